What follows belongs to an exercise in optimizing a design on an open flow for small area; a production flow would make more cautious choices. Only simulation tests tie the RTL to the original design; equivalence was not proved. The runs stand in the order in which they began. Some may have run side by side, so a run need not build on the results above it, and the first need not be the original design. Some runs may be left out. An edit can pass the tests and still lose a function that they never use.

`flow/config.mk`:
```
export PLATFORM = sky130hd
export DESIGN_NAME = DDRControlModule
export DESIGN_NICKNAME = DDRControlModule
export VERILOG_FILES = /design/flow/design.v
export SDC_FILE = /design/flow/constraint.sdc
export NUM_CORES = 4
export LEC_CHECK = 0
export CAP_MARGIN = 20
export CORE_AREA = 5 5 315 315
export DIE_AREA = 0 0 320 320
export SLEW_MARGIN = 20
```
`flow/constraint.sdc`:
```
create_clock -name core_clock -period 7.0 [get_ports {clk}]
set_input_delay 1.4000 -clock core_clock [delete_from_list [all_inputs] [get_ports {clk}]]
set_output_delay 1.4000 -clock core_clock [all_outputs]
set_load 0.01 [all_outputs]
```
`flow/design.v`:
```
module DDRControlModule(input clk, input reset,
    input  io_init_calib_complete,
    input  io_mig_data_valid,
    input  io_mig_rdy,
    input  io_mig_wdf_rdy,
    input [127:0] io_data_from_mig,
    input  io_ram_en,
    input  io_ram_write,
    input [29:0] io_ram_addr,
    input [255:0] io_data_to_ram,
    output[2:0] io_cmd_to_mig,
    output io_app_en,
    output io_ram_rdy,
    output io_app_wdf_wren,
    output io_app_wdf_end,
    output[26:0] io_addr_to_mig,
    output[127:0] io_data_to_mig,
    output[255:0] io_data_to_cpu,
    output[4:0] io_state_to_cpu
);
  reg [4:0] state;
  wire[4:0] T283;
  wire[4:0] T0;
  wire[4:0] T1;
  wire[4:0] T2;
  wire[4:0] T3;
  wire[4:0] T4;
  wire[4:0] T5;
  wire[4:0] T6;
  wire[4:0] T7;
  wire[4:0] T8;
  wire[4:0] T9;
  wire[4:0] T10;
  wire[4:0] T11;
  wire[4:0] T12;
  wire[4:0] T13;
  wire[4:0] T14;
  wire[4:0] T15;
  wire[4:0] T16;
  wire[4:0] T17;
  wire[4:0] T18;
  wire[4:0] T19;
  wire[4:0] T20;
  wire[4:0] T21;
  wire[4:0] T22;
  wire[4:0] T23;
  wire[4:0] T24;
  wire[4:0] T25;
  wire[4:0] T26;
  wire[4:0] T27;
  wire[4:0] T28;
  wire T29;
  wire T30;
  wire T31;
  wire T32;
  wire T33;
  wire not_move;
  wire T34;
  wire T35;
  reg  ram_write_old;
  wire T284;
  wire T36;
  wire T37;
  wire T38;
  wire[22:0] T39;
  wire[22:0] T285;
  reg [21:0] ram_addr_old;
  wire[21:0] T286;
  wire[22:0] T287;
  wire[22:0] T40;
  wire[22:0] T288;
  wire[22:0] T41;
  wire T42;
  wire T43;
  wire T44;
  wire T45;
  wire T46;
  wire T47;
  wire T48;
  wire T49;
  wire T50;
  wire T51;
  wire T52;
  wire T53;
  wire T54;
  wire T55;
  wire T56;
  reg [5:0] counter;
  wire[5:0] T289;
  wire[5:0] T57;
  wire[5:0] T58;
  wire[5:0] T59;
  wire[5:0] T60;
  wire[5:0] T61;
  wire[5:0] T62;
  wire[5:0] T63;
  wire[5:0] T64;
  wire[5:0] T65;
  wire[5:0] T66;
  wire[5:0] T67;
  wire[5:0] T68;
  wire[5:0] T69;
  wire[5:0] T70;
  wire[5:0] T71;
  wire[5:0] T72;
  wire[5:0] T73;
  wire[5:0] T74;
  wire[5:0] T75;
  wire[5:0] T76;
  wire[5:0] T77;
  wire[5:0] T78;
  wire[5:0] T79;
  wire[5:0] T80;
  wire[5:0] T81;
  wire[5:0] T82;
  wire[5:0] T83;
  wire[5:0] T84;
  wire[5:0] T85;
  wire[5:0] T86;
  wire[5:0] T87;
  wire[5:0] T88;
  wire[5:0] T89;
  wire[5:0] T90;
  wire[5:0] T91;
  wire[5:0] T92;
  wire[5:0] T93;
  wire[5:0] T94;
  wire T95;
  wire T96;
  wire[5:0] T97;
  wire T98;
  wire T99;
  wire[5:0] T100;
  wire T101;
  wire T102;
  wire[5:0] T103;
  wire T104;
  wire T105;
  wire[5:0] T106;
  wire T107;
  wire T108;
  wire[5:0] T109;
  wire T110;
  wire T111;
  wire[5:0] T112;
  wire T113;
  wire T114;
  wire[5:0] T115;
  wire T116;
  wire T117;
  wire[5:0] T118;
  wire T119;
  wire T120;
  wire[5:0] T121;
  wire T122;
  wire T123;
  wire[5:0] T124;
  wire T125;
  wire T126;
  wire T127;
  wire T128;
  wire T129;
  wire T130;
  wire T131;
  wire T132;
  wire T133;
  wire T134;
  wire T135;
  wire T136;
  wire T137;
  wire T138;
  wire[127:0] T139;
  wire T140;
  wire T141;
  wire T142;
  wire T143;
  wire T144;
  wire T145;
  wire T146;
  wire T147;
  wire T148;
  wire T149;
  wire T150;
  wire T151;
  wire T152;
  wire T153;
  wire T154;
  wire T155;
  wire T156;
  wire T157;
  wire T158;
  wire T159;
  wire T160;
  wire[127:0] T161;
  wire T162;
  wire T163;
  wire T164;
  wire T165;
  wire T166;
  wire T167;
  wire T168;
  wire T169;
  wire T170;
  wire T171;
  wire T172;
  wire T173;
  wire T174;
  wire T175;
  wire T176;
  wire T177;
  wire T178;
  wire T179;
  wire T180;
  wire T181;
  wire T182;
  wire T183;
  wire[127:0] T184;
  reg [127:0] buffer_old;
  wire[127:0] T290;
  wire[128:0] T291;
  wire[128:0] T185;
  wire[128:0] T186;
  wire[128:0] T292;
  wire[128:0] T187;
  wire[128:0] T293;
  wire[127:0] T188;
  wire[127:0] T189;
  wire[128:0] T190;
  wire[128:0] T191;
  wire[128:0] T192;
  wire[128:0] T294;
  wire[128:0] T193;
  wire[128:0] T295;
  wire[127:0] T194;
  wire[127:0] T195;
  wire[128:0] T196;
  wire[128:0] T197;
  wire[128:0] T198;
  wire T199;
  wire T200;
  wire T201;
  wire T202;
  wire T203;
  wire T204;
  wire T205;
  wire T206;
  wire T207;
  wire T208;
  wire T209;
  wire T210;
  wire T211;
  wire T212;
  wire T213;
  wire T214;
  wire T215;
  wire T216;
  wire T217;
  wire T218;
  wire T219;
  wire T220;
  wire[127:0] T221;
  wire T222;
  wire T223;
  wire T224;
  wire T225;
  wire T226;
  wire T227;
  reg [255:0] buffer;
  wire[255:0] T296;
  wire[256:0] T297;
  wire[256:0] T228;
  wire[256:0] T298;
  wire[255:0] T229;
  wire[255:0] T230;
  wire[255:0] T299;
  wire[127:0] T231;
  wire[127:0] T232;
  wire[255:0] T233;
  wire[255:0] T300;
  wire[128:0] T234;
  wire[128:0] T235;
  wire[126:0] T301;
  wire T302;
  wire[256:0] T236;
  wire[256:0] T303;
  wire[255:0] T237;
  wire[127:0] T238;
  wire[256:0] T239;
  wire[256:0] T240;
  wire[256:0] T241;
  wire[256:0] T304;
  wire[127:0] T242;
  wire[127:0] T243;
  wire[127:0] T244;
  wire[127:0] T245;
  wire[26:0] T305;
  wire[27:0] T246;
  wire[27:0] T247;
  wire[27:0] T248;
  wire[27:0] T249;
  wire[27:0] T250;
  wire[27:0] T251;
  wire[27:0] T252;
  wire[27:0] T253;
  wire[27:0] T254;
  wire[22:0] T255;
  wire[27:0] T256;
  wire[22:0] T257;
  wire[27:0] T258;
  wire[22:0] T259;
  wire[27:0] T260;
  wire[22:0] T261;
  wire[27:0] T262;
  wire[22:0] T263;
  wire[27:0] T264;
  wire[22:0] T265;
  wire[27:0] T266;
  wire[22:0] T267;
  wire[27:0] T268;
  wire[22:0] T269;
  wire T270;
  wire T271;
  wire T272;
  wire T273;
  wire T274;
  wire T275;
  wire T276;
  wire T277;
  wire T278;
  wire T279;
  wire T280;
  wire[2:0] T306;
  wire T281;
  wire T282;
  assign io_state_to_cpu = state;
  assign T283 = reset ? 5'h0 : T0;
  assign T0 = T226 ? 5'h0 : T1;
  assign T1 = T222 ? 5'hf : T2;
  assign T2 = T219 ? 5'hd : T3;
  assign T3 = T216 ? 5'h11 : T4;
  assign T4 = T213 ? 5'h10 : T5;
  assign T5 = T209 ? 5'hd : T6;
  assign T6 = T206 ? 5'hf : T7;
  assign T7 = T203 ? 5'he : T8;
  assign T8 = T199 ? 5'hb : T9;
  assign T9 = T182 ? 5'h9 : T10;
  assign T10 = T179 ? 5'hd : T11;
  assign T11 = T176 ? 5'hc : T12;
  assign T12 = T172 ? 5'h9 : T13;
  assign T13 = T169 ? 5'hb : T14;
  assign T14 = T166 ? 5'ha : T15;
  assign T15 = T162 ? 5'h7 : T16;
  assign T16 = T159 ? 5'h3 : T17;
  assign T17 = T154 ? 5'h11 : T18;
  assign T18 = T151 ? 5'h8 : T19;
  assign T19 = T148 ? 5'h7 : T20;
  assign T20 = T144 ? 5'h4 : T21;
  assign T21 = T140 ? 5'h5 : T22;
  assign T22 = T137 ? 5'h1 : T23;
  assign T23 = T132 ? 5'h3 : T24;
  assign T24 = T129 ? 5'h6 : T25;
  assign T25 = T54 ? 5'h5 : T26;
  assign T26 = T50 ? 5'h2 : T27;
  assign T27 = T48 ? 5'h1 : T28;
  assign T28 = T29 ? 5'h9 : state;
  assign T29 = T32 & T30;
  assign T30 = io_ram_en & T31;
  assign T31 = ~ io_ram_write;
  assign T32 = T46 & T33;
  assign T33 = ~ not_move;
  assign not_move = T43 | T34;
  assign T34 = T37 & T35;
  assign T35 = ram_write_old == io_ram_write;
  assign T284 = reset ? 1'h0 : T36;
  assign T36 = T226 ? io_ram_write : ram_write_old;
  assign T37 = T42 & T38;
  assign T38 = T285 == T39;
  assign T39 = io_ram_addr[25:3];
  assign T285 = {1'h0, ram_addr_old};
  assign T286 = T287[21:0];
  assign T287 = reset ? 23'h0 : T40;
  assign T40 = T226 ? T41 : T288;
  assign T288 = {1'h0, ram_addr_old};
  assign T41 = io_ram_addr[25:3];
  assign T42 = state == 5'h0;
  assign T43 = T45 & T44;
  assign T44 = io_ram_en == 1'h0;
  assign T45 = state == 5'h0;
  assign T46 = io_init_calib_complete & T47;
  assign T47 = state == 5'h0;
  assign T48 = T32 & T49;
  assign T49 = io_ram_en & io_ram_write;
  assign T50 = T52 & T51;
  assign T51 = io_mig_rdy & io_mig_wdf_rdy;
  assign T52 = io_init_calib_complete & T53;
  assign T53 = state == 5'h1;
  assign T54 = T127 & T55;
  assign T55 = io_mig_rdy & T56;
  assign T56 = 6'h3 <= counter;
  assign T289 = reset ? 6'h0 : T57;
  assign T57 = T222 ? 6'h0 : T58;
  assign T58 = T125 ? T124 : T59;
  assign T59 = T213 ? 6'h0 : T60;
  assign T60 = T122 ? T121 : T61;
  assign T61 = T209 ? 6'h0 : T62;
  assign T62 = T206 ? 6'h0 : T63;
  assign T63 = T119 ? T118 : T64;
  assign T64 = T203 ? 6'h0 : T65;
  assign T65 = T116 ? T115 : T66;
  assign T66 = T199 ? 6'h0 : T67;
  assign T67 = T179 ? 6'h0 : T68;
  assign T68 = T113 ? T112 : T69;
  assign T69 = T176 ? 6'h0 : T70;
  assign T70 = T110 ? T109 : T71;
  assign T71 = T172 ? 6'h0 : T72;
  assign T72 = T169 ? 6'h0 : T73;
  assign T73 = T107 ? T106 : T74;
  assign T74 = T166 ? 6'h0 : T75;
  assign T75 = T104 ? T103 : T76;
  assign T76 = T162 ? 6'h0 : T77;
  assign T77 = T154 ? 6'h0 : T78;
  assign T78 = T151 ? 6'h0 : T79;
  assign T79 = T101 ? T100 : T80;
  assign T80 = T148 ? 6'h0 : T81;
  assign T81 = T98 ? T97 : T82;
  assign T82 = T144 ? 6'h0 : T83;
  assign T83 = T140 ? 6'h0 : T84;
  assign T84 = T132 ? 6'h0 : T85;
  assign T85 = T129 ? 6'h0 : T86;
  assign T86 = T95 ? T94 : T87;
  assign T87 = T54 ? 6'h0 : T88;
  assign T88 = T127 ? T93 : T89;
  assign T89 = T50 ? 6'h0 : T90;
  assign T90 = T32 ? 6'h0 : T91;
  assign T91 = io_init_calib_complete ? T92 : counter;
  assign T92 = counter + 6'h1;
  assign T93 = counter + 6'h1;
  assign T94 = counter + 6'h1;
  assign T95 = io_init_calib_complete & T96;
  assign T96 = state == 5'h5;
  assign T97 = counter + 6'h1;
  assign T98 = io_init_calib_complete & T99;
  assign T99 = state == 5'h4;
  assign T100 = counter + 6'h1;
  assign T101 = io_init_calib_complete & T102;
  assign T102 = state == 5'h7;
  assign T103 = counter + 6'h1;
  assign T104 = io_init_calib_complete & T105;
  assign T105 = state == 5'h9;
  assign T106 = counter + 6'h1;
  assign T107 = io_init_calib_complete & T108;
  assign T108 = state == 5'ha;
  assign T109 = counter + 6'h1;
  assign T110 = io_init_calib_complete & T111;
  assign T111 = state == 5'hb;
  assign T112 = counter + 6'h1;
  assign T113 = io_init_calib_complete & T114;
  assign T114 = state == 5'hc;
  assign T115 = counter + 6'h1;
  assign T116 = io_init_calib_complete & T117;
  assign T117 = state == 5'hd;
  assign T118 = counter + 6'h1;
  assign T119 = io_init_calib_complete & T120;
  assign T120 = state == 5'he;
  assign T121 = counter + 6'h1;
  assign T122 = io_init_calib_complete & T123;
  assign T123 = state == 5'hf;
  assign T124 = counter + 6'h1;
  assign T125 = io_init_calib_complete & T126;
  assign T126 = state == 5'h10;
  assign T127 = io_init_calib_complete & T128;
  assign T128 = state == 5'h2;
  assign T129 = T95 & T130;
  assign T130 = io_mig_rdy & T131;
  assign T131 = 6'h1 <= counter;
  assign T132 = T135 & T133;
  assign T133 = io_mig_data_valid & T134;
  assign T134 = 6'h4 <= counter;
  assign T135 = io_init_calib_complete & T136;
  assign T136 = state == 5'h6;
  assign T137 = T132 & T138;
  assign T138 = io_data_from_mig != T139;
  assign T139 = io_data_to_ram[127:0];
  assign T140 = T135 & T141;
  assign T141 = T143 & T142;
  assign T142 = 6'h3c <= counter;
  assign T143 = ~ io_mig_data_valid;
  assign T144 = T146 & T145;
  assign T145 = io_mig_rdy & io_mig_wdf_rdy;
  assign T146 = io_init_calib_complete & T147;
  assign T147 = state == 5'h3;
  assign T148 = T98 & T149;
  assign T149 = io_mig_rdy & T150;
  assign T150 = 6'h3 <= counter;
  assign T151 = T101 & T152;
  assign T152 = io_mig_rdy & T153;
  assign T153 = 6'h1 <= counter;
  assign T154 = T157 & T155;
  assign T155 = io_mig_data_valid & T156;
  assign T156 = 6'h4 <= counter;
  assign T157 = io_init_calib_complete & T158;
  assign T158 = state == 5'h8;
  assign T159 = T154 & T160;
  assign T160 = io_data_from_mig != T161;
  assign T161 = io_data_to_ram[255:128];
  assign T162 = T157 & T163;
  assign T163 = T165 & T164;
  assign T164 = 6'h3c <= counter;
  assign T165 = ~ io_mig_data_valid;
  assign T166 = T104 & T167;
  assign T167 = io_mig_rdy & T168;
  assign T168 = 6'h1 <= counter;
  assign T169 = T107 & T170;
  assign T170 = io_mig_data_valid & T171;
  assign T171 = 6'h4 <= counter;
  assign T172 = T107 & T173;
  assign T173 = T175 & T174;
  assign T174 = 6'h3c <= counter;
  assign T175 = ~ io_mig_data_valid;
  assign T176 = T110 & T177;
  assign T177 = io_mig_rdy & T178;
  assign T178 = 6'h1 <= counter;
  assign T179 = T113 & T180;
  assign T180 = io_mig_data_valid & T181;
  assign T181 = 6'h4 <= counter;
  assign T182 = T179 & T183;
  assign T183 = io_data_from_mig != T184;
  assign T184 = buffer_old;
  assign T290 = T291[127:0];
  assign T291 = reset ? 129'h0 : T185;
  assign T185 = T206 ? T193 : T186;
  assign T186 = T169 ? T187 : T292;
  assign T292 = {1'h0, buffer_old};
  assign T187 = T190 | T293;
  assign T293 = {1'h0, T188};
  assign T188 = T189 << 1'h0;
  assign T189 = io_data_from_mig & 128'hffffffffffffffffffffffffffffffff;
  assign T190 = T294 & T191;
  assign T191 = ~ T192;
  assign T192 = 129'hffffffffffffffffffffffffffffffff;
  assign T294 = {1'h0, buffer_old};
  assign T193 = T196 | T295;
  assign T295 = {1'h0, T194};
  assign T194 = T195 << 1'h0;
  assign T195 = io_data_from_mig & 128'hffffffffffffffffffffffffffffffff;
  assign T196 = T186 & T197;
  assign T197 = ~ T198;
  assign T198 = 129'hffffffffffffffffffffffffffffffff;
  assign T199 = T113 & T200;
  assign T200 = T202 & T201;
  assign T201 = 6'h3c <= counter;
  assign T202 = ~ io_mig_data_valid;
  assign T203 = T116 & T204;
  assign T204 = io_mig_rdy & T205;
  assign T205 = 6'h1 <= counter;
  assign T206 = T119 & T207;
  assign T207 = io_mig_data_valid & T208;
  assign T208 = 6'h4 <= counter;
  assign T209 = T119 & T210;
  assign T210 = T212 & T211;
  assign T211 = 6'h3c <= counter;
  assign T212 = ~ io_mig_data_valid;
  assign T213 = T122 & T214;
  assign T214 = io_mig_rdy & T215;
  assign T215 = 6'h1 <= counter;
  assign T216 = T125 & T217;
  assign T217 = io_mig_data_valid & T218;
  assign T218 = 6'h4 <= counter;
  assign T219 = T216 & T220;
  assign T220 = io_data_from_mig != T221;
  assign T221 = buffer_old;
  assign T222 = T125 & T223;
  assign T223 = T225 & T224;
  assign T224 = 6'h3c <= counter;
  assign T225 = ~ io_mig_data_valid;
  assign T226 = io_init_calib_complete & T227;
  assign T227 = state == 5'h11;
  assign io_data_to_cpu = buffer;
  assign T296 = T297[255:0];
  assign T297 = reset ? 257'h0 : T228;
  assign T228 = T216 ? T236 : T298;
  assign T298 = {1'h0, T229};
  assign T229 = T179 ? T230 : buffer;
  assign T230 = T233 | T299;
  assign T299 = {128'h0, T231};
  assign T231 = T232 << 1'h0;
  assign T232 = io_data_from_mig & 128'hffffffffffffffffffffffffffffffff;
  assign T233 = buffer & T300;
  assign T300 = {T301, T234};
  assign T234 = ~ T235;
  assign T235 = 129'hffffffffffffffffffffffffffffffff;
  assign T301 = T302 ? 127'h7fffffffffffffffffffffffffffffff : 127'h0;
  assign T302 = T234[128];
  assign T236 = T239 | T303;
  assign T303 = {1'h0, T237};
  assign T237 = T238 << 8'h80;
  assign T238 = io_data_from_mig & 128'hffffffffffffffffffffffffffffffff;
  assign T239 = T304 & T240;
  assign T240 = ~ T241;
  assign T241 = 257'hffffffffffffffffffffffffffffffff00000000000000000000000000000000;
  assign T304 = {1'h0, T229};
  assign io_data_to_mig = T242;
  assign T242 = T146 ? T245 : T243;
  assign T243 = T52 ? T244 : 128'h0;
  assign T244 = io_data_to_ram[127:0];
  assign T245 = io_data_to_ram[255:128];
  assign io_addr_to_mig = T305;
  assign T305 = T246[26:0];
  assign T246 = T122 ? T268 : T247;
  assign T247 = T116 ? T266 : T248;
  assign T248 = T110 ? T264 : T249;
  assign T249 = T104 ? T262 : T250;
  assign T250 = T101 ? T260 : T251;
  assign T251 = T146 ? T258 : T252;
  assign T252 = T95 ? T256 : T253;
  assign T253 = T52 ? T254 : 28'h0;
  assign T254 = {T255, 5'h0};
  assign T255 = io_ram_addr[25:3];
  assign T256 = {T257, 5'h0};
  assign T257 = io_ram_addr[25:3];
  assign T258 = {T259, 5'h10};
  assign T259 = io_ram_addr[25:3];
  assign T260 = {T261, 5'h10};
  assign T261 = io_ram_addr[25:3];
  assign T262 = {T263, 5'h0};
  assign T263 = io_ram_addr[25:3];
  assign T264 = {T265, 5'h0};
  assign T265 = io_ram_addr[25:3];
  assign T266 = {T267, 5'h10};
  assign T267 = io_ram_addr[25:3];
  assign T268 = {T269, 5'h10};
  assign T269 = io_ram_addr[25:3];
  assign io_app_wdf_end = T270;
  assign T270 = T146 ? 1'h1 : T52;
  assign io_app_wdf_wren = T271;
  assign T271 = T146 ? 1'h1 : T52;
  assign io_ram_rdy = T272;
  assign T272 = not_move | T273;
  assign T273 = state == 5'h11;
  assign io_app_en = T274;
  assign T274 = T122 ? 1'h1 : T275;
  assign T275 = T116 ? 1'h1 : T276;
  assign T276 = T110 ? 1'h1 : T277;
  assign T277 = T104 ? 1'h1 : T278;
  assign T278 = T101 ? 1'h1 : T279;
  assign T279 = T146 ? 1'h1 : T280;
  assign T280 = T95 ? 1'h1 : T52;
  assign io_cmd_to_mig = T306;
  assign T306 = {2'h0, T281};
  assign T281 = T146 ? 1'h0 : T282;
  assign T282 = T52 == 1'h0;
  always @(posedge clk) begin
    if(reset) begin
      state <= 5'h0;
    end else if(T226) begin
      state <= 5'h0;
    end else if(T222) begin
      state <= 5'hf;
    end else if(T219) begin
      state <= 5'hd;
    end else if(T216) begin
      state <= 5'h11;
    end else if(T213) begin
      state <= 5'h10;
    end else if(T209) begin
      state <= 5'hd;
    end else if(T206) begin
      state <= 5'hf;
    end else if(T203) begin
      state <= 5'he;
    end else if(T199) begin
      state <= 5'hb;
    end else if(T182) begin
      state <= 5'h9;
    end else if(T179) begin
      state <= 5'hd;
    end else if(T176) begin
      state <= 5'hc;
    end else if(T172) begin
      state <= 5'h9;
    end else if(T169) begin
      state <= 5'hb;
    end else if(T166) begin
      state <= 5'ha;
    end else if(T162) begin
      state <= 5'h7;
    end else if(T159) begin
      state <= 5'h3;
    end else if(T154) begin
      state <= 5'h11;
    end else if(T151) begin
      state <= 5'h8;
    end else if(T148) begin
      state <= 5'h7;
    end else if(T144) begin
      state <= 5'h4;
    end else if(T140) begin
      state <= 5'h5;
    end else if(T137) begin
      state <= 5'h1;
    end else if(T132) begin
      state <= 5'h3;
    end else if(T129) begin
      state <= 5'h6;
    end else if(T54) begin
      state <= 5'h5;
    end else if(T50) begin
      state <= 5'h2;
    end else if(T48) begin
      state <= 5'h1;
    end else if(T29) begin
      state <= 5'h9;
    end
    if(reset) begin
      ram_write_old <= 1'h0;
    end else if(T226) begin
      ram_write_old <= io_ram_write;
    end
    ram_addr_old <= T286;
    if(reset) begin
      counter <= 6'h0;
    end else if(T222) begin
      counter <= 6'h0;
    end else if(T125) begin
      counter <= T124;
    end else if(T213) begin
      counter <= 6'h0;
    end else if(T122) begin
      counter <= T121;
    end else if(T209) begin
      counter <= 6'h0;
    end else if(T206) begin
      counter <= 6'h0;
    end else if(T119) begin
      counter <= T118;
    end else if(T203) begin
      counter <= 6'h0;
    end else if(T116) begin
      counter <= T115;
    end else if(T199) begin
      counter <= 6'h0;
    end else if(T179) begin
      counter <= 6'h0;
    end else if(T113) begin
      counter <= T112;
    end else if(T176) begin
      counter <= 6'h0;
    end else if(T110) begin
      counter <= T109;
    end else if(T172) begin
      counter <= 6'h0;
    end else if(T169) begin
      counter <= 6'h0;
    end else if(T107) begin
      counter <= T106;
    end else if(T166) begin
      counter <= 6'h0;
    end else if(T104) begin
      counter <= T103;
    end else if(T162) begin
      counter <= 6'h0;
    end else if(T154) begin
      counter <= 6'h0;
    end else if(T151) begin
      counter <= 6'h0;
    end else if(T101) begin
      counter <= T100;
    end else if(T148) begin
      counter <= 6'h0;
    end else if(T98) begin
      counter <= T97;
    end else if(T144) begin
      counter <= 6'h0;
    end else if(T140) begin
      counter <= 6'h0;
    end else if(T132) begin
      counter <= 6'h0;
    end else if(T129) begin
      counter <= 6'h0;
    end else if(T95) begin
      counter <= T94;
    end else if(T54) begin
      counter <= 6'h0;
    end else if(T127) begin
      counter <= T93;
    end else if(T50) begin
      counter <= 6'h0;
    end else if(T32) begin
      counter <= 6'h0;
    end else if(io_init_calib_complete) begin
      counter <= T92;
    end
    buffer_old <= T290;
    buffer <= T296;
  end
endmodule
```
`flow/run.sh`:
```
#!/bin/bash
# synth_recipe.tcl (not shown) runs the flow's synth.tcl, then flattens the netlist and writes it again
# the make line also repeats each setting of config.mk as NAME=value (left out here)
make -C /OpenROAD-flow-scripts/flow DESIGN_CONFIG=/design/flow/config.mk WORK_HOME=/design/flow/orfs CLKGATE_MAP_FILE= SYNTH_SCRIPT=/design/flow/synth_recipe.tcl finish
```
==> results of run 1 <==
==> kinds of logic (layout without fill, tap and decap cells) <==
logic type / after synthesis / after routing / synth area share
simple gates: 1073 / 1073 / 0.215
compound gates: 593 / 593 / 0.168
flops: 418 / 418 / 0.390
xor+xnor: 407 / 407 / 0.166
other cells: 1 / 18 / 0.000175
mux: 2 / 2 / 0.000932
buf+inv: 322 / 1011 / 0.0590
fa+ha+maj: 2 / 2 / 0.00117
==> worst reg2reg max path, cell delays in order, from the launching register on <==
cell      delay (ps)
dfxtp_1          430
o41ai_4          640
nor2b_1          280
nand2b_4         860
buf_4            670
nand2_1          100
a21oi_1          170
==> cell usage in the layout (no fill, tap or decap), types with 5 or more instances in the layout <==
| cell type | instances |
|---|---|
| dfxtp_1 | 418 |
| bufinv_16 | 8 |
| inv_1 | 10 |
| nor4_1 | 69 |
| o21ai_0 | 6 |
| conb_1 | 6 |
| nand3_1 | 9 |
| nand2_1 | 832 |
| clkinv_2 | 5 |
| xnor2_1 | 176 |
| and2_1 | 27 |
| clkbuf_16 | 53 |
| nand4_1 | 63 |
| nor3_1 | 7 |
| clkbuf_1 | 8 |
| xor2_1 | 231 |
| diode_2 | 12 |
| clkdlybuf4s50_1 | 830 |
| buf_12 | 7 |
| clkbuf_8 | 13 |
| a21oi_1 | 420 |
| nor2_1 | 27 |
| buf_4 | 62 |
| a22o_1 | 129 |
==> worst max-delay path by stage <==
stage / cells after the start / start / endpoint
6_report: 7 / io_init_calib_complete / io_data_to_mig[103]
5_1_grt: 7 / io_init_calib_complete / io_data_to_mig[103]
4_1_cts: 6 / io_init_calib_complete / io_data_to_mig[71]
3_5_place_dp: 6 / io_init_calib_complete / io_data_to_mig[71]
3_3_place_gp: 6 / io_init_calib_complete / io_data_to_mig[71]
2_1_floorplan: 5 / io_init_calib_complete / io_data_to_mig[108]
==> routing by layer <==
metal  global-route usage  share of wire
met1                0.365           0.44
met2                0.426           0.45
met3               0.0541          0.076
met4               0.0905          0.036
met5                    0       0.000089
==> final cells by class <==
cell class                 instances  area, µm²
fill                            9930      62300
multi-input combinational       2083      11900
timing repair buffer             901       8930
sequential                       418       8370
tap                             1265       1580
clock buffer                      74       1540
clock inverter                    26        440
inverter                          10       37.5
antenna                           12       30.0
==> registers in the layout, summed over array words and instances (netlist names) <==
register       cells
buffer           256
buffer_old       128
ram_addr_old      22
counter            6
state              5
ram_write_old      1
==> stage by stage <==
stage	std cells	utilization	worst slack (ps)	cell area (µm²)
after floorplan	2823	-	2700	21500
after global placement	4676	0.324	1250	30900
after detailed placement	4677	0.324	1190	30900
after CTS	4777	0.345	1160	32800
after global routing	4785	0.345	986	32900
final	4789	0.345	1160	32900
==> summary.md, run 1 <==
| Metric | Value |
|---|---|
| Run status | finished clean |
| Top cells by area, synth | dfxtp_1, nand2_1, a21oi_1 |
| FF-to-FF setup slack | 3750 ps |
| Hold Crit Class | flip-flop to flip-flop |
| Largest net degree at the start of global routing | 169 |
| Port buffer count | between 800 and 900 |
| Setup TNS | 0 ps |
| WL/cell | 30.5 µm |
| Clock Skew | roughly 35 ps |
| HPWL Detailed | 116000 µm |
| Final hold slack | 453 ps |
| Setup CP Type | input pin to output pin |
| Total Wirelength | ~150000 µm |
| Initial antenna violation count | 23 |
| Slowest stage cell on the critical path | and2_4 |
| Actual slew at the worst max-slew pin | 1160 ps |
| Cells after synthesis | 2818 |
| Number of buffers created by CTS | 53 |
| Crit path capture type | output pin |
| Slew headroom | 0.220 |
| FF-to-FF Start | counter[2] |
| Ports | 845 |
| RSZ-0062 raised after global routing | false |
| Initial drt markers | around 2300 |
| Critical Path AT | 4440 ps |
| Clock latency on the worst-skew pair | about 660 ps |
| Reg clk slew, reported paths | ~60 ps |
| Hold path endpoint | buffer[6] |
| CP max FO | 39 |
| Clk root buf | clkbuf_16 |
| Fin crit share | 0.834 |
| Area leader, netlist | dfxtp_1 |
| Worst path bufs/invs | 4 |
| Delay-heaviest family, CP | buffers and inverters |
| Gp weighted congestion | just over 0.9 |
| Yosys cell types | 63 |
| CTS tree | yes |
| Min-delay src | buffer[6] |
| Cell with the most instances after synthesis | nand2_1 |
| Min Tclk post-route | 5840 ps |
| Final antenna-violating net count | 0 |
| Top post-synthesis cells by count | nand2_1, a21oi_1, dfxtp_1, clkbuf_1, xor2_1 |
| Worst Hold Depth | 2 |
| Top cell type's share of synthesized area | 0.390 |
| Initial Utilization | 0.226 |
| Ys async rst share | 0 |
| FF-to-FF End | buffer_old[7] |
| Post-synth EDFFs | 0 |
| Clock buffer depth | 3 |
| Main synth FF type | dfxtp_1 |
| Max capacitance violation total | 0 |
| Vias in the first global route | between 20000 and 25000 |
| Gr usage total | 0.268 |
| P&R area growth vs syn | 53.0% |
| Slew Viols, Final | 0 |
| Ys Warns | 1 |
| Share of cells above drive strength 1 | 0.0544 |
| Area of the die | between 100000 and 150000 µm² |
| Syn_area_per_cell | 7.62 µm² |
| DIE HEIGHT | 320 µm |
| Hold Vio Cnt, Final | 0 |
| Die X | 320 µm |
| H-tree depth | 2 |
| Sequential element share of the synthesized area | 0.390 |
| Postcts setup bufs | 0 |
| Mapped cell area | 21500 µm² |
| Detailed Routing Iterations Pass 1 | 5 |
| Row count | 113 |
| CP Cell Sequence | clkdlybuf4s50_1 -> buf_4 -> nor4b_1 -> and2_4 -> buf_4 -> a22o_1 -> clkdlybuf4s50_1 |
| FMAX | 171 MHz |
| Nets | 3891 |
| # DRC | 0 |
| Critical Path Source Type | input pin |
| CTS Hold Bufs | 0 |
| Yosys reg bits | 418 |
| Worst EP required | 5600 ps |
| DR vias/cell | 4.85 |
| R2r worst-path depth | 6 |
| Total number of vias | 23200 |
| Crit-path max cell delay | 790 ps |
| Grt ovf | 0 |
| Cts repair resizes | 0 |
| Core Area | ~95000 µm² |
| # clock sinks | roughly 420 |
| First-pass GRT wire length | 191000 µm |
| Final setup fails | 0 |
Power of run 1 is not shown: the default activity estimate is doubtful for this run.
==> run 2, diff against run 1 <==
==> flow/design.v (replaced) <==
module DDRControlModule(input clk, input reset,
    input  io_init_calib_complete,
    input  io_mig_data_valid,
    input  io_mig_rdy,
    input  io_mig_wdf_rdy,
    input [127:0] io_data_from_mig,
    input  io_ram_en,
    input  io_ram_write,
    input [29:0] io_ram_addr,
    input [255:0] io_data_to_ram,
    output[2:0] io_cmd_to_mig,
    output io_app_en,
    output io_ram_rdy,
    output io_app_wdf_wren,
    output io_app_wdf_end,
    output[26:0] io_addr_to_mig,
    output[127:0] io_data_to_mig,
    output[255:0] io_data_to_cpu,
    output[4:0] io_state_to_cpu
);
  reg  [4:0]   state;
  reg  [5:0]   counter;
  reg          ram_write_old;
  reg  [21:0]  ram_addr_old;
  reg  [127:0] lo;
  reg  [127:0] hi;
  wire c = io_init_calib_complete;
  wire v = io_mig_data_valid;
  wire s0  = state == 5'd0;
  wire s16 = state[4] & ~state[0];
  wire s17 = state[4] & state[0];
  wire lowst = ~state[4];
  wire [3:0] sl = state[3:0];
  wire ge1  = counter != 6'd0;
  wire ge3  = counter >= 6'd3;
  wire ge4  = counter >= 6'd4;
  wire ge60 = counter >= 6'd60;
  wire hit  = ~io_ram_addr[25] & (ram_addr_old == io_ram_addr[24:3]) &
              (ram_write_old == io_ram_write);
  wire move = io_ram_en & ~hit;
  wire rsel = state[4] | (state[3] & state[2]);
  wire hsel = state[3] | (state[1] & ~state[2]);
  wire [127:0] op = rsel ? hi : (hsel ? io_data_to_ram[255:128] : io_data_to_ram[127:0]);
  wire mismatch = io_data_from_mig != op;
  wire rb_done = v & ge4;
  wire rb_to   = ~v & ge60;
  reg [4:0] nstate;
  reg       clr;
  always @(*) begin
    nstate = state;
    clr = 1'b0;
    if (s17) begin
      nstate = 5'd0;
    end else if (s16) begin
      if (rb_done) nstate = mismatch ? 5'd13 : 5'd17;
      else if (rb_to) begin nstate = 5'd15; clr = 1'b1; end
    end else begin
      case (sl)
        4'd0:  if (move) begin nstate = io_ram_write ? 5'd1 : 5'd9; clr = 1'b1; end
        4'd1:  if (io_mig_rdy & io_mig_wdf_rdy) begin nstate = 5'd2; clr = 1'b1; end
        4'd2:  if (io_mig_rdy & ge3) begin nstate = 5'd5; clr = 1'b1; end
        4'd3:  if (io_mig_rdy & io_mig_wdf_rdy) begin nstate = 5'd4; clr = 1'b1; end
        4'd4:  if (io_mig_rdy & ge3) begin nstate = 5'd7; clr = 1'b1; end
        4'd5:  if (io_mig_rdy & ge1) begin nstate = 5'd6; clr = 1'b1; end
        4'd6:  if (rb_done) begin nstate = mismatch ? 5'd1 : 5'd3; clr = 1'b1; end
               else if (rb_to) begin nstate = 5'd5; clr = 1'b1; end
        4'd7:  if (io_mig_rdy & ge1) begin nstate = 5'd8; clr = 1'b1; end
        4'd8:  if (rb_done) begin nstate = mismatch ? 5'd3 : 5'd17; clr = 1'b1; end
               else if (rb_to) begin nstate = 5'd7; clr = 1'b1; end
        4'd9:  if (io_mig_rdy & ge1) begin nstate = 5'd10; clr = 1'b1; end
        4'd10: if (rb_done) begin nstate = 5'd11; clr = 1'b1; end
               else if (rb_to) begin nstate = 5'd9; clr = 1'b1; end
        4'd11: if (io_mig_rdy & ge1) begin nstate = 5'd12; clr = 1'b1; end
        4'd12: if (rb_done) begin nstate = mismatch ? 5'd9 : 5'd13; clr = 1'b1; end
               else if (rb_to) begin nstate = 5'd11; clr = 1'b1; end
        4'd13: if (io_mig_rdy & ge1) begin nstate = 5'd14; clr = 1'b1; end
        4'd14: if (rb_done) begin nstate = 5'd15; clr = 1'b1; end
               else if (rb_to) begin nstate = 5'd13; clr = 1'b1; end
        default: if (io_mig_rdy & ge1) begin nstate = 5'd16; clr = 1'b1; end
      endcase
    end
  end
  wire hi_we = c & lowst & ((sl == 4'd10) | (sl == 4'd14)) & rb_done;
  wire lo_we = c & lowst & (sl == 4'd12) & rb_done;
  wire done_we = c & s17;
  always @(posedge clk) begin
    if (reset) state <= 5'd0;
    else if (c) state <= nstate;
    if (c) counter <= clr ? 6'd0 : counter + 6'd1;
    if (reset) begin
      ram_write_old <= 1'b0;
      ram_addr_old <= 22'd0;
    end else if (done_we) begin
      ram_write_old <= io_ram_write;
      ram_addr_old <= io_ram_addr[24:3];
    end
    if (reset) hi <= 128'd0;
    else if (hi_we) hi <= io_data_from_mig;
    if (reset) lo <= 128'd0;
    else if (lo_we) lo <= hi;
  end
  wire iss = c & state[0] & lowst;
  wire wr  = iss & ~state[3] & ~state[2];
  assign io_state_to_cpu = state;
  assign io_ram_rdy      = (s0 & (~io_ram_en | hit)) | s17;
  assign io_app_en       = iss;
  assign io_app_wdf_wren = wr;
  assign io_app_wdf_end  = wr;
  assign io_cmd_to_mig   = {2'b00, state[3] | state[2]};
  assign io_addr_to_mig  = {io_ram_addr[24:3], state[3] ? state[2] : state[1], 4'h0};
  assign io_data_to_mig  = op;
  assign io_data_to_cpu  = {hi, lo};
endmodule
==> summary.md, run 2 <==
| Metric | Value |
|---|---|
| Vias in the first global route | 22600 (was 21800) |
| Gr usage total | 0.316 (was 0.268) |
| Top cells by area, synth | dfxtp_1, nand2_1, a21oi_1 (unchanged) |
| Crit path capture type | output pin (unchanged) |
| H-tree depth | 2 (unchanged) |
| Sequential element share of the synthesized area | 0.334 (was 0.390) |
| Min Tclk post-route | 5750 ps (was 5840 ps) |
| Post-synth EDFFs | 6 (was 0) |
| Largest net degree at the start of global routing | 168 (was 169) |
| Row count | 113 (unchanged) |
| Total number of vias | 24300 (was 23200) |
| Gp weighted congestion | 0.998 (was 0.906) |
| Setup CP Type | flip-flop to output pin (was input pin to output pin) |
| Clock buffer depth | 3 (unchanged) |
| Grt ovf | 0 (unchanged) |
| Run status | finished clean (unchanged) |
| Clk root buf | clkbuf_16 (unchanged) |
| Number of buffers created by CTS | 44 (was 53) |
| Initial antenna violation count | 120 (was 23) |
| Hold Crit Class | flip-flop to flip-flop (unchanged) |
| Hold Vio Cnt, Final | 0 (unchanged) |
| CTS Hold Bufs | 0 (unchanged) |
| Worst Slack Setup Final | 1250 ps (was 1160 ps) |
| XOR/XNOR share of the synthesized area | 0.0145 (was 0.166) |
| Area of the die | 102000 µm² (unchanged) |
| Share of cells above drive strength 1 | 0.0545 (was 0.0544) |
| Setup TNS | 0 ps (unchanged) |
| Port buffer count | 831 (unchanged) |
| FMAX | 174 MHz (was 171 MHz) |
| Ys Warns | 1 (unchanged) |
| Yosys cell types | 89 (was 63) |
| Reg clk slew, reported paths | 60 ps (about the same) |
| P&R area growth vs syn | 62.7% (was 53.0%) |
| Ports | 845 (unchanged) |
| CP endpoint | io_data_to_mig[86] (was io_data_to_mig[103]) |
| Placed Area | 26900 µm² (was 30900 µm²) |
| Yosys reg bits | 290 (was 418) |
| R2r worst-path depth | 10 (was 6) |
| Initial drt markers | 3065 (was 2299) |
| CTS tree | yes (unchanged) |
| # clock sinks | 290 (was 418) |
| Final setup fails | 0 (unchanged) |
| Cts repair resizes | 0 (unchanged) |
| Largest regs | hi (128), lo (128), ram_addr_old (22) (was buffer (256), buffer_old (128), ram_addr_old (22)) |
| Fin crit share | 0.822 (was 0.834) |
| FF-to-FF End | state[2] (was buffer_old[7]) |
| Final Instance Area | 28500 µm² (was 32900 µm²) |
| Critical Path Source Type | flip-flop (was input pin) |
| Cells after synthesis | 2466 (was 2818) |
| Commonest non-fill, non-tap cell in the layout | clkdlybuf4s50_1 (was nand2_1) |
| WL/cell | 37.7 µm (was 30.5 µm) |
| # DRC | 0 (unchanged) |
| DIE HEIGHT | 320 µm (unchanged) |
| CP max FO | 35 (was 39) |
| Total Wirelength | 172000 µm (was 146000 µm) |
| Actual slew at the worst max-slew pin | 1190 ps (was 1160 ps) |
| M1 WL | 63800 µm (about the same) |
| FF-to-FF Start | state[1] (was counter[2]) |
| Final antenna-violating net count | 0 (unchanged) |
| RSZ-0062 raised after global routing | false (unchanged) |
| Critical Path AT | 4350 ps (was 4440 ps) |
| Top sig layer | met5 (unchanged) |
| Cell with the most instances after synthesis | nand2_1 (unchanged) |
| Multiplexer area fraction after synthesis | 0.0171 (was 0.000932) |
| Max capacitance violation total | 0 (unchanged) |
| Worst EP required | 5600 ps (about the same) |
| Clock Skew | 36.1 ps (was 35.0 ps) |
| Largest family of logic cells by synthesized area | compound AO/OA/AOI/OAI gates (was simple AND/OR/NAND/NOR gates) |
| Post-Synth Adder-Cell Area | 0.00143 (was 0.00117) |
| Top cell type's share of synthesized area | 0.324 (was 0.390) |
| Metal3 WL | 23400 µm (was 11100 µm) |
| Die X | 320 µm (unchanged) |
| First-pass GRT wire length | 220000 µm (was 191000 µm) |
| Top post-synthesis cells by count | nand2_1, a21oi_1, dfxtp_1, nor2_1, inv_1 (was nand2_1, a21oi_1, dfxtp_1, clkbuf_1, xor2_1) |
| Clock latency on the worst-skew pair | 640 ps (was 660 ps) |
| Area leader, netlist | dfxtp_1 (unchanged) |
| Initial Utilization | 0.184 (was 0.226) |
| Slew headroom | 0.204 (was 0.220) |
| Slew Viols, Final | 0 (unchanged) |
| Syn_area_per_cell | 7.11 µm² (was 7.62 µm²) |
| HPWL Detailed | 142000 µm (was 116000 µm) |
| Post-synthesis simple-gate area fraction | 0.258 (was 0.215) |
| Synth Area in Compound Gates | 0.281 (was 0.168) |
| DR vias/cell | 5.32 (was 4.85) |
| Detailed Routing Iterations Pass 1 | 7 (was 5) |
| Core Area | 95200 µm² (unchanged) |
| Met2 WL | 73200 µm (was 65600 µm) |
| Crit path from | state[1] (was io_init_calib_complete) |
| Mapped cell area | 17500 µm² (was 21500 µm²) |
| Postcts setup bufs | 0 (unchanged) |
| Main synth FF type | dfxtp_1 (unchanged) |
| Ys async rst share | 0 (unchanged) |
| FF-to-FF setup slack | 1910 ps (was 3750 ps) |
| Nets | 3616 (was 3891) |
| Highest-count cells in the layout ignoring fill and taps | clkdlybuf4s50_1, nand2_1, a21oi_1 (was nand2_1, clkdlybuf4s50_1, a21oi_1) |
| Pre-CTS setup slack | 1710 ps (was 1190 ps) |
run 2: cell types whose count changed after synthesis, moves of 54 or more:
cell | before | now
dfxtp_1 | 418 | 284
nand3_1 | 10 | 64
clkbuf_1 | 284 | 105
nor2_1 | 28 | 155
inv_1 | 10 | 128
a21oi_1 | 420 | 304
nand2_1 | 833 | 601
xnor2_1 | 176 | 13
xor2_1 | 231 | 16
a22o_1 | 129 | 7
run 2: worst max-delay path, stage by stage, from the launching register on:
cell and delay, ps:
dfxtp_1 900, nand2b_4 520, nand2_1 860, o22ai_1 210
nor2_1 520, clkdlybuf4s50_1 680
run 2: cells by family after synthesis:
family / after synthesis
multiplexers: 30
other: 1
XOR/XNOR: 29
flip-flops: 290
adder cells (fa/ha/maj): 2
AND/OR/NAND/NOR: 1029
AO/OA/AOI/OAI: 744
buffers and inverters: 341
run 2: cell type report:
class / count / area [µm²]
Timing Repair Buffer: 887 / 8810
Tap cell: 1265 / 1580
Antenna cell: 68 / 170
Sequential cell: 290 / 5870
Clock inverter: 25 / 279
Multi-Input combinational cell: 1840 / 10100
Fill cell: 10400 / 66600
Inverter: 129 / 487
Clock buffer: 56 / 1220
run 2: how the worst min path moves through the flow:
stage,startpoint,endpoint,depth (start not counted)
6_report,lo[56],lo[56],2
5_1_grt,lo[25],lo[25],2
4_1_cts,lo[54],lo[54],2
3_5_place_dp,lo[20],lo[20],2
3_3_place_gp,lo[119],lo[119],2
2_1_floorplan,lo[0],lo[0],2
run 2: metal layers:
metal  global-route usage  vias up
met1                0.359    11700
met2                0.479     1707
li1                     -    10300
met3                0.166      437
met4                0.170       74
met5                    0        -
run 2: through the flow:
step            util  hold slack [ps]  instances
4_1_cts        0.298              454       4492
6_report       0.300              451       4560
3_3_place_gp   0.282              441       4411
2_1_floorplan      -              481       2471
5_1_grt        0.299              468       4523
3_5_place_dp   0.282              446       4411
Power of run 2 is not shown: the default activity estimate is doubtful for this run.
==> run 3, diff against run 2 <==
--- a/flow/design.v
+++ b/flow/design.v
@@ -41,6 +41,8 @@
   wire rsel = state[4] | (state[3] & state[2]);
   wire hsel = state[3] | (state[1] & ~state[2]);
-  wire [127:0] op = rsel ? hi : (hsel ? io_data_to_ram[255:128] : io_data_to_ram[127:0]);
-  wire mismatch = io_data_from_mig != op;
+  wire sa = ~rsel & ~hsel;
+  wire sb = ~rsel & hsel;
+  wire [127:0] op, x, hd, ld;
+  wire mismatch = |x;
   wire rb_done = v & ge4;
   wire rb_to   = ~v & ge60;
@@ -84,4 +86,18 @@
   wire lo_we = c & lowst & (sl == 4'd12) & rb_done;
   wire done_we = c & s17;
+  wire he1 = ~reset & hi_we;
+  wire he0 = ~reset & ~hi_we;
+  wire le1 = ~reset & lo_we;
+  wire le0 = ~reset & ~lo_we;
+  genvar i;
+  generate
+    for (i = 0; i < 128; i = i + 1) begin : g_bit
+      DDRSel3 u_sel(.a(io_data_to_ram[i]), .b(io_data_to_ram[128 + i]), .c(hi[i]),
+                    .sa(sa), .sb(sb), .sc(rsel), .y(op[i]));
+      DDRXor  u_x(.a(io_data_from_mig[i]), .b(op[i]), .y(x[i]));
+      DDRHold u_h(.d(io_data_from_mig[i]), .q(hi[i]), .e1(he1), .e0(he0), .y(hd[i]));
+      DDRHold u_l(.d(hi[i]), .q(lo[i]), .e1(le1), .e0(le0), .y(ld[i]));
+    end
+  endgenerate
   always @(posedge clk) begin
     if (reset) state <= 5'd0;
@@ -95,8 +111,6 @@
       ram_addr_old <= io_ram_addr[24:3];
     end
-    if (reset) hi <= 128'd0;
-    else if (hi_we) hi <= io_data_from_mig;
-    if (reset) lo <= 128'd0;
-    else if (lo_we) lo <= hi;
+    hi <= hd;
+    lo <= ld;
   end
   wire iss = c & state[0] & lowst;
@@ -112,2 +126,11 @@
   assign io_data_to_cpu  = {hi, lo};
 endmodule
+module DDRSel3(input a, input b, input c, input sa, input sb, input sc, output y);
+  assign y = (sa & a) | (sb & b) | (sc & c);
+endmodule
+module DDRXor(input a, input b, output y);
+  assign y = a ^ b;
+endmodule
+module DDRHold(input d, input q, input e1, input e0, output y);
+  assign y = (e1 & d) | (e0 & q);
+endmodule
--- a/flow/config.mk
+++ b/flow/config.mk
@@ -10,2 +10,3 @@
 export DIE_AREA = 0 0 320 320
 export SLEW_MARGIN = 20
+export SYNTH_HIERARCHICAL = 1
==> summary.md, run 3 <==
| Metric | Value |
|---|---|
| Top cell type's share of synthesized area | 0.440 (was 0.324) |
| Core Area | 95200 µm² (unchanged) |
| CP max FO | 49 (was 35) |
| RSZ-0062 raised after global routing | false (unchanged) |
| Initial drt markers | 1381 (was 3065) |
| DIE HEIGHT | 320 µm (unchanged) |
| Grt ovf | 0 (unchanged) |
| Run status | finished clean (unchanged) |
| Largest regs | hi (128), lo (128), ram_addr_old (22) (unchanged) |
| Crit path from | state[1] (unchanged) |
| FF-to-FF setup slack | 1410 ps (was 1910 ps) |
| Total number of vias | 14600 (was 24300) |
| Syn_area_per_cell | 10.3 µm² (was 7.11 µm²) |
| Worst path bufs/invs | 3 (was 1) |
| Largest net degree at the start of global routing | 80 (was 168) |
| Postcts setup bufs | 0 (unchanged) |
| Initial antenna violation count | 24 (was 120) |
| Max capacitance violation total | 0 (unchanged) |
| Vias in the first global route | 15000 (was 22600) |
| Die X | 320 µm (unchanged) |
| CP Cell Sequence | inv_1 -> nor2_1 -> nor3_4 -> buf_4 -> a222oi_1 -> inv_1 -> xor2_1 -> nor4_1 -> nand4_1 -> nor4_1 -> nand3_1 -> or3_1 -> a311oi_1 (was nand2b_4 -> nand2_1 -> o22ai_1 -> nor2_1 -> clkdlybuf4s50_1) |
| Port buffer count | 831 (unchanged) |
| Post-synth EDFFs | 6 (unchanged) |
| Yosys cell types | 56 (was 89) |
| Placed Area | 23000 µm² (was 26900 µm²) |
| Filler Cell Count | 10200 (was 10400) |
| First-pass GRT wire length | 118000 µm (was 220000 µm) |
| H-tree depth | 2 (unchanged) |
| R2r worst-path depth | 13 (was 10) |
| FF-to-FF Start | state[1] (unchanged) |
| Nets | 2535 (was 3616) |
| Slew Viols, Final | 0 (unchanged) |
| CTS Hold Bufs | 0 (unchanged) |
| FF-to-FF End | state[2] (unchanged) |
| Total Wirelength | 87000 µm (was 172000 µm) |
| Gr usage total | 0.158 (was 0.316) |
| Setup CP Type | flip-flop to flip-flop (was flip-flop to output pin) |
| Initial Utilization | 0.136 (was 0.184) |
| Row count | 113 (unchanged) |
| Area of the die | 102000 µm² (unchanged) |
| HPWL Detailed | 69700 µm (was 142000 µm) |
| # DRC | 0 (unchanged) |
| Actual slew at the worst max-slew pin | 1010 ps (was 1190 ps) |
| Placed cell count | 3337 (was 4411) |
| Final Instance Area | 24300 µm² (was 28500 µm²) |
| Clock buffer depth | 3 (unchanged) |
| Clock Skew | 25.4 ps (was 36.1 ps) |
| FMAX | 179 MHz (was 174 MHz) |
| Mapped cell area | 12900 µm² (was 17500 µm²) |
| Number of buffers created by CTS | 37 (was 44) |
| Yosys reg bits | 290 (unchanged) |
| Cells after synthesis | 1251 (was 2466) |
| Top cells by area, synth | dfxtp_1, a22o_1, xor2_1 (was dfxtp_1, nand2_1, a21oi_1) |
| Slew headroom | 0.329 (was 0.204) |
| Reg clk slew, reported paths | 70 ps (was 60 ps) |
| Highest-count cells in the layout ignoring fill and taps | clkdlybuf4s50_1, dfxtp_1, a22o_1 (was clkdlybuf4s50_1, nand2_1, a21oi_1) |
| Hold Crit Class | flip-flop to flip-flop (unchanged) |
| Hold Vio Cnt, Final | 0 (unchanged) |
| Critical Path AT | 6030 ps (was 4350 ps) |
| Main synth FF type | dfxtp_1 (unchanged) |
| Top post-synthesis cells by count | dfxtp_1, a22o_1, xor2_1, inv_1, a222oi_1 (was nand2_1, a21oi_1, dfxtp_1, nor2_1, inv_1) |
| Cts repair resizes | 0 (unchanged) |
| Gp weighted congestion | 0.871 (was 0.998) |
| Delay-heaviest family, CP | simple AND/OR/NAND/NOR gates (unchanged) |
| Fin crit share | 0.798 (was 0.822) |
| Final setup fails | 0 (unchanged) |
| Final hold slack | 465 ps (was 451 ps) |
| Critical Path Source Type | flip-flop (unchanged) |
| Final antenna-violating net count | 0 (unchanged) |
| P&R area growth vs syn | 87.6% (was 62.7%) |
| Share of cells above drive strength 1 | 0.0506 (was 0.0545) |
| Ports | 845 (unchanged) |
| CP Depth | 13 (was 5) |
| Cell with the most instances after synthesis | dfxtp_1 (was nand2_1) |
| Slowest stage cell on the critical path | a222oi_1 (was dfxtp_1) |
| WL/cell | 25.5 µm (was 37.7 µm) |
| Pre-CTS setup slack | 1460 ps (was 1710 ps) |
| Finished Layout Cells | 3409 (was 4560) |
| # clock sinks | 290 (unchanged) |
| CTS tree | yes (unchanged) |
| Clk root buf | clkbuf_16 (unchanged) |
| Crit path capture type | flip-flop (was output pin) |
| Min Tclk post-route | 5590 ps (was 5750 ps) |
| Clock latency on the worst-skew pair | 560 ps (was 640 ps) |
| Worst EP required | 7450 ps (was 5600 ps) |
| Sequential element share of the synthesized area | 0.454 (was 0.334) |
| CP endpoint | state[2] (was io_data_to_mig[86]) |
| Worst Slack Setup Final | 1410 ps (was 1250 ps) |
| Ys Warns | 7 (was 1) |
| Ys async rst share | 0 (unchanged) |
| Crit-path max cell delay | 850 ps (was 900 ps) |
| Commonest non-fill, non-tap cell in the layout | clkdlybuf4s50_1 (unchanged) |
| Detailed Routing Iterations Pass 1 | 8 (was 7) |
| Area leader, netlist | dfxtp_1 (unchanged) |
| DR vias/cell | 4.28 (was 5.32) |
[run 3: layer usage]
layer / global-route usage / part of all wire / vias to the layer above
met4: 0.0401 / 0.023 / 14
met1: 0.194 / 0.41 / 7062
met3: 0.0594 / 0.098 / 92
met2: 0.263 / 0.47 / 767
li1: - / - / 6655
met5: 0.00787 / 0.0023 / -
[run 3: kinds of logic (layout without fill, tap and decap cells)]
kind of cell	after synthesis	in the layout	synth area share
muxes	1	1	0.000774
xor gates and xnor gates	156	156	0.106
adders and majority gates	2	2	0.00193
and+or+nand+nor	156	156	0.0630
buffers and inverters	186	1066	0.0636
other	1	14	0.000290
DFF	290	290	0.454
AOI/OAI and AO/OA	459	459	0.311
[run 3: worst register-to-register path: stages, from the launching register on]
cell	delay, ps
dfxtp_1	820
inv_1	180
nor2_1	290
nor3_4	80
buf_4	330
a222oi_1	910
inv_1	200
xor2_1	210
nor4_1	350
nand4_1	580
nor4_1	470
nand3_1	350
or3_1	470
a311oi_1	250
[run 3: worst min-delay path by stage]
stage,startpoint,end,slack (ps),cells past startpoint
after floorplan,ram_addr_old[0],ram_addr_old[0],450,2
after global placement,lo[92],lo[92],450,1
after detailed placement,lo[75],lo[75],450,1
after CTS,ram_addr_old[21],ram_addr_old[21],470,2
after global routing,lo[45],lo[45],480,1
final,ram_addr_old[13],ram_addr_old[13],460,2
[run 3: stage by stage]
stage,utilization,setup TNS (ps)
floorplan,-,-75680
global placement,0.241,0
detailed placement,0.241,0
CTS,0.255,0
global route,0.255,0
finish,0.255,0
[run 3: per-module statistics from Yosys, one instance, submodules excluded]
module | cell area (µm²) | flip-flops and latches | cells inside | copies in the design
DDRControlModule | 7810 | 290 | 611 | 1
DDRSel3 | 13.8 | 0 | 2 | 128
DDRHold | 8.76 | 0 | 1 | 256
DDRXor | 8.76 | 0 | 1 | 128
[run 3: layout make-up]
| class | count | area [µm²] | share of cell area |
|---|---|---|---|
| inverters | 134 | 503 | 0.0207 |
| clock buffers | 56 | 1150 | 0.0474 |
| multi-input cells | 780 | 6350 | 0.262 |
| repair buffers | 868 | 8650 | 0.356 |
| clock inverters | 8 | 144 | 0.00593 |
| flip-flops and latches | 290 | 5870 | 0.242 |
| diodes | 8 | 20.0 | 0.000825 |
| well taps | 1265 | 1580 | 0.0652 |
Power of run 3 is not shown: the default activity estimate is doubtful for this run.
==> run 4, diff against run 3 <==
--- a/flow/config.mk
+++ b/flow/config.mk
@@ -7,6 +7,8 @@
 export LEC_CHECK = 0
 export CAP_MARGIN = 20
-export CORE_AREA = 5 5 315 315
-export DIE_AREA = 0 0 320 320
+export CORE_AREA = 5 5 245 245
+export CTS_BUF_LIST = sky130_fd_sc_hd__clkbuf_8
+export CTS_CLUSTER_SIZE = 40
+export DIE_AREA = 0 0 250 250
 export SLEW_MARGIN = 20
 export SYNTH_HIERARCHICAL = 1
==> summary.md, run 4 <==
| Metric | Value |
|---|---|
| Top cells by area, synth | dfxtp_1, a22o_1, xor2_1 (unchanged) |
| Ys async rst share | 0 (unchanged) |
| Detailed Routing Iterations Pass 1 | 10 (was 8) |
| H-tree depth | 2 (unchanged) |
| DR vias/cell | 5.07 (was 4.28) |
| Syn_area_per_cell | 10.3 µm² (unchanged) |
| Total number of vias | 14800 (was 14600) |
| Post-Synth Adder-Cell Area | 0.00193 (unchanged) |
| FF+latch area | 5870 µm² (unchanged) |
| WL/cell | 26.3 µm (was 25.5 µm) |
| Postcts setup bufs | 0 (unchanged) |
| Clk root buf | clkbuf_8 (was clkbuf_16) |
| Share of cells above drive strength 1 | 0.0514 (was 0.0506) |
| Highest-count cells in the layout ignoring fill and taps | clkdlybuf4s50_1, dfxtp_1, a22o_1 (unchanged) |
| Port buffer count | 831 (unchanged) |
| Cell with the most instances after synthesis | dfxtp_1 (unchanged) |
| CTS Hold Bufs | 0 (unchanged) |
| Main synth FF type | dfxtp_1 (unchanged) |
| Number of buffers created by CTS | 52 (was 37) |
| Initial antenna violation count | 27 (was 24) |
| Post-synthesis simple-gate area fraction | 0.0630 (unchanged) |
| # DRC | 0 (unchanged) |
| Slowest stage cell on the critical path | dfxtp_1 (was a222oi_1) |
| Nets | 2531 (was 2535) |
| Cts repair resizes | 0 (unchanged) |
| Yosys cell types | 56 (unchanged) |
| Clock Skew | 24.3 ps (was 25.4 ps) |
| HPWL Detailed | 59000 µm (was 69700 µm) |
| First-pass GRT wire length | 109000 µm (was 118000 µm) |
| Ys Warns | 7 (unchanged) |
| Hold Crit Class | flip-flop to flip-flop (unchanged) |
| Critical Path Source Type | flip-flop (unchanged) |
| Total Wirelength | 77000 µm (was 87000 µm) |
| Clock latency on the worst-skew pair | 620 ps (was 560 ps) |
| Initial Utilization | 0.225 (was 0.136) |
| Initial drt markers | 1713 (was 1381) |
| Gp weighted congestion | 0.930 (was 0.871) |
| Critical Path AT | 4030 ps (was 6030 ps) |
| Row count | 88 (was 113) |
| Worst path bufs/invs | 4 (was 3) |
| FMAX | 184 MHz (was 179 MHz) |
| Hold Vio Cnt, Final | 0 (unchanged) |
| Placed Area | 22200 µm² (was 23000 µm²) |
| Synth Area in Compound Gates | 0.311 (unchanged) |
| Post-synth EDFFs | 6 (unchanged) |
| Sequential element share of the synthesized area | 0.454 (unchanged) |
| Top cell type's share of synthesized area | 0.440 (unchanged) |
| Setup TNS | 0 ps (unchanged) |
| Max capacitance violation total | 0 (unchanged) |
| Area leader, netlist | dfxtp_1 (unchanged) |
| Ports | 845 (unchanged) |
| Gr usage total | 0.228 (was 0.158) |
| Clock buffer depth | 3 (unchanged) |
| Die X | 250 µm (was 320 µm) |
| # clock sinks | 290 (unchanged) |
| Grt ovf | 0 (unchanged) |
| Final antenna-violating net count | 0 (unchanged) |
| Setup CP Type | flip-flop to output pin (was flip-flop to flip-flop) |
| Actual slew at the worst max-slew pin | 899 ps (was 1010 ps) |
| Reg clk slew, reported paths | 60 ps (was 70 ps) |
| CP Cell Sequence | nand2_1 -> nand2b_4 -> buf_12 -> buf_4 -> a222oi_1 -> inv_1 -> clkdlybuf4s50_1 (was inv_1 -> nor2_1 -> nor3_4 -> buf_4 -> a222oi_1 -> inv_1 -> xor2_1 -> nor4_1 -> nand4_1 -> nor4_1 -> nand3_1 -> or3_1 -> a311oi_1) |
| DIE HEIGHT | 250 µm (was 320 µm) |
| P&R area growth vs syn | 80.3% (was 87.6%) |
| CTS tree | yes (unchanged) |
| Multiplexer area fraction after synthesis | 0.000774 (unchanged) |
| Top post-synthesis cells by count | dfxtp_1, a22o_1, xor2_1, inv_1, a222oi_1 (unchanged) |
| Yosys reg bits | 290 (unchanged) |
| Final Instance Area | 23300 µm² (was 24300 µm²) |
| Run status | finished clean (unchanged) |
| Vias in the first global route | 15000 (about the same) |
| Cells after synthesis | 1251 (unchanged) |
| Largest family of logic cells by synthesized area | compound AO/OA/AOI/OAI gates (unchanged) |
| Mapped cell area | 12900 µm² (unchanged) |
| Delay-heaviest family, CP | buffers and inverters (was simple AND/OR/NAND/NOR gates) |
| Crit path capture type | output pin (was flip-flop) |
| Core Area | 57400 µm² (was 95200 µm²) |
| RSZ-0062 raised after global routing | false (unchanged) |
| Slew Viols, Final | 0 (unchanged) |
| Multi-input gate area | 6350 µm² (unchanged) |
| Min Tclk post-route | 5430 ps (was 5590 ps) |
| Worst EP required | 5600 ps (was 7450 ps) |
| Final setup fails | 0 (unchanged) |
| Area of the die | 62500 µm² (was 102000 µm²) |
| Slew headroom | 0.399 (was 0.329) |
| Filler Cell Count | 5591 (was 10200) |
| Crit-path max cell delay | 880 ps (was 850 ps) |
| CP max FO | 52 (was 49) |
| Fin crit share | 0.776 (was 0.798) |
| Largest regs | hi (128), lo (128), ram_addr_old (22) (unchanged) |
| Largest net degree at the start of global routing | 129 (was 80) |
| Commonest non-fill, non-tap cell in the layout | clkdlybuf4s50_1 (unchanged) |
| XOR/XNOR share of the synthesized area | 0.106 (unchanged) |
==> run 4: cell types whose count changed in the layout (fill, tap and decap cells not counted), sizes merged <==
cell	previous run	this run
buf	37	18
diode	8	16
clkinv	3	5
bufinv	4	2
clkinvlp	0	2
clkbuf	56	68
inv	135	146
==> run 4: layer usage <==
| metal | global-route usage | vias up | routed length (µm) | share of wire |
|---|---|---|---|---|
| met4 | 0.0753 | 8 | 2470 | 0.032 |
| met1 | 0.282 | 7152 | 30600 | 0.40 |
| met5 | 0 | - | 67 | 0.00087 |
| met2 | 0.378 | 862 | 36300 | 0.47 |
| met3 | 0.0740 | 135 | 7460 | 0.097 |
| li1 | - | 6668 | - | - |
==> run 4: worst register-to-register path: cells and delay by family (launching register included) <==
family | cells | cell delay [ps]
compound gates | 2 | 700
flops | 1 | 830
xor+xnor | 1 | 210
buf+inv | 4 | 910
simple gates | 7 | 2530
==> run 4: cell families after synthesis <==
| kind of cell | count (synthesis) |
|---|---|
| AOI/OAI and AO/OA | 459 |
| buffers and inverters | 186 |
| DFF | 290 |
| adders and majority gates | 2 |
| other | 1 |
| xor gates and xnor gates | 156 |
| muxes | 1 |
| and+or+nand+nor | 156 |
==> run 4: cell type report <==
class                           instances  area share
Timing Repair Buffer                  849       0.365
Multi-Input combinational cell        780       0.272
Antenna cell                           16     0.00172
Inverter                              134      0.0216
Clock buffer                           68      0.0401
Clock inverter                         21     0.00644
Sequential cell                       290       0.252
Tap cell                              765      0.0410
==> run 4: per-stage QoR <==
| step | util | std cells | hold WS, ps | worst slack (ps) |
|---|---|---|---|---|
| 2_1_floorplan | - | 1256 | 448 | -591 |
| 3_3_place_gp | 0.387 | 2818 | 452 | 1490 |
| 3_5_place_dp | 0.387 | 2818 | 452 | 1390 |
| 4_1_cts | 0.406 | 2907 | 470 | 1630 |
| 5_1_grt | 0.406 | 2920 | 484 | 1240 |
| 6_report | 0.407 | 2923 | 466 | 1570 |
==> run 4: final timing paths <==
path,slack [ps],start,end,cells after the start
hold / removal,470,lo[88],lo[88],1
hold reg to reg,470,lo[88],lo[88],1
setup reg to reg,1700,state[1],state[2],14
setup / recovery,1570,state[2],io_data_to_mig[76],7
==> run 4: Yosys stat by module (local to each module, per instance) <==
module	cells	times used
DDRXor	1	128
DDRSel3	2	128
DDRHold	1	256
DDRControlModule	611	1
Power of run 4 is not shown: the default activity estimate is doubtful for this run.
==> run 5, diff against run 4 <==
==> flow/flow/run.sh (new file) <==
#!/bin/bash
set -euo pipefail
export BUFFER_PORTS_ARGS="-buffer_cell sky130_fd_sc_hd__buf_1"
export CTS_ARGS="-sink_clustering_enable -repair_clock_nets -sink_clustering_size 30 -sink_clustering_max_diameter 80 -buf_list sky130_fd_sc_hd__clkbuf_16 -dont_use_dummy_load"
bash standard.sh finish > flow_make.log 2>&1
==> flow/standard.sh (new file) <==
#!/bin/bash
# synth_recipe.tcl (not shown) runs the flow's synth.tcl, then flattens the netlist and writes it again
# the make line also repeats each setting of config.mk as NAME=value (left out here)
make -C /OpenROAD-flow-scripts/flow DESIGN_CONFIG=/design/flow/config.mk WORK_HOME=/design/flow/orfs CLKGATE_MAP_FILE= SYNTH_SCRIPT=/design/flow/synth_recipe.tcl "${@:-finish}"
--- a/flow/config.mk
+++ b/flow/config.mk
@@ -8,6 +8,4 @@
 export CAP_MARGIN = 20
 export CORE_AREA = 5 5 245 245
-export CTS_BUF_LIST = sky130_fd_sc_hd__clkbuf_8
-export CTS_CLUSTER_SIZE = 40
 export DIE_AREA = 0 0 250 250
 export SLEW_MARGIN = 20
removed: flow/run.sh
==> summary.md, run 5 <==
| Metric | Value |
|---|---|
| CTS tree | yes (unchanged) |
| FF-to-FF End | state[2] (unchanged) |
| H-tree depth | 1 (was 2) |
| Yosys reg bits | 290 (unchanged) |
| RSZ-0062 raised after global routing | false (unchanged) |
| Hold Crit Class | flip-flop to flip-flop (unchanged) |
| P&R area growth vs syn | 35.9% (was 80.3%) |
| Initial Utilization | 0.225 (unchanged) |
| Worst EP required | 7430 ps (was 5600 ps) |
| Final hold slack | 466 ps (about the same) |
| Mapped cell area | 12900 µm² (unchanged) |
| Slew Viols, Final | 0 (unchanged) |
| Clk root buf | clkbuf_16 (was clkbuf_8) |
| Top post-synthesis cells by count | dfxtp_1, a22o_1, xor2_1, inv_1, a222oi_1 (unchanged) |
| Ys async rst share | 0 (unchanged) |
| First-pass GRT wire length | 97200 µm (was 109000 µm) |
| Hold path endpoint | ram_write_old (was lo[88]) |
| Nets | 2501 (was 2531) |
| WL/cell | 24.4 µm (was 26.3 µm) |
| Min Tclk post-route | 4850 ps (was 5430 ps) |
| Clock latency on the worst-skew pair | 560 ps (was 620 ps) |
| Critical Path AT | 5270 ps (was 4030 ps) |
| Row count | 88 (unchanged) |
| Filler Cell Count | 6216 (was 5591) |
| Actual slew at the worst max-slew pin | 1100 ps (was 899 ps) |
| Cell with the most instances after synthesis | dfxtp_1 (unchanged) |
| Ys Warns | 7 (unchanged) |
| Largest net degree at the start of global routing | 129 (unchanged) |
| Top cell type's share of synthesized area | 0.440 (unchanged) |
| Commonest non-fill, non-tap cell in the layout | buf_1 (was clkdlybuf4s50_1) |
| Cells after synthesis | 1251 (unchanged) |
| Min-delay src | ram_write_old (was lo[88]) |
| Total Wirelength | 69800 µm (was 77000 µm) |
| R2r worst-path depth | 13 (was 14) |
| Clock buffer depth | 3 (unchanged) |
| CP Depth | 13 (was 7) |
| FF-to-FF Start | state[3] (was state[1]) |
| Most used cell, CP | buf_4 |
| FF-to-FF setup slack | 2150 ps (was 1700 ps) |
| Final setup fails | 0 (unchanged) |
| Final Instance Area | 17600 µm² (was 23300 µm²) |
| Area of the die | 62500 µm² (unchanged) |
| Postcts setup bufs | 0 (unchanged) |
| Area leader, netlist | dfxtp_1 (unchanged) |
| Slowest stage cell on the critical path | buf_4 (was dfxtp_1) |
| Main synth FF type | dfxtp_1 (unchanged) |
| Placed cell count | 2818 (unchanged) |
| Clock Skew | 49.2 ps (was 24.3 ps) |
| Delay-heaviest family, CP | simple AND/OR/NAND/NOR gates (was buffers and inverters) |
| DR vias/cell | 5.11 (was 5.07) |
| Worst Hold Depth | 2 (was 1) |
| Core Area | 57400 µm² (unchanged) |
| # DRC | 0 (unchanged) |
| Gr usage total | 0.203 (was 0.228) |
| Sequential element share of the synthesized area | 0.454 (unchanged) |
| Worst path bufs/invs | 4 (unchanged) |
| Critical Path Source Type | flip-flop (unchanged) |
| HPWL Detailed | 53900 µm (was 59000 µm) |
| Yosys cell types | 56 (unchanged) |
| Finished Layout Cells | 2859 (was 2923) |
| Initial drt markers | 1746 (was 1713) |
| Ports | 845 (unchanged) |
| Detailed Routing Iterations Pass 1 | 7 (was 10) |
| Total number of vias | 14600 (was 14800) |
| Grt ovf | 0 (unchanged) |
| Highest-count cells in the layout ignoring fill and taps | buf_1, dfxtp_1, a22o_1 (was clkdlybuf4s50_1, dfxtp_1, a22o_1) |
| Share of cells above drive strength 1 | 0.0265 (was 0.0514) |
| Cts repair resizes | 0 (unchanged) |
| Slew headroom | 0.265 (was 0.399) |
| Crit-path max cell delay | 790 ps (was 880 ps) |
| Top cells by area, synth | dfxtp_1, a22o_1, xor2_1 (unchanged) |
| Max capacitance violation total | 0 (unchanged) |
| Placed Area | 17000 µm² (was 22200 µm²) |
| Setup CP Type | flip-flop to flip-flop (was flip-flop to output pin) |
| CP Cell Sequence | buf_4 -> nor3_4 -> buf_4 -> buf_4 -> a222oi_1 -> inv_1 -> xor2_1 -> nor4_1 -> nand4_1 -> nor4_1 -> nand3_1 -> or3_1 -> a311oi_1 (was nand2_1 -> nand2b_4 -> buf_12 -> buf_4 -> a222oi_1 -> inv_1 -> clkdlybuf4s50_1) |
| Fin crit share | 0.692 (was 0.776) |
| Run status | finished clean (unchanged) |
| Port buffer count | 831 (unchanged) |
| # clock sinks | 290 (unchanged) |
| Initial antenna violation count | 39 (was 27) |
| Syn_area_per_cell | 10.3 µm² (unchanged) |
| Vias in the first global route | 13900 (was 15000) |
| Gp weighted congestion | 0.960 (was 0.930) |
| CTS Hold Bufs | 0 (unchanged) |
| Post-synth EDFFs | 6 (unchanged) |
| Die X | 250 µm (unchanged) |
| Reg clk slew, reported paths | 70 ps (was 60 ps) |
| DIE HEIGHT | 250 µm (unchanged) |
| CP max FO | 72 (was 52) |
| Final antenna-violating net count | 0 (unchanged) |
| Crit path capture type | flip-flop (was output pin) |
| Hold Vio Cnt, Final | 0 (unchanged) |
| Number of buffers created by CTS | 21 (was 52) |
| FMAX | 206 MHz (was 184 MHz) |
| Largest regs | hi (128), lo (128), ram_addr_old (22) (unchanged) |
[run 5: changes by cell type in the layout (fill, tap and decap cells not counted), moves of 2 or more]
cell,before,now
buf_1,0,830
clkbuf_8,68,0
clkinvlp_4,2,0
clkbuf_16,0,21
clkinv_2,5,0
clkdlybuf4s50_1,831,0
inv_1,145,134
diode_2,16,19
bufinv_16,2,0
[run 5: cell type report]
cell class | instances | area [µm²] | area share
antenna | 19 | 47.5 | 0.00271
sequential | 290 | 5870 | 0.334
multi-input combinational | 780 | 6350 | 0.362
clock buffer | 21 | 526 | 0.0299
inverter | 134 | 503 | 0.0286
tap | 765 | 957 | 0.0545
timing repair buffer | 850 | 3320 | 0.189
[run 5: worst max-delay path by stage]
stage | end | from | slack, ps
2_1_floorplan | lo[0] | io_mig_data_valid | -590
3_5_place_dp | state[2] | state[3] | 1460
3_3_place_gp | state[2] | state[3] | 1540
6_report | state[2] | state[3] | 2150
4_1_cts | state[2] | state[3] | 1430
5_1_grt | state[2] | state[2] | 1830
[run 5: worst reg2reg max path: stages, from the launching register on]
cell      delay [ps]
dfxtp_1          300
buf_4            200
nor3_4           390
buf_4            800
buf_4            470
a222oi_1         180
inv_1            130
xor2_1            80
nor4_1           570
nand4_1          340
nor4_1           330
nand3_1          290
or3_1            440
a311oi_1         250
[run 5: kinds of logic (layout without fill, tap and decap cells)]
logic type / count (synthesis) / count (layout) / synth area share
adders and majority gates: 2 / 2 / 0.00193
buffers and inverters: 186 / 1005 / 0.0636
DFF: 290 / 290 / 0.454
and+or+nand+nor: 156 / 156 / 0.0630
xor gates and xnor gates: 156 / 156 / 0.106
other: 1 / 25 / 0.000290
AOI/OAI and AO/OA: 459 / 459 / 0.311
muxes: 1 / 1 / 0.000774
[run 5: metrics by stage]
| step | worst slack [ps] | setup TNS (ps) | utilization |
|---|---|---|---|
| after floorplan | -591 | -75680 | - |
| after global placement | 1540 | 0 | 0.296 |
| after detailed placement | 1460 | 0 | 0.296 |
| after CTS | 1430 | 0 | 0.305 |
| after global routing | 1830 | 0 | 0.306 |
| final | 2150 | 0 | 0.306 |
[run 5: routing by layer]
metal / GRT usage / part of all wire / up-vias
li1: - / - / 6557
met1: 0.253 / 0.39 / 7050
met2: 0.321 / 0.46 / 883
met3: 0.0741 / 0.12 / 101
met4: 0.0840 / 0.038 / 10
met5: 0 / 0.00095 / -
[run 5: Yosys stat by module, one instance, submodules excluded]
module,copies in the design,cells,area [µm²],flip-flops and latches
DDRXor,128,1,8.76,0
DDRSel3,128,2,13.8,0
DDRHold,256,1,8.76,0
DDRControlModule,1,611,7810,290
Power of run 5 is not shown: the default activity estimate is doubtful for this run.
==> run 6, diff against run 5 <==
==> flow/flow/run.sh (replaced) <==
#!/bin/bash
set -euo pipefail
export BUFFER_PORTS_ARGS="-buffer_cell sky130_fd_sc_hd__buf_1"
export CTS_ARGS="-sink_clustering_enable -repair_clock_nets -sink_clustering_size 16 -sink_clustering_max_diameter 60 -buf_list sky130_fd_sc_hd__clkbuf_8 -dont_use_dummy_load"
bash standard.sh finish > flow_make.log 2>&1
==> summary.md, run 6 <==
| Metric | Value |
|---|---|
| Nets | 2508 (was 2501) |
| Post-synth EDFFs | 6 (unchanged) |
| Slew headroom | 0.345 (was 0.265) |
| Gr usage total | 0.203 (about the same) |
| Gp weighted congestion | 0.960 (unchanged) |
| Hold Crit Class | flip-flop to flip-flop (unchanged) |
| Final setup fails | 0 (unchanged) |
| CTS tree | yes (unchanged) |
| Initial drt markers | 1633 (was 1746) |
| Core Area | 57400 µm² (unchanged) |
| Run status | finished clean (unchanged) |
| Clock latency on the worst-skew pair | 650 ps (was 560 ps) |
| H-tree depth | 1 (unchanged) |
| Crit path capture type | flip-flop (unchanged) |
| Mapped cell area | 12900 µm² (unchanged) |
| Clk root buf | clkbuf_8 (was clkbuf_16) |
| Critical Path AT | 5330 ps (was 5270 ps) |
| # clock sinks | 290 (unchanged) |
| RSZ-0062 raised after global routing | false (unchanged) |
| CP max FO | 72 (unchanged) |
| First-pass GRT wire length | 97700 µm (was 97200 µm) |
| Ports | 845 (unchanged) |
| Filler Cell Count | 6224 (was 6216) |
| Top cells by area, synth | dfxtp_1, a22o_1, xor2_1 (unchanged) |
| Cell with the most instances after synthesis | dfxtp_1 (unchanged) |
| Total number of vias | 14600 (about the same) |
| Largest regs | hi (128), lo (128), ram_addr_old (22) (unchanged) |
| Slew Viols, Final | 0 (unchanged) |
| Number of buffers created by CTS | 28 (was 21) |
| Grt ovf | 0 (unchanged) |
| Ys async rst share | 0 (unchanged) |
| Postcts setup bufs | 0 (unchanged) |
| Die X | 250 µm (unchanged) |
| Port buffer count | 831 (unchanged) |
| Initial antenna violation count | 34 (was 39) |
| Top cell type's share of synthesized area | 0.440 (unchanged) |
| Actual slew at the worst max-slew pin | 983 ps (was 1100 ps) |
| # DRC | 0 (unchanged) |
| Area leader, netlist | dfxtp_1 (unchanged) |
| Total Wirelength | 69900 µm (was 69800 µm) |
| Final antenna-violating net count | 0 (unchanged) |
| Share of cells above drive strength 1 | 0.0298 (was 0.0265) |
| Clock Skew | 87.6 ps (was 49.2 ps) |
| CTS Hold Bufs | 0 (unchanged) |
| Reg clk slew, reported paths | 50 ps (was 70 ps) |
| R2r worst-path depth | 13 (unchanged) |
| Cts repair resizes | 0 (unchanged) |
| Clock buffer depth | 3 (unchanged) |
| Min Tclk post-route | 4840 ps (was 4850 ps) |
| WL/cell | 24.4 µm (about the same) |
| Detailed Routing Iterations Pass 1 | 9 (was 7) |
| DIE HEIGHT | 250 µm (unchanged) |
| Hold Vio Cnt, Final | 0 (unchanged) |
| Main synth FF type | dfxtp_1 (unchanged) |
| Highest-count cells in the layout ignoring fill and taps | buf_1, dfxtp_1, a22o_1 (unchanged) |
| P&R area growth vs syn | 34.7% (was 35.9%) |
| Top post-synthesis cells by count | dfxtp_1, a22o_1, xor2_1, inv_1, a222oi_1 (unchanged) |
| Initial Utilization | 0.225 (unchanged) |
| Cells after synthesis | 1251 (unchanged) |
| Syn_area_per_cell | 10.3 µm² (unchanged) |
| Max capacitance violation total | 0 (unchanged) |
| Yosys cell types | 56 (unchanged) |
| Ys Warns | 7 (unchanged) |
| Critical Path Source Type | flip-flop (unchanged) |
| Setup TNS | 0 ps (unchanged) |
| Sequential element share of the synthesized area | 0.454 (unchanged) |
| Worst Hold Depth | 1 (was 2) |
| Setup CP Type | flip-flop to flip-flop (unchanged) |
| Largest net degree at the start of global routing | 129 (unchanged) |
| Vias in the first global route | 13900 (about the same) |
| FMAX | 207 MHz (was 206 MHz) |
| Area of the die | 62500 µm² (unchanged) |
| Yosys reg bits | 290 (unchanged) |
| Row count | 88 (unchanged) |
| HPWL Detailed | 53900 µm (unchanged) |
| Commonest non-fill, non-tap cell in the layout | buf_1 (unchanged) |
| Fin crit share | 0.691 (was 0.692) |
| Worst EP required | 7490 ps (was 7430 ps) |
| DR vias/cell | 5.10 (was 5.11) |
## run 6: cell type report
cell class	count	area [µm²]	share of cell area
diodes	16	40.0	0.00230
clock buffers	28	385	0.0221
inverters	134	503	0.0289
multi-input cells	780	6350	0.365
flip-flops and latches	290	5870	0.337
well taps	765	957	0.0549
repair buffers	850	3320	0.191
## run 6: metal layers
metal / vias to the layer above / wire length (µm) / part of all wire / GRT usage
li1: 6562 / - / - / -
met1: 7031 / 27700 / 0.40 / 0.264
met2: 901 / 32900 / 0.47 / 0.332
met3: 87 / 7650 / 0.11 / 0.0589
met4: 6 / 1660 / 0.024 / 0.0575
met5: - / 41 / 0.00059 / 0
## run 6: worst max-delay path, cell delays in order (launching register included)
cell	delay [ps]
dfxtp_1	290
buf_4	210
nor3_4	390
buf_4	790
buf_4	440
a222oi_1	160
inv_1	130
xor2_1	80
nor4_1	530
nand4_1	330
nor4_1	340
nand3_1	320
or3_1	450
a311oi_1	250
## run 6: cells by family (layout without fill, tap and decap cells)
family,after synthesis,after routing,share of synthesized area
other,1,22,0.000290
multiplexers,1,1,0.000774
AND/OR/NAND/NOR,156,156,0.0630
buffers and inverters,186,1012,0.0636
XOR/XNOR,156,156,0.106
AO/OA/AOI/OAI,459,459,0.311
adder cells (fa/ha/maj),2,2,0.00193
flip-flops,290,290,0.454
## run 6: worst paths after layout
kind	from	endpoint	slack, ps
min	lo[3]	lo[3]	470
max	state[3]	state[2]	2160
max reg2reg	state[3]	state[2]	2160
min reg2reg	lo[3]	lo[3]	470
## run 6: modules after synthesis (local to each module, per instance)
module,area (µm²),flops+latches,times used,cells
DDRSel3,13.8,0,128,2
DDRXor,8.76,0,128,1
DDRControlModule,7810,290,1,611
DDRHold,8.76,0,256,1
## run 6: per-stage QoR
| step | setup WS, ps | utilization | cells | hold WS (ps) | cell area, µm² |
|---|---|---|---|---|---|
| 2_1_floorplan | -591 | - | 1256 | 448 | 13000 |
| 3_3_place_gp | 1540 | 0.296 | 2818 | 451 | 17000 |
| 3_5_place_dp | 1460 | 0.296 | 2818 | 451 | 17000 |
| 4_1_cts | 1430 | 0.303 | 2846 | 471 | 17400 |
| 5_1_grt | 1850 | 0.304 | 2860 | 484 | 17400 |
| 6_report | 2160 | 0.304 | 2863 | 469 | 17400 |
Power of run 6 is not shown: the default activity estimate is doubtful for this run.
==> run 7, diff against run 6 <==
--- a/flow/flow/run.sh
+++ b/flow/flow/run.sh
@@ -1,3 +1,7 @@
 #!/bin/bash
+# Own layout flow: the standard flow (standard.sh, unchanged synthesis) with
+#  - port buffers made of the smallest buffer cell (buf_1) instead of ORFS's default pick,
+#  - a clock tree of clkbuf_8 with sink clusters of up to 16 and no dummy loads.
+# Each ORFS step writes its own log under orfs/logs; make's output goes to flow_make.log.
 set -euo pipefail
 export BUFFER_PORTS_ARGS="-buffer_cell sky130_fd_sc_hd__buf_1"
==> summary.md, run 7 <==
| Metric | Value |
|---|---|
| Ys async rst share | 0 (unchanged) |
| Detailed Routing Iterations Pass 1 | 9 (unchanged) |
| Slowest stage cell on the critical path | buf_4 (unchanged) |
| Filler Cell Count | 6224 (unchanged) |
| Cell with the most instances after synthesis | dfxtp_1 (unchanged) |
| Final antenna-violating net count | 0 (unchanged) |
| Total Wirelength | 69900 µm (unchanged) |
| Clock latency on the worst-skew pair | 650 ps (about the same) |
| Clock Skew | 87.6 ps (unchanged) |
| Initial drt markers | 1633 (unchanged) |
| Syn_area_per_cell | 10.3 µm² (unchanged) |
| Gr usage total | 0.203 (unchanged) |
| Worst EP required | 7490 ps (about the same) |
| Core Area | 57400 µm² (unchanged) |
| Crit-path max cell delay | 790 ps (about the same) |
| Gp weighted congestion | 0.960 (unchanged) |
| H-tree depth | 1 (unchanged) |
| Share of cells above drive strength 1 | 0.0298 (unchanged) |
| Clk root buf | clkbuf_8 (unchanged) |
| Initial Utilization | 0.225 (unchanged) |
| Grt ovf | 0 (unchanged) |
| Run status | finished clean (unchanged) |
| Finished Core Util | 0.304 (unchanged) |
| Mapped cell area | 12900 µm² (unchanged) |
| Crit path capture type | flip-flop (unchanged) |
| CTS tree | yes (unchanged) |
| Post-synth EDFFs | 6 (unchanged) |
| Cells after synthesis | 1251 (unchanged) |
| Initial antenna violation count | 34 (unchanged) |
| Sequential element share of the synthesized area | 0.454 (unchanged) |
| FMAX | 207 MHz (unchanged) |
| First-pass GRT wire length | 97700 µm (unchanged) |
| FF+latch area | 5870 µm² (unchanged) |
| Nets | 2508 (unchanged) |
| Delay-heaviest family, CP | simple AND/OR/NAND/NOR gates (unchanged) |
| Clock buffer depth | 3 (unchanged) |
| Worst path bufs/invs | 4 (unchanged) |
| Area leader, netlist | dfxtp_1 (unchanged) |
| Reg clk slew, reported paths | 50 ps (about the same) |
| Multi-input gate area | 6350 µm² (unchanged) |
| Critical Path Source Type | flip-flop (unchanged) |
| Commonest non-fill, non-tap cell in the layout | buf_1 (unchanged) |
| Hold Vio Cnt, Final | 0 (unchanged) |
| RSZ-0062 raised after global routing | false (unchanged) |
| Slew Viols, Final | 0 (unchanged) |
| Slew headroom | 0.345 (unchanged) |
| CP Cell Sequence | buf_4 -> nor3_4 -> buf_4 -> buf_4 -> a222oi_1 -> inv_1 -> xor2_1 -> nor4_1 -> nand4_1 -> nor4_1 -> nand3_1 -> or3_1 -> a311oi_1 (unchanged) |
| Top cell type's share of synthesized area | 0.440 (unchanged) |
| Postcts setup bufs | 0 (unchanged) |
| Fin crit share | 0.691 (unchanged) |
| Actual slew at the worst max-slew pin | 983 ps (unchanged) |
| Number of buffers created by CTS | 28 (unchanged) |
| Port buffer count | 831 (unchanged) |
| DR vias/cell | 5.10 (unchanged) |
| Cts repair resizes | 0 (unchanged) |
| Ys Warns | 7 (unchanged) |
| CTS Hold Bufs | 0 (unchanged) |
| WL/cell | 24.4 µm (unchanged) |
| Largest regs | hi (128), lo (128), ram_addr_old (22) (unchanged) |
| # DRC | 0 (unchanged) |
| Finished Layout Cells | 2863 (unchanged) |
| HPWL Detailed | 53900 µm (unchanged) |
| Final setup fails | 0 (unchanged) |
| Critical Path AT | 5330 ps (about the same) |
| Worst Slack Setup Final | 2160 ps (unchanged) |
| Most used cell, CP | buf_4 (unchanged) |
| Yosys reg bits | 290 (unchanged) |
| Die X | 250 µm (unchanged) |
| Hold Crit Class | flip-flop to flip-flop (unchanged) |
| Row count | 88 (unchanged) |
| Setup CP Type | flip-flop to flip-flop (unchanged) |
| Top post-synthesis cells by count | dfxtp_1, a22o_1, xor2_1, inv_1, a222oi_1 (unchanged) |
| Min Tclk post-route | 4840 ps (unchanged) |
| P&R area growth vs syn | 34.7% (unchanged) |
| Total number of vias | 14600 (unchanged) |
| Main synth FF type | dfxtp_1 (unchanged) |
| Placed cell count | 2818 (unchanged) |
| Ports | 845 (unchanged) |
| Area of the die | 62500 µm² (unchanged) |
| Top cells by area, synth | dfxtp_1, a22o_1, xor2_1 (unchanged) |
| DIE HEIGHT | 250 µm (unchanged) |
| # clock sinks | 290 (unchanged) |
| Yosys cell types | 56 (unchanged) |
| Largest net degree at the start of global routing | 129 (unchanged) |
| Pre-CTS setup slack | 1460 ps (unchanged) |
| CP max FO | 72 (unchanged) |
| Highest-count cells in the layout ignoring fill and taps | buf_1, dfxtp_1, a22o_1 (unchanged) |
| Vias in the first global route | 13900 (unchanged) |
| Max capacitance violation total | 0 (unchanged) |
## run 7: logic make-up after synthesis
logic type,share of synthesized area
adders and majority gates,0.00193
muxes,0.000774
and+or+nand+nor,0.0630
DFF,0.454
AOI/OAI and AO/OA,0.311
other,0.000290
buffers and inverters,0.0636
xor gates and xnor gates,0.106
## run 7: worst paths after layout
kind | from | endpoint | slack [ps] | depth (start not counted)
hold / removal | lo[3] | lo[3] | 470 | 1
setup reg to reg | state[3] | state[2] | 2160 | 13
hold reg to reg | lo[3] | lo[3] | 470 | 1
setup / recovery | state[3] | state[2] | 2160 | 13
## run 7: layout make-up
class	count	area share
Multi-Input combinational cell	780	0.365
Sequential cell	290	0.337
Timing Repair Buffer	850	0.191
Tap cell	765	0.0549
Inverter	134	0.0289
Clock buffer	28	0.0221
Antenna cell	16	0.00230
## run 7: per-stage QoR
stage               setup TNS, ps  hold WS [ps]  area (µm²)
finish                          0           469       17400
global route                    0           484       17400
CTS                             0           471       17400
detailed placement              0           451       17000
global placement                0           451       17000
floorplan                  -75680           448       13000
## run 7: per-module statistics from Yosys, one instance, submodules excluded
module / cells inside / flip-flops and latches
DDRControlModule: 611 / 290
DDRHold: 1 / 0
DDRSel3: 2 / 0
DDRXor: 1 / 0
## run 7: metal layers
| layer | wire, µm | vias up | global-route usage | part of all wire |
|---|---|---|---|---|
| met5 | 41 | - | 0 | 0.00059 |
| met2 | 32900 | 901 | 0.332 | 0.47 |
| li1 | - | 6562 | - | - |
| met1 | 27700 | 7031 | 0.264 | 0.40 |
| met4 | 1660 | 6 | 0.0575 | 0.024 |
| met3 | 7650 | 87 | 0.0589 | 0.11 |
Power of run 7 is not shown: the default activity estimate is doubtful for this run.
==> run 8, diff against run 7 <==
--- a/flow/config.mk
+++ b/flow/config.mk
@@ -7,6 +7,6 @@
 export LEC_CHECK = 0
 export CAP_MARGIN = 20
-export CORE_AREA = 5 5 245 245
-export DIE_AREA = 0 0 250 250
+export CORE_AREA = 5 5 195 195
+export DIE_AREA = 0 0 200 200
 export SLEW_MARGIN = 20
 export SYNTH_HIERARCHICAL = 1
==> summary.md, run 8 <==
| Metric | Value |
|---|---|
| Run status | aborted with a tool error (was finished clean) |
| Fail Step | I/O pin placement |
| First Err | [ERROR PPL-0024] Number of IO pins (845) exceeds maximum number of available positions (718). Increase the die perimeter from 800.00um to 1149.20um. |
| Die X | 200 µm (was 250 µm) |
| Yosys cell types | 56 (unchanged) |
| Row count | 69 (was 88) |
| Top post-synthesis cells by count | dfxtp_1, a22o_1, xor2_1, inv_1, a222oi_1 (unchanged) |
| Cells after synthesis | 1251 (unchanged) |
| Top cells by area, synth | dfxtp_1, a22o_1, xor2_1 (unchanged) |
| Ys Warns | 7 (unchanged) |
| Mapped cell area | 12900 µm² (unchanged) |
| DIE HEIGHT | 200 µm (was 250 µm) |
| Sequential element share of the synthesized area | 0.454 (unchanged) |
| Area leader, netlist | dfxtp_1 (unchanged) |
| Yosys reg bits | 290 (unchanged) |
| Ys async rst share | 0 (unchanged) |
| Cell with the most instances after synthesis | dfxtp_1 (unchanged) |
| Top cell type's share of synthesized area | 0.440 (unchanged) |
| Main synth FF type | dfxtp_1 (unchanged) |
| Initial Utilization | 0.364 (was 0.225) |
| Syn_area_per_cell | 10.3 µm² (unchanged) |
| Post-synth EDFFs | 6 (unchanged) |
[run 8: per-module statistics from Yosys (local to each module, per instance)]
module	times used	flip-flops and latches	cells	cell area [µm²]
DDRXor	128	0	1	8.76
DDRHold	256	0	1	8.76
DDRSel3	128	0	2	13.8
DDRControlModule	1	290	611	7810
[run 8: logic make-up after synthesis]
kind of cell,count (synthesis),share of synthesized area
fa+ha+maj,2,0.00193
flops,290,0.454
compound gates,459,0.311
xor+xnor,156,0.106
simple gates,156,0.0630
other cells,1,0.000290
mux,1,0.000774
buf+inv,186,0.0636
==> run 9, diff against run 8 <==
--- a/flow/config.mk
+++ b/flow/config.mk
@@ -7,6 +7,6 @@
 export LEC_CHECK = 0
 export CAP_MARGIN = 20
-export CORE_AREA = 5 5 195 195
-export DIE_AREA = 0 0 200 200
+export CORE_AREA = 5 5 235 235
+export DIE_AREA = 0 0 240 240
 export SLEW_MARGIN = 20
 export SYNTH_HIERARCHICAL = 1
==> summary.md, run 9 <==
| Metric | Value |
|---|---|
| Run status | finished clean (was aborted with a tool error) |
| FMAX | 187 MHz |
| Hold Crit Class | flip-flop to flip-flop |
| Gp weighted congestion | approximately 1.0 |
| Ys async rst share | 0 (unchanged) |
| Slew Viols, Final | 0 |
| Die X | 240 µm (was 200 µm) |
| Yosys reg bits | 290 (unchanged) |
| CP max FO | 51 |
| Clock buffer depth | 3 |
| CTS Hold Bufs | 0 |
| Cts repair resizes | 0 |
| Placed Area | 16900 µm² |
| Worst EP required | 7500 ps |
| Reg clk slew, reported paths | 60 ps |
| Initial Utilization | 0.247 (was 0.364) |
| Worst path bufs/invs | 2 |
| Delay-heaviest family, CP | simple AND/OR/NAND/NOR gates |
| Initial antenna violation count | 44 |
| Crit path capture type | flip-flop |
| Postcts setup bufs | 0 |
| Initial drt markers | approximately 1800 |
| Total number of vias | ~15000 |
| Top cell type's share of synthesized area | 0.440 (unchanged) |
| Largest regs | hi (128), lo (128), ram_addr_old (22) |
| Largest net degree at the start of global routing | 129 |
| Fin crit share | 0.762 |
| Vias in the first global route | approximately 14000 |
| Filler Cell Count | 5650 |
| Number of buffers created by CTS | 28 |
| Main synth FF type | dfxtp_1 (unchanged) |
| Grt ovf | 0 |
| DIE HEIGHT | 240 µm (was 200 µm) |
| Port buffer count | 831 |
| First-pass GRT wire length | around 97000 µm |
| Clock latency on the worst-skew pair | about 650 ps |
| Crit-path max cell delay | 890 ps |
| Min Tclk post-route | 5340 ps |
| Total Wirelength | 71500 µm |
| # DRC | 0 |
| WL/cell | 25.6 µm |
| Detailed Routing Iterations Pass 1 | 9 |
| Area leader, netlist | dfxtp_1 (unchanged) |
| Share of cells above drive strength 1 | 0.0279 |
| Post-synth EDFFs | 6 (unchanged) |
| H-tree depth | 1 |
| Hold Vio Cnt, Final | 0 |
| Commonest non-fill, non-tap cell in the layout | buf_1 |
| Nets | 2505 |
| Cells after synthesis | 1251 (unchanged) |
| # clock sinks | a little under 300 |
| Area of the die | 57600 µm² |
| Max capacitance violation total | 0 |
| RSZ-0062 raised after global routing | false |
| Cell with the most instances after synthesis | dfxtp_1 (unchanged) |
| Critical Path Source Type | flip-flop |
| Core Area | 52400 µm² |
| Slew headroom | 0.358 |
| Actual slew at the worst max-slew pin | between 900 and 1000 ps |
| HPWL Detailed | 56500 µm |
| Top post-synthesis cells by count | dfxtp_1, a22o_1, xor2_1, inv_1, a222oi_1 (unchanged) |
| Final setup fails | 0 |
| Slowest stage cell on the critical path | dfxtp_1 |
| Ys Warns | 7 (unchanged) |
| DR vias/cell | 5.36 |
| Clock Skew | ~74 ps |
| Clk root buf | clkbuf_8 |
| Critical Path AT | 5840 ps |
| P&R area growth vs syn | 33.9% |
| Setup TNS | 0 ps |
| Highest-count cells in the layout ignoring fill and taps | buf_1, dfxtp_1, a22o_1 |
| Syn_area_per_cell | 10.3 µm² (unchanged) |
| Final antenna-violating net count | 0 |
| Sequential element share of the synthesized area | 0.454 (unchanged) |
| Final Instance Area | about 17000 µm² |
| Setup CP Type | flip-flop to flip-flop |
| Ports | 845 |
| CP Cell Sequence | nand2_1 -> nand2b_4 -> buf_12 -> a222oi_1 -> inv_1 -> xor2_1 -> nor4_1 -> nand4_1 -> nor3_1 -> nand3_1 -> or3_1 -> a311oi_1 |
| Gr usage total | 0.224 |
| CTS tree | yes |
| Row count | 84 (was 69) |
| Yosys cell types | 56 (unchanged) |
| Mapped cell area | 12900 µm² (unchanged) |
| Top cells by area, synth | dfxtp_1, a22o_1, xor2_1 (unchanged) |
-- run 9: final cells by class --
type / instances / area [µm²] / share of cell area
diodes: 28 / 70.1 / 0.00405
clock buffers: 28 / 385 / 0.0223
inverters: 134 / 503 / 0.0290
multi-input cells: 780 / 6350 / 0.367
flip-flops and latches: 290 / 5870 / 0.339
well taps: 688 / 861 / 0.0497
repair buffers: 847 / 3280 / 0.189
-- run 9: worst register-to-register path, stage by stage, from the launching register on --
cell,delay [ps]
dfxtp_1,890
nand2_1,380
nand2b_4,640
buf_12,420
a222oi_1,200
inv_1,140
xor2_1,90
nor4_1,590
nand4_1,260
nor3_1,590
nand3_1,380
or3_1,440
a311oi_1,240
-- run 9: kinds of logic (layout without fill, tap and decap cells) --
kind of cell               Yosys count  after routing  synth area share
DFF                                290            290             0.454
buffers and inverters              186           1009            0.0636
other                                1             34          0.000290
muxes                                1              1          0.000774
and+or+nand+nor                    156            156            0.0630
adders and majority gates            2              2           0.00193
xor gates and xnor gates           156            156             0.106
AOI/OAI and AO/OA                  459            459             0.311
-- run 9: worst paths after layout --
check	from	to	slack [ps]	depth (start not counted)
hold reg to reg	lo[14]	lo[14]	460	1
setup / recovery	state[2]	state[2]	1660	12
hold / removal	lo[14]	lo[14]	460	1
setup reg to reg	state[2]	state[2]	1660	12
-- run 9: through the flow --
step | utilization | setup WS [ps] | cells | hold WS, ps
2_1_floorplan | - | -591 | 1256 | 448
3_3_place_gp | 0.322 | 1820 | 2739 | 451
3_5_place_dp | 0.322 | 1710 | 2739 | 453
4_1_cts | 0.329 | 1700 | 2767 | 470
5_1_grt | 0.329 | 1460 | 2776 | 483
6_report | 0.330 | 1660 | 2795 | 464
-- run 9: metal layers --
| layer | GRT usage | up-vias | wire length, µm |
|---|---|---|---|
| met5 | 0 | - | 89 |
| met4 | 0.0628 | 12 | 2090 |
| met3 | 0.0545 | 128 | 8520 |
| met2 | 0.373 | 946 | 34000 |
| met1 | 0.290 | 7329 | 26800 |
| li1 | - | 6573 | - |
-- run 9: Yosys stat by module, one instance, submodules excluded --
module | times used | cells | flip-flops and latches
DDRSel3 | 128 | 2 | 0
DDRControlModule | 1 | 611 | 290
DDRHold | 256 | 1 | 0
DDRXor | 128 | 1 | 0
Power of run 9 is not shown: the default activity estimate is doubtful for this run.
==> run 10, diff against run 9 <==
--- a/flow/flow/run.sh
+++ b/flow/flow/run.sh
@@ -6,4 +6,4 @@
 set -euo pipefail
 export BUFFER_PORTS_ARGS="-buffer_cell sky130_fd_sc_hd__buf_1"
-export CTS_ARGS="-sink_clustering_enable -repair_clock_nets -sink_clustering_size 16 -sink_clustering_max_diameter 60 -buf_list sky130_fd_sc_hd__clkbuf_8 -dont_use_dummy_load"
+export CTS_ARGS="-sink_clustering_enable -repair_clock_nets -sink_clustering_size 10 -sink_clustering_max_diameter 40 -buf_list sky130_fd_sc_hd__clkbuf_4 -dont_use_dummy_load"
 bash standard.sh finish > flow_make.log 2>&1
==> summary.md, run 10 <==
| Metric | Value |
|---|---|
| Max capacitance violation total | 0 (unchanged) |
| Cells after synthesis | 1251 (unchanged) |
| Largest regs | hi (128), lo (128), ram_addr_old (22) (unchanged) |
| HPWL Detailed | 56500 µm (unchanged) |
| Highest-count cells in the layout ignoring fill and taps | buf_1, dfxtp_1, a22o_1 (unchanged) |
| Syn_area_per_cell | 10.3 µm² (unchanged) |
| GRT met2 Usage | 0.372 (was 0.373) |
| Gp weighted congestion | 1.04 (unchanged) |
| Run status | finished clean (unchanged) |
| M3 GR Usage | 0.0647 (was 0.0545) |
| Critical Path AT | 6000 ps (was 5840 ps) |
| Cell with the most instances after synthesis | dfxtp_1 (unchanged) |
| Grt ovf | 0 (unchanged) |
| CTS Hold Bufs | 0 (unchanged) |
| Ys Warns | 7 (unchanged) |
| Nets | 2527 (was 2505) |
| Area of the die | 57600 µm² (unchanged) |
| Slew Viols, Final | 0 (unchanged) |
| # DRC | 0 (unchanged) |
| Fin crit share | 0.771 (was 0.762) |
| # clock sinks | 290 (unchanged) |
| RSZ-0062 raised after global routing | false (unchanged) |
| FMAX | 185 MHz (was 187 MHz) |
| Row count | 84 (unchanged) |
| Postcts setup bufs | 0 (unchanged) |
| Cts repair resizes | 0 (unchanged) |
| Core Area | 52400 µm² (unchanged) |
| Total Wirelength | 71400 µm (was 71500 µm) |
| Top post-synthesis cells by count | dfxtp_1, a22o_1, xor2_1, inv_1, a222oi_1 (unchanged) |
| Worst Hold Depth | 2 (was 1) |
| DIE HEIGHT | 240 µm (unchanged) |
| Reg clk slew, reported paths | 70 ps (was 60 ps) |
| Die X | 240 µm (unchanged) |
| Port buffer count | 831 (unchanged) |
| Main synth FF type | dfxtp_1 (unchanged) |
| Initial Utilization | 0.247 (unchanged) |
| Commonest non-fill, non-tap cell in the layout | buf_1 (unchanged) |
| CTS tree | yes (unchanged) |
| Worst EP required | 7610 ps (was 7500 ps) |
| Ys async rst share | 0 (unchanged) |
| Yosys cell types | 56 (unchanged) |
| Worst path bufs/invs | 2 (unchanged) |
| Sequential element share of the synthesized area | 0.454 (unchanged) |
| Hold Crit Class | flip-flop to flip-flop (unchanged) |
| Min Tclk post-route | 5400 ps (was 5340 ps) |
| Share of cells above drive strength 1 | 0.0381 (was 0.0279) |
| Gr busiest metal | met2 (unchanged) |
| WL/cell | 25.4 µm (was 25.6 µm) |
| First-pass GRT wire length | 97500 µm (was 97400 µm) |
| CP Cell Sequence | nor2_1 -> nor3_4 -> buf_4 -> a222oi_1 -> inv_1 -> xor2_1 -> nor4_1 -> nand4_1 -> nor3_1 -> nand3_1 -> or3_1 -> a311oi_1 (was nand2_1 -> nand2b_4 -> buf_12 -> a222oi_1 -> inv_1 -> xor2_1 -> nor4_1 -> nand4_1 -> nor3_1 -> nand3_1 -> or3_1 -> a311oi_1) |
| P&R area growth vs syn | 33.8% (was 33.9%) |
| Hold Vio Cnt, Final | 0 (unchanged) |
| Clk root buf | clkbuf_4 (was clkbuf_8) |
| Clock Skew | 59.2 ps (was 74.3 ps) |
| DR vias/cell | 5.31 (was 5.36) |
| CP max FO | 59 (was 51) |
| Top cells by area, synth | dfxtp_1, a22o_1, xor2_1 (unchanged) |
| Number of buffers created by CTS | 50 (was 28) |
| Crit path capture type | flip-flop (unchanged) |
| Setup CP Type | flip-flop to flip-flop (unchanged) |
| Setup TNS | 0 ps (unchanged) |
| Actual slew at the worst max-slew pin | 946 ps (was 961 ps) |
| CP Depth | 12 (unchanged) |
| Top cell type's share of synthesized area | 0.440 (unchanged) |
| Initial antenna violation count | 45 (was 44) |
| Clock buffer depth | 3 (unchanged) |
| Pre-CTS setup slack | 1710 ps (unchanged) |
| Filler Cell Count | 5668 (was 5650) |
| Grt met1 use | 0.286 (was 0.290) |
| Worst Slack Setup Final | 1600 ps (was 1660 ps) |
| Detailed Routing Iterations Pass 1 | 10 (was 9) |
| H-tree depth | 2 (was 1) |
| FF-to-FF setup slack | 1600 ps (was 1660 ps) |
| Final setup fails | 0 (unchanged) |
| Delay-heaviest family, CP | simple AND/OR/NAND/NOR gates (unchanged) |
| Largest net degree at the start of global routing | 129 (unchanged) |
| Area leader, netlist | dfxtp_1 (unchanged) |
| Vias in the first global route | 14300 (was 14100) |
| Yosys reg bits | 290 (unchanged) |
| Final antenna-violating net count | 0 (unchanged) |
| Gr usage total | 0.226 (was 0.224) |
| R2r worst-path depth | 12 (unchanged) |
| Slew headroom | 0.369 (was 0.358) |
| Total number of vias | 14900 (was 15000) |
| Crit-path max cell delay | 890 ps (about the same) |
| Slowest stage cell on the critical path | dfxtp_1 (unchanged) |
| Critical Path Source Type | flip-flop (unchanged) |
| Mapped cell area | 12900 µm² (unchanged) |
| Post-synth EDFFs | 6 (unchanged) |
| Initial drt markers | 1859 (was 1836) |
| Ports | 845 (unchanged) |
| Clock latency on the worst-skew pair | 730 ps (was 650 ps) |
==> run 10: cell counts after synthesis <==
Identical to the previous run, type by type.
==> run 10: path summary, 6_finish.rpt <==
| kind | start | end |
|---|---|---|
| max | state[2] | state[2] |
| min | ram_addr_old[13] | ram_addr_old[13] |
| max reg2reg | state[2] | state[2] |
| min reg2reg | ram_addr_old[13] | ram_addr_old[13] |
==> run 10: per-stage QoR <==
stage / cell area (µm²) / hold slack (ps) / utilization / cells
4_1_cts: 17200 / 468 / 0.329 / 2789
3_5_place_dp: 16900 / 453 / 0.322 / 2739
3_3_place_gp: 16900 / 451 / 0.322 / 2739
5_1_grt: 17300 / 486 / 0.329 / 2800
6_report: 17300 / 468 / 0.330 / 2816
2_1_floorplan: 13000 / 448 / - / 1256
==> run 10: layer usage <==
layer  vias to the layer above  share of wire
met1                      7263           0.37
met4                        12          0.031
met5                         -         0.0011
met3                       128           0.12
li1                       6624              -
met2                       921           0.47
==> run 10: worst min-delay path, cell delays in order, from the launching register on <==
cell and delay, ps:
dfxtp_1 320, nand2_1 50, a21oi_1 50
==> run 10: layout make-up <==
cell class | count | area [µm²] | share of cell area
clock buffer | 50 | 375 | 0.0217
inverter | 134 | 503 | 0.0291
timing repair buffer | 847 | 3280 | 0.189
tap | 688 | 861 | 0.0497
antenna | 27 | 67.6 | 0.00390
sequential | 290 | 5870 | 0.339
multi-input combinational | 780 | 6350 | 0.367
==> run 10: per-module statistics from Yosys (local to each module, per instance) <==
module,cells inside,cell area [µm²],flip-flops and latches
DDRControlModule,611,7810,290
DDRSel3,2,13.8,0
DDRHold,1,8.76,0
DDRXor,1,8.76,0
==> run 10: cell families after synthesis <==
logic type                 after synthesis  synth area share
other                                    1          0.000290
xor gates and xnor gates               156             0.106
muxes                                    1          0.000774
and+or+nand+nor                        156            0.0630
DFF                                    290             0.454
adders and majority gates                2           0.00193
AOI/OAI and AO/OA                      459             0.311
buffers and inverters                  186            0.0636
Power of run 10 is not shown: the default activity estimate is doubtful for this run.
==> run 11, diff against run 10 <==
--- a/flow/flow/run.sh
+++ b/flow/flow/run.sh
@@ -6,4 +6,4 @@
 set -euo pipefail
 export BUFFER_PORTS_ARGS="-buffer_cell sky130_fd_sc_hd__buf_1"
-export CTS_ARGS="-sink_clustering_enable -repair_clock_nets -sink_clustering_size 10 -sink_clustering_max_diameter 40 -buf_list sky130_fd_sc_hd__clkbuf_4 -dont_use_dummy_load"
+export CTS_ARGS="-sink_clustering_enable -repair_clock_nets -sink_clustering_size 16 -sink_clustering_max_diameter 60 -buf_list sky130_fd_sc_hd__clkbuf_8 -dont_use_dummy_load"
 bash standard.sh finish > flow_make.log 2>&1
--- a/flow/config.mk
+++ b/flow/config.mk
@@ -6,7 +6,7 @@
 export NUM_CORES = 4
 export LEC_CHECK = 0
-export CAP_MARGIN = 20
+export CAP_MARGIN = 0
 export CORE_AREA = 5 5 235 235
 export DIE_AREA = 0 0 240 240
-export SLEW_MARGIN = 20
+export SLEW_MARGIN = 0
 export SYNTH_HIERARCHICAL = 1
==> summary.md, run 11 <==
| Metric | Value |
|---|---|
| Actual slew at the worst max-slew pin | 961 ps (was 946 ps) |
| Top post-synthesis cells by count | dfxtp_1, a22o_1, xor2_1, inv_1, a222oi_1 (unchanged) |
| Total Wirelength | 71500 µm (was 71400 µm) |
| Final setup fails | 0 (unchanged) |
| Ports | 845 (unchanged) |
| FF+latch area | 5870 µm² (unchanged) |
| R2r worst-path depth | 12 (unchanged) |
| Worst path bufs/invs | 2 (unchanged) |
| Sequential element share of the synthesized area | 0.454 (unchanged) |
| Yosys reg bits | 290 (unchanged) |
| DIE HEIGHT | 240 µm (unchanged) |
| H-tree depth | 1 (was 2) |
| Top cell type's share of synthesized area | 0.440 (unchanged) |
| Initial drt markers | 1836 (was 1859) |
| Top cells by area, synth | dfxtp_1, a22o_1, xor2_1 (unchanged) |
| Gp weighted congestion | 1.04 (unchanged) |
| Final Instance Area | 17300 µm² (about the same) |
| Filler Cell Count | 5650 (was 5668) |
| Initial Utilization | 0.247 (unchanged) |
| Worst Hold Depth | 1 (was 2) |
| Clock Skew | 74.3 ps (was 59.2 ps) |
| Crit path capture type | flip-flop (unchanged) |
| First-pass GRT wire length | 97400 µm (was 97500 µm) |
| Placed Area | 16900 µm² (unchanged) |
| Main synth FF type | dfxtp_1 (unchanged) |
| P&R area growth vs syn | 33.9% (was 33.8%) |
| Initial antenna violation count | 44 (was 45) |
| Final hold slack | 464 ps (was 468 ps) |
| Cells after synthesis | 1251 (unchanged) |
| Fin crit share | 0.762 (was 0.771) |
| WL/cell | 25.6 µm (was 25.4 µm) |
| Syn_area_per_cell | 10.3 µm² (unchanged) |
| Largest net degree at the start of global routing | 129 (unchanged) |
| Highest-count cells in the layout ignoring fill and taps | buf_1, dfxtp_1, a22o_1 (unchanged) |
| Finished Core Util | 0.330 (about the same) |
| Delay-heaviest family, CP | simple AND/OR/NAND/NOR gates (unchanged) |
| FMAX | 187 MHz (was 185 MHz) |
| Ys async rst share | 0 (unchanged) |
| CTS Hold Bufs | 0 (unchanged) |
| Number of buffers created by CTS | 28 (was 50) |
| CTS tree | yes (unchanged) |
| Min Tclk post-route | 5340 ps (was 5400 ps) |
| Gr usage total | 0.224 (was 0.226) |
| Die X | 240 µm (unchanged) |
| Clock latency on the worst-skew pair | 650 ps (was 730 ps) |
| Ys Warns | 7 (unchanged) |
| Total number of vias | 15000 (was 14900) |
| Slowest stage cell on the critical path | dfxtp_1 (unchanged) |
| RSZ-0062 raised after global routing | false (unchanged) |
| Clk root buf | clkbuf_8 (was clkbuf_4) |
| Slew Viols, Final | 0 (unchanged) |
| Nets | 2505 (was 2527) |
| # clock sinks | 290 (unchanged) |
| Detailed Routing Iterations Pass 1 | 9 (was 10) |
| Cell with the most instances after synthesis | dfxtp_1 (unchanged) |
| Port buffer count | 831 (unchanged) |
| Multi-input gate area | 6350 µm² (unchanged) |
| Critical Path AT | 5840 ps (was 6000 ps) |
| Run status | finished clean (unchanged) |
| Largest regs | hi (128), lo (128), ram_addr_old (22) (unchanged) |
| Yosys cell types | 56 (unchanged) |
| Cts repair resizes | 0 (unchanged) |
| Commonest non-fill, non-tap cell in the layout | buf_1 (unchanged) |
| Vias in the first global route | 14100 (was 14300) |
| Setup CP Type | flip-flop to flip-flop (unchanged) |
| Core Area | 52400 µm² (unchanged) |
| Reg clk slew, reported paths | 60 ps (was 70 ps) |
| Post-synth EDFFs | 6 (unchanged) |
| DR vias/cell | 5.36 (was 5.31) |
| Critical Path Source Type | flip-flop (unchanged) |
| Hold Vio Cnt, Final | 0 (unchanged) |
| Slew headroom | 0.358 (was 0.369) |
| Postcts setup bufs | 0 (unchanged) |
| Crit-path max cell delay | 890 ps (about the same) |
| # DRC | 0 (unchanged) |
| Area of the die | 57600 µm² (unchanged) |
| CP Depth | 12 (unchanged) |
| Area leader, netlist | dfxtp_1 (unchanged) |
| CP max FO | 51 (was 59) |
| Worst EP required | 7500 ps (was 7610 ps) |
| Hold Crit Class | flip-flop to flip-flop (unchanged) |
| Final antenna-violating net count | 0 (unchanged) |
| Share of cells above drive strength 1 | 0.0279 (was 0.0381) |
| Mapped cell area | 12900 µm² (unchanged) |
| Row count | 84 (unchanged) |
| HPWL Detailed | 56500 µm (unchanged) |
| Max capacitance violation total | 0 (unchanged) |
| CP Cell Sequence | nand2_1 -> nand2b_4 -> buf_12 -> a222oi_1 -> inv_1 -> xor2_1 -> nor4_1 -> nand4_1 -> nor3_1 -> nand3_1 -> or3_1 -> a311oi_1 (was nor2_1 -> nor3_4 -> buf_4 -> a222oi_1 -> inv_1 -> xor2_1 -> nor4_1 -> nand4_1 -> nor3_1 -> nand3_1 -> or3_1 -> a311oi_1) |
| Clock buffer depth | 3 (unchanged) |
| Grt ovf | 0 (unchanged) |
-- run 11: cell count changes in the layout (fill, tap and decap cells not counted) --
cell / change
diode_2: +1
clkbuf_4: -50
clkbuf_8: +28
-- run 11: per-module statistics from Yosys, one instance, submodules excluded --
module	cells inside	cell area [µm²]	flops+latches
DDRControlModule	611	7810	290
DDRSel3	2	13.8	0
DDRHold	1	8.76	0
DDRXor	1	8.76	0
-- run 11: cell families after synthesis --
kind of cell,Yosys count,share of synthesized area
AOI/OAI and AO/OA,459,0.311
DFF,290,0.454
buffers and inverters,186,0.0636
xor gates and xnor gates,156,0.106
and+or+nand+nor,156,0.0630
adders and majority gates,2,0.00193
other,1,0.000290
muxes,1,0.000774
-- run 11: cell type report --
type / count / share of cell area
Inverter: 134 / 0.0290
Sequential cell: 290 / 0.339
Multi-Input combinational cell: 780 / 0.367
Timing Repair Buffer: 847 / 0.189
Clock buffer: 28 / 0.0223
Tap cell: 688 / 0.0497
Antenna cell: 28 / 0.00405
-- run 11: metrics by stage --
stage,instances,setup WS (ps),setup TNS (ps)
after floorplan,1256,-591,-75680
after global placement,2739,1820,0
after detailed placement,2739,1710,0
after CTS,2767,1700,0
after global routing,2776,1460,0
final,2795,1660,0
-- run 11: layer usage --
layer / routed length (µm) / share of wire / vias up / GRT usage
met1: 26800 / 0.37 / 7329 / 0.290
met5: 89 / 0.0012 / - / 0
met2: 34000 / 0.48 / 946 / 0.373
met4: 2090 / 0.029 / 12 / 0.0628
li1: - / - / 6573 / -
met3: 8520 / 0.12 / 128 / 0.0545
-- run 11: path summary, 6_finish.rpt --
path / slack (ps) / startpoint / to
setup / recovery: 1660 / state[2] / state[2]
hold / removal: 460 / lo[14] / lo[14]
setup reg to reg: 1660 / state[2] / state[2]
hold reg to reg: 460 / lo[14] / lo[14]
Power of run 11 is not shown: the default activity estimate is doubtful for this run.
==> run 12, diff against run 11 <==
--- a/flow/config.mk
+++ b/flow/config.mk
@@ -6,7 +6,8 @@
 export NUM_CORES = 4
 export LEC_CHECK = 0
-export CAP_MARGIN = 0
-export CORE_AREA = 5 5 235 235
-export DIE_AREA = 0 0 240 240
-export SLEW_MARGIN = 0
+export CAP_MARGIN = 20
+export CORE_AREA = 5 5 245 245
+export DIE_AREA = 0 0 250 250
+export PLACE_DENSITY = 0.85
+export SLEW_MARGIN = 20
 export SYNTH_HIERARCHICAL = 1
==> summary.md, run 12 <==
| Metric | Value |
|---|---|
| Reg clk slew, reported paths | 70 ps (was 60 ps) |
| Clock latency on the worst-skew pair | 610 ps (was 650 ps) |
| Largest regs | hi (128), lo (128), ram_addr_old (22) (unchanged) |
| Cts repair resizes | 0 (unchanged) |
| Worst EP required | 7500 ps (about the same) |
| Cell with the most instances after synthesis | dfxtp_1 (unchanged) |
| Crit-path max cell delay | 890 ps (about the same) |
| CTS Hold Bufs | 0 (unchanged) |
| Mapped cell area | 12900 µm² (unchanged) |
| HPWL Detailed | 55700 µm (was 56500 µm) |
| CP Cell Sequence | nand2_1 -> nand2b_4 -> buf_4 -> a222oi_1 -> inv_1 -> xor2_1 -> nor4_1 -> nand4_1 -> nor3_1 -> nand3_1 -> or3_1 -> a311oi_1 (was nand2_1 -> nand2b_4 -> buf_12 -> a222oi_1 -> inv_1 -> xor2_1 -> nor4_1 -> nand4_1 -> nor3_1 -> nand3_1 -> or3_1 -> a311oi_1) |
| Postcts setup bufs | 0 (unchanged) |
| Top cell type's share of synthesized area | 0.440 (unchanged) |
| Slowest stage cell on the critical path | dfxtp_1 (unchanged) |
| Fin crit share | 0.800 (was 0.762) |
| Detailed Routing Iterations Pass 1 | 10 (was 9) |
| # clock sinks | 290 (unchanged) |
| Clock Skew | 54.8 ps (was 74.3 ps) |
| First-pass GRT wire length | 98900 µm (was 97400 µm) |
| Core Area | 57400 µm² (was 52400 µm²) |
| Worst path bufs/invs | 2 (unchanged) |
| Final Instance Area | 17400 µm² (was 17300 µm²) |
| Share of cells above drive strength 1 | 0.0302 (was 0.0279) |
| DR vias/cell | 5.27 (was 5.36) |
| Critical Path AT | 6100 ps (was 5840 ps) |
| Nets | 2510 (was 2505) |
| Slew headroom | 0.342 (was 0.358) |
| Gr usage total | 0.207 (was 0.224) |
| Yosys reg bits | 290 (unchanged) |
| Crit path capture type | flip-flop (unchanged) |
| H-tree depth | 1 (unchanged) |
| Min Tclk post-route | 5600 ps (was 5340 ps) |
| Setup CP Type | flip-flop to flip-flop (unchanged) |
| Actual slew at the worst max-slew pin | 986 ps (was 961 ps) |
| DIE HEIGHT | 250 µm (was 240 µm) |
| Largest net degree at the start of global routing | 128 (was 129) |
| Port buffer count | 831 (unchanged) |
| Initial antenna violation count | 37 (was 44) |
| # DRC | 0 (unchanged) |
| Hold Crit Class | flip-flop to flip-flop (unchanged) |
| Clock buffer depth | 3 (unchanged) |
| Commonest non-fill, non-tap cell in the layout | buf_1 (unchanged) |
| Ys async rst share | 0 (unchanged) |
| Gp weighted congestion | 1.00 (was 1.04) |
| Post-synth EDFFs | 6 (unchanged) |
| Initial drt markers | 2328 (was 1836) |
| Initial Utilization | 0.225 (was 0.247) |
| Number of buffers created by CTS | 27 (was 28) |
| Main synth FF type | dfxtp_1 (unchanged) |
| Final antenna-violating net count | 0 (unchanged) |
| Finished Layout Cells | 2872 (was 2795) |
| Slew Viols, Final | 0 (unchanged) |
| Critical Path Source Type | flip-flop (unchanged) |
| Clk root buf | clkbuf_8 (unchanged) |
| WL/cell | 24.9 µm (was 25.6 µm) |
| Area of the die | 62500 µm² (was 57600 µm²) |
| RSZ-0062 raised after global routing | false (unchanged) |
| Hold Vio Cnt, Final | 0 (unchanged) |
| Cells after synthesis | 1251 (unchanged) |
| Max capacitance violation total | 0 (unchanged) |
| FF-to-FF setup slack | 1400 ps (was 1660 ps) |
| Top cells by area, synth | dfxtp_1, a22o_1, xor2_1 (unchanged) |
| Total number of vias | 15100 (was 15000) |
| Row count | 88 (was 84) |
| Area leader, netlist | dfxtp_1 (unchanged) |
| Placed cell count | 2822 (was 2739) |
| Grt ovf | 0 (unchanged) |
| Placed Area | 17000 µm² (was 16900 µm²) |
| Total Wirelength | 71400 µm (was 71500 µm) |
| Yosys cell types | 56 (unchanged) |
| Vias in the first global route | 14200 (was 14100) |
| Die X | 250 µm (was 240 µm) |
| CP max FO | 55 (was 51) |
| Top post-synthesis cells by count | dfxtp_1, a22o_1, xor2_1, inv_1, a222oi_1 (unchanged) |
| Highest-count cells in the layout ignoring fill and taps | buf_1, dfxtp_1, a22o_1 (unchanged) |
| FMAX | 179 MHz (was 187 MHz) |
| P&R area growth vs syn | 34.9% (was 33.9%) |
| Ports | 845 (unchanged) |
| Delay-heaviest family, CP | simple AND/OR/NAND/NOR gates (unchanged) |
| Syn_area_per_cell | 10.3 µm² (unchanged) |
| Final setup fails | 0 (unchanged) |
| Ys Warns | 7 (unchanged) |
| Sequential element share of the synthesized area | 0.454 (unchanged) |
| Finished Core Util | 0.304 (was 0.330) |
| Run status | finished clean (unchanged) |
| CTS tree | yes (unchanged) |
run 12: metrics by stage:
stage          hold WS (ps)  worst slack (ps)  setup TNS (ps)
2_1_floorplan           448              -591          -75680
3_3_place_gp            450              1750               0
3_5_place_dp            451              1570               0
4_1_cts                 470              1560               0
5_1_grt                 480              1250               0
6_report                471              1400               0
run 12: kinds of logic after synthesis:
group                    share of synthesized area
AO/OA/AOI/OAI                                0.311
flip-flops                                   0.454
buffers and inverters                       0.0636
XOR/XNOR                                     0.106
AND/OR/NAND/NOR                             0.0630
adder cells (fa/ha/maj)                    0.00193
other                                     0.000290
multiplexers                              0.000774
run 12: final cells by class:
| type | instances | area (µm²) |
|---|---|---|
| repair buffers | 853 | 3330 |
| clock buffers | 27 | 372 |
| inverters | 134 | 503 |
| diodes | 23 | 57.6 |
| flip-flops and latches | 290 | 5870 |
| well taps | 765 | 957 |
| fillers | 6126 | 39900 |
| multi-input cells | 780 | 6350 |
run 12: final timing paths:
| kind | startpoint | end | depth (start not counted) |
|---|---|---|---|
| max | state[2] | state[2] | 12 |
| min | lo[101] | lo[101] | 1 |
| max reg2reg | state[2] | state[2] | 12 |
| min reg2reg | lo[101] | lo[101] | 1 |
run 12: modules after synthesis (local to each module, per instance):
module / copies in the design / cells inside / cell area [µm²] / flops+latches
DDRControlModule: 1 / 611 / 7810 / 290
DDRHold: 256 / 1 / 8.76 / 0
DDRSel3: 128 / 2 / 13.8 / 0
DDRXor: 128 / 1 / 8.76 / 0
run 12: worst reg2reg max path, stage by stage, from the launching register on:
cell	delay, ps
dfxtp_1	890
nand2_1	390
nand2b_4	740
buf_4	530
a222oi_1	190
inv_1	160
xor2_1	80
nor4_1	410
nand4_1	230
nor3_1	770
nand3_1	400
or3_1	430
a311oi_1	270
run 12: metal layers:
layer  up-vias  GRT usage  wire (µm)
li1       6582          -          -
met1      7218      0.251      25800
met2      1129      0.333      32600
met3       182     0.0712       9020
met4        12     0.0934       3960
met5         -          0         84
Power of run 12 is not shown: the default activity estimate is doubtful for this run.
==> run 13, diff against run 12 <==
--- a/flow/config.mk
+++ b/flow/config.mk
@@ -9,5 +9,6 @@
 export CORE_AREA = 5 5 245 245
 export DIE_AREA = 0 0 250 250
-export PLACE_DENSITY = 0.85
+export GPL_ROUTABILITY_DRIVEN = 0
+export GPL_TIMING_DRIVEN = 0
 export SLEW_MARGIN = 20
 export SYNTH_HIERARCHICAL = 1
==> summary.md, run 13 <==
| Metric | Value |
|---|---|
| Worst EP required | 7450 ps (was 7500 ps) |
| Total Wirelength | 69500 µm (was 71400 µm) |
| Ports | 845 (unchanged) |
| CTS Hold Bufs | 0 (unchanged) |
| Hold Vio Cnt, Final | 0 (unchanged) |
| Cells after synthesis | 1251 (unchanged) |
| Initial drt markers | 1997 (was 2328) |
| Final setup fails | 0 (unchanged) |
| Run status | finished clean (unchanged) |
| CP max FO | 19 (was 55) |
| Largest regs | hi (128), lo (128), ram_addr_old (22) (unchanged) |
| Max capacitance violation total | 0 (unchanged) |
| Vias in the first global route | 14400 (was 14200) |
| FF+latch area | 5870 µm² (unchanged) |
| Top post-synthesis cells by count | dfxtp_1, a22o_1, xor2_1, inv_1, a222oi_1 (unchanged) |
| Postcts setup bufs | 0 (unchanged) |
| Worst path bufs/invs | 7 (was 2) |
| # clock sinks | 290 (unchanged) |
| Sequential element share of the synthesized area | 0.454 (unchanged) |
| Highest-count cells in the layout ignoring fill and taps | buf_1, dfxtp_1, a22o_1 (unchanged) |
| Total number of vias | 15100 (about the same) |
| Ys async rst share | 0 (unchanged) |
| Share of cells above drive strength 1 | 0.0569 (was 0.0302) |
| Post-synth EDFFs | 6 (unchanged) |
| Setup CP Type | flip-flop to flip-flop (unchanged) |
| Slew Viols, Final | 0 (unchanged) |
| Commonest non-fill, non-tap cell in the layout | buf_1 (unchanged) |
| Slew headroom | 0.500 (was 0.342) |
| Top cells by area, synth | dfxtp_1, a22o_1, xor2_1 (unchanged) |
| DIE HEIGHT | 250 µm (unchanged) |
| Actual slew at the worst max-slew pin | 748 ps (was 986 ps) |
| Initial antenna violation count | 32 (was 37) |
| Detailed Routing Iterations Pass 1 | 10 (unchanged) |
| Slowest stage cell on the critical path | nor3_4 (was dfxtp_1) |
| Row count | 88 (unchanged) |
| Port buffer count | 831 (unchanged) |
| Die X | 250 µm (unchanged) |
| Gr usage total | 0.202 (was 0.207) |
| Clock latency on the worst-skew pair | 620 ps (was 610 ps) |
| FMAX | 177 MHz (was 179 MHz) |
| Delay-heaviest family, CP | simple AND/OR/NAND/NOR gates (unchanged) |
| Yosys reg bits | 290 (unchanged) |
| Cts repair resizes | 0 (unchanged) |
| Multi-input gate area | 6350 µm² (unchanged) |
| First-pass GRT wire length | 97800 µm (was 98900 µm) |
| Finished Core Util | 0.320 (was 0.304) |
| Final antenna-violating net count | 0 (unchanged) |
| P&R area growth vs syn | 41.7% (was 34.9%) |
| Clock Skew | 75.7 ps (was 54.8 ps) |
| Core Area | 57400 µm² (unchanged) |
| Largest net degree at the start of global routing | 63 (was 128) |
| Most used cell, CP | buf_8 |
| Nets | 2588 (was 2510) |
| Main synth FF type | dfxtp_1 (unchanged) |
| Grt ovf | 0 (unchanged) |
| Yosys cell types | 56 (unchanged) |
| Number of buffers created by CTS | 26 (was 27) |
| CP Cell Sequence | clkbuf_1 -> clkbuf_1 -> nor2_1 -> nor3_4 -> buf_8 -> buf_8 -> buf_8 -> buf_8 -> a222oi_1 -> inv_1 -> xor2_1 -> nor4_1 -> nand4_1 -> nor3_1 -> nand3_1 -> or3_1 -> a311oi_1 (was nand2_1 -> nand2b_4 -> buf_4 -> a222oi_1 -> inv_1 -> xor2_1 -> nor4_1 -> nand4_1 -> nor3_1 -> nand3_1 -> or3_1 -> a311oi_1) |
| Min Tclk post-route | 5640 ps (was 5600 ps) |
| H-tree depth | 1 (unchanged) |
| Mapped cell area | 12900 µm² (unchanged) |
| # DRC | 0 (unchanged) |
| Filler Cell Count | 6165 (was 6126) |
| DR vias/cell | 5.11 (was 5.27) |
| Ys Warns | 7 (unchanged) |
| CTS tree | yes (unchanged) |
| Crit-path max cell delay | 620 ps (was 890 ps) |
| Critical Path Source Type | flip-flop (unchanged) |
| Clock buffer depth | 3 (unchanged) |
| Top cell type's share of synthesized area | 0.440 (unchanged) |
| Initial Utilization | 0.225 (unchanged) |
| Fin crit share | 0.806 (was 0.800) |
| WL/cell | 23.6 µm (was 24.9 µm) |
| Hold Crit Class | flip-flop to flip-flop (unchanged) |
| Reg clk slew, reported paths | 100 ps (was 70 ps) |
| Critical Path AT | 6090 ps (was 6100 ps) |
| Syn_area_per_cell | 10.3 µm² (unchanged) |
| RSZ-0062 raised after global routing | false (unchanged) |
| Crit path capture type | flip-flop (unchanged) |
| Clk root buf | clkbuf_8 (unchanged) |
| Area of the die | 62500 µm² (unchanged) |
| Cell with the most instances after synthesis | dfxtp_1 (unchanged) |
| HPWL Detailed | 57000 µm (was 55700 µm) |
| Area leader, netlist | dfxtp_1 (unchanged) |
run 13: stage by stage:
stage          std cells  hold slack, ps  instance area, µm²  setup TNS, ps  setup WS, ps
2_1_floorplan       1256             448               13000         -75680          -591
3_3_place_gp        2852             450               17100       -1728950         -5770
3_5_place_dp        2901             451               17900              0          1380
4_1_cts             2927             473               18300              0          1340
5_1_grt             2940             485               18300              0          1070
6_report            2948             470               18300              0          1360
run 13: final cells by class:
cell class,instances,area share
clock buffers,26,0.0195
inverters,134,0.0274
multi-input cells,780,0.347
repair buffers,880,0.214
diodes,21,0.00287
plain buffers,52,0.0174
flip-flops and latches,290,0.320
well taps,765,0.0522
run 13: tightest hold or removal path: cells and delay by family (launching register included):
family,cells,cell delay [ps]
AO/OA/AOI/OAI,1,50
AND/OR/NAND/NOR,1,50
flip-flops,1,330
run 13: path summary, 6_finish.rpt:
kind / end / cells past startpoint / startpoint / slack, ps
worst min register to register: ram_addr_old[6] / 2 / ram_addr_old[6] / 470
worst max-delay path: state[2] / 17 / state[3] / 1360
worst max register to register: state[2] / 17 / state[3] / 1360
worst min-delay path: ram_addr_old[6] / 2 / ram_addr_old[6] / 470
run 13: per-module statistics from Yosys, one instance, submodules excluded:
module / area (µm²) / cells / times used / flip-flops and latches
DDRControlModule: 7810 / 611 / 1 / 290
DDRSel3: 13.8 / 2 / 128 / 0
DDRHold: 8.76 / 1 / 256 / 0
DDRXor: 8.76 / 1 / 128 / 0
run 13: kinds of logic (layout without fill, tap and decap cells):
logic type                 count (synthesis)  count (layout)  synth area share
AOI/OAI and AO/OA                        459             459             0.311
muxes                                      1               1          0.000774
adders and majority gates                  2               2           0.00193
buffers and inverters                    186            1092            0.0636
DFF                                      290             290             0.454
other                                      1              27          0.000290
and+or+nand+nor                          156             156            0.0630
xor gates and xnor gates                 156             156             0.106
run 13: per-layer routing:
metal  share of wire  routed length [µm]  up-vias  track usage
met2            0.46               32000      965        0.318
met4           0.033                2320        2       0.0725
met5         0.00019                  13        -            0
li1                -                   -     6734            -
met3            0.11                7610      110       0.0523
met1            0.40               27600     7253        0.269
Power of run 13 is not shown: the default activity estimate is doubtful for this run.
==> run 14, diff against run 13 <==
--- a/flow/flow/run.sh
+++ b/flow/flow/run.sh
@@ -6,4 +6,4 @@
 set -euo pipefail
 export BUFFER_PORTS_ARGS="-buffer_cell sky130_fd_sc_hd__buf_1"
-export CTS_ARGS="-sink_clustering_enable -repair_clock_nets -sink_clustering_size 16 -sink_clustering_max_diameter 60 -buf_list sky130_fd_sc_hd__clkbuf_8 -dont_use_dummy_load"
+export CTS_ARGS="-sink_clustering_enable -repair_clock_nets -sink_clustering_size 24 -sink_clustering_max_diameter 100 -buf_list {sky130_fd_sc_hd__clkbuf_4 sky130_fd_sc_hd__clkbuf_8 sky130_fd_sc_hd__clkbuf_16} -dont_use_dummy_load"
 bash standard.sh finish > flow_make.log 2>&1
--- a/flow/config.mk
+++ b/flow/config.mk
@@ -9,6 +9,4 @@
 export CORE_AREA = 5 5 245 245
 export DIE_AREA = 0 0 250 250
-export GPL_ROUTABILITY_DRIVEN = 0
-export GPL_TIMING_DRIVEN = 0
 export SLEW_MARGIN = 20
 export SYNTH_HIERARCHICAL = 1
==> summary.md, run 14 <==
| Metric | Value |
|---|---|
| Initial antenna violation count | 38 (was 32) |
| Post-synth EDFFs | 6 (unchanged) |
| FF-to-FF Start | state[3] (unchanged) |
| Slew headroom | 0.295 (was 0.500) |
| CTS Hold Bufs | 0 (unchanged) |
| Commonest non-fill, non-tap cell in the layout | buf_1 (unchanged) |
| DIE HEIGHT | 250 µm (unchanged) |
| Min Tclk post-route | 4900 ps (was 5640 ps) |
| Crit path capture type | flip-flop (unchanged) |
| Initial drt markers | 1741 (was 1997) |
| RSZ-0062 raised after global routing | false (unchanged) |
| HPWL Detailed | 53900 µm (was 57000 µm) |
| Critical Path Source Type | flip-flop (unchanged) |
| Total Wirelength | 70100 µm (was 69500 µm) |
| Clk root buf | clkbuf_16 (was clkbuf_8) |
| Run status | finished clean (unchanged) |
| Largest net degree at the start of global routing | 129 (was 63) |
| Postcts setup bufs | 0 (unchanged) |
| Placed cell count | 2818 (was 2901) |
| CP max FO | 72 (was 19) |
| Detailed Routing Iterations Pass 1 | 7 (was 10) |
| Nets | 2497 (was 2588) |
| Mapped cell area | 12900 µm² (unchanged) |
| Hold Vio Cnt, Final | 0 (unchanged) |
| Actual slew at the worst max-slew pin | 1060 ps (was 748 ps) |
| Number of buffers created by CTS | 17 (was 26) |
| Worst EP required | 7420 ps (was 7450 ps) |
| FF-to-FF setup slack | 2100 ps (was 1360 ps) |
| Cell with the most instances after synthesis | dfxtp_1 (unchanged) |
| Cts repair resizes | 0 (unchanged) |
| Gp weighted congestion | 0.960 |
| Fin crit share | 0.700 (was 0.806) |
| Hold path endpoint | ram_write_old (was ram_addr_old[6]) |
| Top cell type's share of synthesized area | 0.440 (unchanged) |
| Port buffer count | 831 (unchanged) |
| Ports | 845 (unchanged) |
| Clock Skew | 58.1 ps (was 75.7 ps) |
| Core Area | 57400 µm² (unchanged) |
| WL/cell | 24.6 µm (was 23.6 µm) |
| Hold Crit Class | flip-flop to flip-flop (unchanged) |
| Initial Utilization | 0.225 (unchanged) |
| Main synth FF type | dfxtp_1 (unchanged) |
| Share of cells above drive strength 1 | 0.0246 (was 0.0569) |
| Top cells by area, synth | dfxtp_1, a22o_1, xor2_1 (unchanged) |
| M1 WL | 27300 µm (was 27600 µm) |
| Clock latency on the worst-skew pair | 560 ps (was 620 ps) |
| Largest regs | hi (128), lo (128), ram_addr_old (22) (unchanged) |
| Reg clk slew, reported paths | 90 ps (was 100 ps) |
| Cells after synthesis | 1251 (unchanged) |
| # clock sinks | 290 (unchanged) |
| Sequential element share of the synthesized area | 0.454 (unchanged) |
| Slew Viols, Final | 0 (unchanged) |
| Placed Area | 17000 µm² (was 17900 µm²) |
| Area leader, netlist | dfxtp_1 (unchanged) |
| Min-delay src | ram_write_old (was ram_addr_old[6]) |
| Die X | 250 µm (unchanged) |
| H-tree depth | 1 (unchanged) |
| FF-to-FF End | state[2] (unchanged) |
| CTS tree | yes (unchanged) |
| Ys Warns | 7 (unchanged) |
| Total number of vias | 14600 (was 15100) |
| Finished Layout Cells | 2854 (was 2948) |
| Yosys cell types | 56 (unchanged) |
| Setup CP Type | flip-flop to flip-flop (unchanged) |
| Highest-count cells in the layout ignoring fill and taps | buf_1, dfxtp_1, a22o_1 (unchanged) |
| Syn_area_per_cell | 10.3 µm² (unchanged) |
| Vias in the first global route | 13900 (was 14400) |
| Final antenna-violating net count | 0 (unchanged) |
| P&R area growth vs syn | 35.1% (was 41.7%) |
| Gr usage total | 0.204 (was 0.202) |
| Area of the die | 62500 µm² (unchanged) |
| Final hold slack | 469 ps (was 470 ps) |
| Top sig layer | met5 (unchanged) |
| Yosys reg bits | 290 (unchanged) |
| Row count | 88 (unchanged) |
| Final setup fails | 0 (unchanged) |
| Ys async rst share | 0 (unchanged) |
| Critical Path AT | 5320 ps (was 6090 ps) |
| First-pass GRT wire length | 97200 µm (was 97800 µm) |
| DR vias/cell | 5.12 (was 5.11) |
| Max capacitance violation total | 0 (unchanged) |
| Grt ovf | 0 (unchanged) |
| Top post-synthesis cells by count | dfxtp_1, a22o_1, xor2_1, inv_1, a222oi_1 (unchanged) |
| R2r worst-path depth | 13 (was 17) |
| FMAX | 204 MHz (was 177 MHz) |
| # DRC | 0 (unchanged) |
| Final Instance Area | 17500 µm² (was 18300 µm²) |
| Clock buffer depth | 3 (unchanged) |
| Metal3 WL | 7920 µm (was 7610 µm) |
| Met2 WL | 31900 µm (was 32000 µm) |
| Worst Hold Depth | 2 (unchanged) |
| Finished Core Util | 0.305 (was 0.320) |
==> run 14: changes by cell type in the layout (fill, tap and decap cells not counted), moves of 2 or more <==
cell and delta:
buf_8 -22, diode_2 -3, clkbuf_1 -17, buf_1 -2
buf_4 -19, buf_16 -11, clkbuf_8 -26, buf_6 -12
clkbuf_16 +17, buf_12 +4, buf_2 -4
==> run 14: through the flow <==
step	setup WS (ps)	setup TNS, ps
after floorplan	-591	-75680
after global placement	1540	0
after detailed placement	1460	0
after CTS	1430	0
after global routing	1820	0
final	2100	0
==> run 14: Yosys stat by module (local to each module, per instance) <==
module | times used | flops+latches | cells inside | area (µm²)
DDRControlModule | 1 | 290 | 611 | 7810
DDRHold | 256 | 0 | 1 | 8.76
DDRXor | 128 | 0 | 1 | 8.76
DDRSel3 | 128 | 0 | 2 | 13.8
==> run 14: metal layers <==
layer,vias up,GRT usage
li1,6552,-
met1,7049,0.256
met2,881,0.322
met3,117,0.0708
met4,10,0.0798
met5,-,0
==> run 14: how the worst max path moves through the flow <==
stage / start / endpoint / slack [ps] / depth (start not counted)
3_3_place_gp: state[3] / state[2] / 1540 / 13
3_5_place_dp: state[3] / state[2] / 1460 / 13
6_report: state[3] / state[2] / 2100 / 13
2_1_floorplan: io_mig_data_valid / lo[0] / -590 / 4
5_1_grt: state[2] / state[2] / 1820 / 12
4_1_cts: state[3] / state[2] / 1430 / 13
==> run 14: layout make-up <==
cell class              count  area [µm²]
fillers                  6212       39900
multi-input cells         780        6350
flip-flops and latches    290        5870
repair buffers            850        3320
well taps                 765         957
inverters                 134         503
clock buffers              17         425
diodes                     18        45.0
==> run 14: cell families after synthesis <==
| logic type | synth area share |
|---|---|
| simple gates | 0.0630 |
| mux | 0.000774 |
| other cells | 0.000290 |
| flops | 0.454 |
| xor+xnor | 0.106 |
| fa+ha+maj | 0.00193 |
| compound gates | 0.311 |
| buf+inv | 0.0636 |
==> run 14: worst max-delay path, cell delays in order (launching register included) <==
cell,delay (ps)
dfxtp_1,300
buf_4,200
nor3_4,380
buf_4,790
buf_4,440
a222oi_1,160
inv_1,130
xor2_1,80
nor4_1,580
nand4_1,340
nor4_1,340
nand3_1,320
or3_1,450
a311oi_1,250
Power of run 14 is not shown: the default activity estimate is doubtful for this run.

re-timing with driven ports:
In the flow no input, the clock included, has a driving cell. The finished layouts below were timed again as built, in two steps. Step 1 assumes that a clkbuf_16 drives the clock port and a buf_2 every other input. Step 2 times the ports against the registers' clock, not the clock port: input delays grow and output delays shrink by t, the midpoint of the rising clock arrivals with the driver on. Slacks: ideal ports / drivers / drivers and shift; pairs: ideal ports / drivers.
run	t, ns	setup slack, ns	worst hold slack (ns)	worst setup path after step 2	latest minus earliest clock arrival (ns)
run 1	0.706	1.160 / 1.129 / 1.129	0.453 / 0.453 / 0.453	input to output	0.036 / 0.037
run 2	0.684	1.247 / 1.186 / 1.585	0.451 / 0.451 / 0.451	input to register	0.038 / 0.038
run 3	0.609	1.414 / 1.414 / 1.414	0.465 / 0.465 / 0.465	register to register	0.027 / 0.027
run 4	0.653	1.566 / 1.516 / 1.591	0.466 / 0.466 / 0.466	input to register	0.025 / 0.025
run 5	0.587	2.154 / 2.154 / 1.975	0.466 / 0.466 / 0.466	input to register	0.056 / 0.057
run 6	0.659	2.165 / 2.165 / 2.076	0.469 / 0.469 / 0.469	input to register	0.087 / 0.088
run 7	0.659	2.165 / 2.165 / 2.076	0.469 / 0.469 / 0.469	input to register	0.087 / 0.088
run 9	0.654	1.665 / 1.665 / 1.665	0.464 / 0.464 / 0.464	register to register	0.090 / 0.090
run 10	0.753	1.604 / 1.604 / 1.604	0.468 / 0.468 / 0.468	register to register	0.082 / 0.082
run 11	0.654	1.665 / 1.665 / 1.665	0.464 / 0.464 / 0.464	register to register	0.090 / 0.090
run 12	0.641	1.401 / 1.401 / 1.401	0.471 / 0.471 / 0.471	register to register	0.071 / 0.071
run 13	0.629	1.360 / 1.360 / 1.360	0.470 / 0.470 / 0.470	register to register	0.075 / 0.075
run 14	0.583	2.100 / 2.100 / 1.950	0.469 / 0.469 / 0.469	input to register	0.059 / 0.059
After both steps every run listed still meets setup and hold. The setup slack of run 5, which loses most, moves by 0.000 ns with the drivers and by -0.179 ns with both steps.
